Background: an optimization exercise with open tools, aiming at small area. Do not read the settings as production practice. Function was checked by simulation only, so behaviour that the tests miss may differ from the original. Runs are listed by start time; runs that overlapped did not see each other's results, and the first one shown may already differ from the original design. Some runs may be left out. An edit can pass the tests and still lose a function that they never use. No driver is modelled on the clock port, so clocking that relies on it looks cheaper here than on a real chip. Power and IR drop assume default switching activity.

## design/flow/run.sh

```bash
#!/bin/bash
# synth_recipe.tcl (not shown) runs the flow's synth.tcl, then flattens the netlist and writes it again
# the make line also repeats each setting of config.mk as NAME=value (left out here)
make -C /OpenROAD-flow-scripts/flow DESIGN_CONFIG=/design/flow/config.mk WORK_HOME=/design/flow/orfs CLKGATE_MAP_FILE= SYNTH_SCRIPT=/design/flow/synth_recipe.tcl finish
```

## design/flow/config.mk

```make
export PLATFORM = sky130hd
export DESIGN_NAME = reram_controller
export DESIGN_NICKNAME = reram_controller
export VERILOG_FILES = /design/flow/design.v
export SDC_FILE = /design/flow/constraint.sdc
export NUM_CORES = 4
export LEC_CHECK = 0
export CAP_MARGIN = 40
export CELL_PAD_IN_SITES_DETAIL_PLACEMENT = 1
export CELL_PAD_IN_SITES_GLOBAL_PLACEMENT = 2
export CORE_MARGIN = 2
export CORE_UTILIZATION = 35
export SLEW_MARGIN = 40
```

## design/flow/constraint.sdc

```tcl
create_clock -name core_clock -period 10.0 [get_ports {clk}]
set_input_delay 2.0000 -clock core_clock [delete_from_list [all_inputs] [get_ports {clk}]]
set_output_delay 2.0000 -clock core_clock [all_outputs]
set_load 0.01 [all_outputs]
```

## design/flow/design.v

```verilog
`timescale 1ns / 1ps
module reram_controller #(
    parameter INPUT_WIDTH = 8,
    parameter OUTPUT_WIDTH = 12,
    parameter INPUT_SIZE = 784,
    parameter OUTPUT_SIZE = 256
)(
    input  wire                     clk,
    input  wire                     rst_n,
    input  wire                     start,
    output reg                      done,
    output reg                      busy,
    input  wire [INPUT_WIDTH-1:0]   input_data,
    input  wire                     input_valid,
    output reg                      input_ready,
    output wire [9:0]               dac_out,
    output wire                     dac_valid,
    output wire                     xbar_enable,
    output wire [9:0]               xbar_addr,
    input  wire [OUTPUT_WIDTH-1:0]  xbar_data,
    input  wire                     xbar_valid,
    output reg  [OUTPUT_WIDTH-1:0]  output_data,
    output reg  [7:0]               output_addr,
    output reg                      output_valid
);
    reg        ph;           
    reg        xe;           
    reg  [7:0] dac;          
    reg  [7:0] xa;           
    reg  [7:0] sample0;      
    reg  [11:0] tmp;
    assign dac_out     = {dac, 2'b00};
    assign dac_valid   = xe;
    assign xbar_enable = xe;
    assign xbar_addr   = {2'b00, xa};
    wire st_idle = ~busy;
    wire st_load = busy & ~ph & ~xe & ~output_valid;
    wire st_wait = (input_ready & ph) | ((xe | output_valid) & ~ph);
    wire st_cd   = xe & ph;
    wire st_ow   = busy & ph & ~input_ready & ~xe & ~output_valid;
    wire st_done = output_valid & ph;
    wire cnt_first = tmp[0] & tmp[1] & tmp[2] & ~tmp[4] & ~tmp[8] & ~tmp[9];
    wire cnt_last  = ~tmp[3] & tmp[4] & ~tmp[8] & ~tmp[9];
    wire last_neuron = &xa;
    always @(posedge clk or negedge rst_n) begin
        if (!rst_n) begin
            busy         <= 1'b0;
            input_ready  <= 1'b0;
            xe           <= 1'b0;
            output_valid <= 1'b0;
            done         <= 1'b0;
            ph           <= 1'b0;
        end else begin
            busy         <= st_idle ? start : ~st_done;
            input_ready  <= st_load;
            xe           <= st_wait;
            output_valid <= st_ow;
            done         <= st_done;
            ph           <= (st_load & input_valid & cnt_last) |
                            (st_wait & xbar_valid) | st_cd |
                            (st_ow & last_neuron);
        end
    end
    always @(posedge clk) begin
        tmp[11:10] <= xbar_data[11:10];
        if (ph)
            tmp[9:0] <= xbar_data[9:0];
        else if (st_idle)
            tmp[9:0] <= 10'd7;
        else if (input_valid)
            tmp[9:0] <= tmp[9:0] - 1'b1;
        if (cnt_first)
            sample0 <= input_data;
    end
    wire wait_first_load = input_ready & ph;
    wire wait_first_ow   = output_valid & ~ph;
    always @(posedge clk or negedge rst_n) begin
        if (!rst_n) begin
            dac         <= 8'b0;
            xa          <= 8'b0;
            output_addr <= 8'b0;
            output_data <= {OUTPUT_WIDTH{1'b0}};
        end else begin
            if (wait_first_load)
                dac <= sample0;
            if (wait_first_ow | (wait_first_load & xa[7]))
                xa <= xa + 1'b1;
            if (st_ow) begin
                output_addr <= xa;
                output_data <= tmp;
            end
        end
    end
endmodule
```

==> impl_metrics.json, run 1 <==
{
  "grt_pass1_vias": 1951,
  "endpoint_kind": "primary output",
  "post-route-drc-count": 0,
  "crit_type": "register to primary output",
  "synth_warnings": 1,
  "reg2reg_depth": 3,
  "clk_pin_slew_ns": 0.07,
  "wl_per_cell_um": 16.38,
  "slowest_stage": "clkdlybuf4s50_1",
  "place_inst": 348,
  "path_cells": "clkdlybuf4s50_1",
  "nNetsFinal": 288,
  "ys_ff_latch": 62,
  "crit_path_start": "busy$_DFF_PN0_",
  "core-area_um2": 7292,
  "drt_pre_antenna_iters": 4,
  "dieArea_um2": 8257,
  "reg2reg_slack_ns": 8.06,
  "rows": 31,
  "grt_remaining_overflow": 0,
  "p_per_area_nw_per_um2": 310.6,
  "antenna_found_initial": 0,
  "rsz0062_at_grt": "false",
  "root_buffer": "clkbuf_8",
  "clock_skew_ns": 0.007954,
  "clockBufferDepth": 2,
  "setup_violations": 0,
  "worst_skew_pair.late_latency_ns": 0.33,
  "grt_pass1_wl_mm": 9.887,
  "area_delta_synth_final_pct": 34.96,
  "fp.dieW_um": 90.87,
  "fp.dieH_um": 90.87,
  "max-cap-violations": 0,
  "ys.flop_type": "dfrtp_1",
  "crit_family": "buffers and inverters",
  "power.leakage_uw": 0.001461,
  "start_util": 0.3622,
  "worstPathMaxFanout": 7,
  "critPathMaxStageDelay_ns": 0.59,
  "synth_common_cells": "42 x dfrtp_1, 18 x edfxtp_1, 15 x nand2_1",
  "synthCells": 189,
  "drt_iter0_markers": 29,
  "synth_area_leader_cell": "dfrtp_1",
  "vias": 1717,
  "clock-sinks": 62,
  "cp.required_ns": 8.00,
  "cts_tree": "built",
  "seq_area_frac_synth": 0.6177,
  "htreeDepth": 3,
  "synth-edff-count": 18,
  "syn_area_um2": 2641,
  "r2r_start": "ph$_DFF_PN0_",
  "slew_violations": 0,
  "whs_ns": 0.4736,
  "synth_cell_types": 34,
  "postCtsHoldBufs": 0,
  "crit_arrival_ns": 1.41,
  "cp.depth": 1,
  "ant_nets": 0,
  "via_per_inst": 4.717,
  "routed_wl_mm": 5.964,
  "grt_max_degree": 43,
  "tightest_slew_ns": 0.6372,
  "r2r_end": "output_data[10]$_DFFE_PN0P_",
  "cts_buffers": 9,
  "final_cells": 364,
  "n_antenna_cell": 0,
  "yosysMostFrequentCell": "dfrtp_1",
  "synth_top_area_frac": 0.3979,
  "hold_start": "tmp[11]$_DFF_P_",
  "drive_above_1_share": 0.1849,
  "relSlewSlack": 0.5752,
  "fmax_ghz": 0.2933,
  "hold_violations": 0,
  "hold_class": "register to register",
  "cts_resized": 0,
  "outcome": "no timing/DRC/antenna violations",
  "synth.area.top_cells": "dfrtp_1 40%, edfxtp_1 20%, mux2_4 8.0%, mux2_2 6.0%, xnor2_1 2.7%",
  "setup_tns_ns": 0,
  "worstHoldPathCells": 1,
  "post_cts_buffers": 0,
  "p_total_uw": 1107,
  "ys_async_sr_fraction": 0.6774,
  "syn_avg_cell_area_um2": 13.98,
  "path_buf_inv": 1,
  "ios": 71,
  "io_buffers": 66,
  "routabilityCongestion": 0.7827,
  "ir_drop_mv": 0.1121,
  "layout_min_cycle_time_ns": 3.410,
  "start_kind": "register",
  "grtUsageTotal": 0.1550,
  "hpwl_mm": 4.206,
  "timing.critical_path.to": "busy",
  "min_period_over_period": 0.3410
}
layout by cell type, fill, tap and decap left out, types with 3 or more instances in the layout:
cell and n:
ha_1 3, conb_1 4, nand4_1 4, nor2b_1 5
dfrtp_1 42, a21oi_1 3, nand2_1 15, nand3_1 5
clkdlybuf4s50_1 65, nor2_1 6, o21ai_0 9, edfxtp_1 18
nor3_1 3, clkbuf_8 9, mux2_2 14, mux2_4 14
xor2_1 7, inv_1 4, xnor2_1 8
where the power goes:
group | internal [µW] | leakage [µW] | total (µW) | switching, µW
sequential | 371 | 0.000715 | 473 | 103
clock | 105 | 0.0000904 | 204 | 99.2
combinational | 251 | 0.000655 | 430 | 179
how the worst min path moves through the flow:
stage,to,slack (ns)
after floorplan,output_data[10]$_DFFE_PN0P_,0.44
after global placement,output_data[11]$_DFFE_PN0P_,0.45
after detailed placement,output_data[11]$_DFFE_PN0P_,0.46
after CTS,output_data[11]$_DFFE_PN0P_,0.48
after global routing,output_data[11]$_DFFE_PN0P_,0.49
final,output_data[11]$_DFFE_PN0P_,0.47
flip-flops by register name (all words and copies together) (netlist names):
register      count
tmp              12
dac               8
input_ready       1
ph                1
xe                1
busy              1
output_addr       8
xa                8
done              1
output_data      12
output_valid      1
sample0           8
layout make-up:
| type | instances | area, µm² |
|---|---|---|
| clock buffers | 11 | 152.6 |
| repair buffers | 66 | 658.1 |
| flip-flops and latches | 62 | 1632 |
| well taps | 99 | 123.9 |
| clock inverters | 5 | 33.78 |
| fillers | 787 | 3727 |
| inverters | 4 | 15.01 |
| multi-input cells | 117 | 949.7 |
stage by stage:
stage | util | setup WS, ns | cell area [µm²]
6_report | 0.4888 | 6.590 | 3565
5_1_grt | 0.4888 | 6.510 | 3565
4_1_cts | 0.4888 | 6.552 | 3565
3_5_place_dp | 0.4633 | 6.706 | 3378
3_3_place_gp | 0.4617 | 6.777 | 3367
2_1_floorplan | - | 7.360 | 2653
logic make-up (layout without fill, tap and decap cells):
group                      count (synthesis)  in the layout  synth area share
xor gates and xnor gates                  15             15           0.04974
adders and majority gates                  3              3           0.01421
and+or+nand+nor                           52             52            0.1137
DFF                                       62             62            0.6177
other                                      1              4          0.001420
AOI/OAI and AO/OA                         15             15           0.03127
muxes                                     28             28            0.1393
buffers and inverters                     13             86           0.03268
routing by layer:
layer,part of all wire,GRT usage,vias to the layer above
li1,-,-,796
met1,0.43,0.1818,865
met2,0.52,0.2674,47
met3,0.040,0.03088,9
met4,0.014,0.08207,0
met5,0,0,-
==> run 2: changes to the inputs <==
--- a/design/flow/design.v
+++ b/design/flow/design.v
@@ -26,12 +26,14 @@
     reg        ph;           
     reg        xe;           
     reg  [7:0] dac;          
-    reg  [7:0] xa;           
+    reg        seen_ow;      
     reg  [7:0] sample0;      
     reg  [11:0] tmp;
     assign dac_out     = {dac, 2'b00};
     assign dac_valid   = xe;
     assign xbar_enable = xe;
+    wire st_mid = xe | (busy & ph & ~input_ready & ~output_valid);
+    wire [7:0] xa = output_addr + (st_mid & seen_ow);
     assign xbar_addr   = {2'b00, xa};
     wire st_idle = ~busy;
     wire st_load = busy & ~ph & ~xe & ~output_valid;
@@ -39,8 +41,8 @@
     wire st_cd   = xe & ph;
     wire st_ow   = busy & ph & ~input_ready & ~xe & ~output_valid;
     wire st_done = output_valid & ph;
-    wire cnt_first = tmp[0] & tmp[1] & tmp[2] & ~tmp[4] & ~tmp[8] & ~tmp[9];
-    wire cnt_last  = ~tmp[3] & tmp[4] & ~tmp[8] & ~tmp[9];
+    wire cnt_first = ~|tmp[7:0];
+    wire cnt_last  = &{tmp[9:7], tmp[4], tmp[2:0]};
     wire last_neuron = &xa;
     always @(posedge clk or negedge rst_n) begin
         if (!rst_n) begin
@@ -66,26 +68,24 @@
         if (ph)
             tmp[9:0] <= xbar_data[9:0];
         else if (st_idle)
-            tmp[9:0] <= 10'd7;
+            tmp[9:0] <= 10'd0;
         else if (input_valid)
-            tmp[9:0] <= tmp[9:0] - 1'b1;
+            tmp[9:0] <= {tmp[8:0], ~(tmp[9] ^ tmp[0])};
         if (cnt_first)
             sample0 <= input_data;
     end
     wire wait_first_load = input_ready & ph;
-    wire wait_first_ow   = output_valid & ~ph;
     always @(posedge clk or negedge rst_n) begin
         if (!rst_n) begin
             dac         <= 8'b0;
-            xa          <= 8'b0;
+            seen_ow     <= 1'b0;
             output_addr <= 8'b0;
             output_data <= {OUTPUT_WIDTH{1'b0}};
         end else begin
             if (wait_first_load)
                 dac <= sample0;
-            if (wait_first_ow | (wait_first_load & xa[7]))
-                xa <= xa + 1'b1;
             if (st_ow) begin
+                seen_ow     <= 1'b1;
                 output_addr <= xa;
                 output_data <= tmp;
             end
==> design/flow/flow/run.sh (new file) <==
#!/bin/bash
# Standard synthesis; then the standard ORFS layout with minimum-size port
# buffers and combinational cells downsized after floorplan.
set -euo pipefail
F=$(pwd)/flow
bash standard.sh synth > synth.log 2>&1
bash standard.sh \
  "BUFFER_PORTS_ARGS=-buffer_cell sky130_fd_sc_hd__buf_1" \
  POST_FLOORPLAN_TCL=$F/downsize.tcl \
  SKIP_REPAIR_TIE_FANOUT=1 \
  finish > layout.log 2>&1
==> design/flow/flow/downsize.tcl (new file) <==
# Swap every combinational cell to the smallest cell of the same function
# (same name but for the drive-strength suffix). Registers are left alone.
set dont_use {}
if {[info exists ::env(DONT_USE_CELLS)]} { set dont_use $::env(DONT_USE_CELLS) }
set db [ord::get_db]
set block [ord::get_db_block]
set n 0
foreach inst [$block getInsts] {
  set name [[$inst getMaster] getName]
  if {![regexp {^(sky130_fd_sc_hd__[a-z0-9]+)_([0-9]+)$} $name -> base drv]} { continue }
  if {[regexp {__(df|edf|sdf|sedf|dl|conb|tap|fill|decap|clk|probe|lpflow)} $name]} { continue }
  set best $name
  set bestw [[$inst getMaster] getWidth]
  foreach d {0 1 2 3 4 6 8 12 16} {
    set cn ${base}_$d
    if {[lsearch -exact $dont_use $cn] >= 0} { continue }
    set mm [$db findMaster $cn]
    if {$mm == "NULL" || $mm == ""} { continue }
    if {[$mm getWidth] < $bestw} { set best $cn; set bestw [$mm getWidth] }
  }
  if {$best ne $name} {
    replace_cell [$inst getName] $best
    incr n
  }
}
puts "downsize: replaced $n cells"
==> design/flow/standard.sh (new file) <==
#!/bin/bash
# synth_recipe.tcl (not shown) runs the flow's synth.tcl, then flattens the netlist and writes it again
# the make line also repeats each setting of config.mk as NAME=value (left out here)
make -C /OpenROAD-flow-scripts/flow DESIGN_CONFIG=/design/flow/config.mk WORK_HOME=/design/flow/orfs CLKGATE_MAP_FILE= SYNTH_SCRIPT=/design/flow/synth_recipe.tcl "${@:-finish}"
removed: design/flow/run.sh
==> run 2 against run 1 <==
Still clean on timing, DRC and antenna. Setup slack got worse by 0.94 ns. Wire length decreased by 13%. Synthesized cell count shrank 3.7%. Area after synthesis fell by 14%. First-iteration DRC count rose to 2.6 times the previous value. Critical endpoint is now xbar_addr[6]. Highest routed layer unchanged.
==> impl_metrics.json, run 2 <==
{
  "grt_pass1_vias": 1636,
  "worstPathMaxFanout": 20,
  "layout_min_cycle_time_ns": 4.347,
  "p_switching_uw": 321.1,
  "reg2reg_depth": 4,
  "routabilityCongestion": 0.8086,
  "endpoint_kind": "primary output",
  "fp.dieH_um": 84.55,
  "start_util": 0.3597,
  "synth_warnings": 1,
  "routed_wl_mm": 5.216,
  "antenna_found_initial": 0,
  "io_buffers": 66,
  "relSlewSlack": 0.4931,
  "yosysMostFrequentCell": "nand2_1",
  "timing.critical_path.to": "xbar_addr[6]",
  "fp.dieW_um": 84.55,
  "grt_use_met1": 0.1919,
  "swShare": 0.3968,
  "setup_violations": 0,
  "ys_async_sr_fraction": 0.6364,
  "final_common_cell": "buf_1",
  "syn_area_um2": 2271,
  "p_per_area_nw_per_um2": 308.9,
  "rsz0062_at_grt": "false",
  "worst_skew_pair.late_latency_ns": 0.32,
  "p_int_uw": 488.1,
  "synth.area.top_cells": "dfrtp_1 39%, edfxtp_1 24%, nand2_1 7.6%, mux2_2 4.0%, a22o_1 3.9%",
  "crit_path_start": "ph$_DFF_PN0_",
  "postCtsHoldBufs": 0,
  "grt_remaining_overflow": 0,
  "fin_util": 0.4150,
  "core-area_um2": 6314,
  "crit_arrival_ns": 2.35,
  "comb_power_share": 0.343,
  "post_cts_buffers": 0,
  "mostFrequentLayoutCells": "65 x buf_1, 46 x nand2_1, 35 x dfrtp_1",
  "grt_pass1_wl_mm": 8.466,
  "ios": 71,
  "dieArea_um2": 7149,
  "cp.depth": 6,
  "fmax_ghz": 0.2301,
  "via_per_inst": 4.888,
  "p_seq_frac": 0.493,
  "drive_above_1_share": 0.07377,
  "r2r_end": "ph$_DFF_PN0_",
  "min_period_over_period": 0.4347,
  "clockBufferDepth": 2,
  "drt_pre_antenna_iters": 4,
  "ys.flop_type": "dfrtp_1",
  "syn_avg_cell_area_um2": 12.48,
  "seq_area_frac_synth": 0.6413,
  "area_delta_synth_final_pct": 15.37,
  "grtUsageMet3": 0.03736,
  "synth_area_leader_cell": "dfrtp_1",
  "clock-sinks": 55,
  "grtUsageMet2": 0.2634,
  "slew_violations": 0,
  "crit_type": "register to primary output",
  "reg2reg_slack_ns": 7.50,
  "grtUsageTotal": 0.1518,
  "grt_max_degree": 36,
  "htreeDepth": 2,
  "tightest_slew_ns": 0.7589,
  "top_regs": "output_data (12), tmp (12)",
  "hold_violations": 0,
  "vias": 1569,
  "nNetsFinal": 270,
  "max-cap-violations": 0,
  "n_antenna_cell": 0,
  "setup_tns_ns": 0,
  "outcome": "no timing/DRC/antenna violations",
  "synth_cell_types": 35,
  "hold_class": "register to register",
  "start_kind": "register",
  "root_buffer": "clkbuf_8",
  "synthCells": 182,
  "wl_per_cell_um": 16.25,
  "cts_resized": 0,
  "ys_ff_latch": 55,
  "dp_slack_ns": 5.948,
  "clk_pin_slew_ns": 0.11,
  "path_cells": "nor4bb_1 > o21a_1 > ha_1 > and4_1 > xor2_1 > buf_1",
  "cp.required_ns": 8.00,
  "hpwl_mm": 3.813,
  "critPathMaxStageDelay_ns": 0.72,
  "clock_power_share": 0.164,
  "clock_skew_ns": 0.005961,
  "path_buf_inv": 1,
  "synth-edff-count": 18,
  "timing.final.ws_setup_ns": 5.653,
  "busiest_layer": "met2",
  "cts_tree": "built",
  "rows": 29,
  "crit_family": "flip-flops",
  "r2r_start": "ph$_DFF_PN0_",
  "ant_nets": 0,
  "slowest_stage": "dfrtp_1",
  "ir_drop_mv": 0.1118,
  "synth_common_cells": "46 x nand2_1, 35 x dfrtp_1, 18 x edfxtp_1",
  "synth_top_area_frac": 0.3857,
  "post-route-drc-count": 0,
  "num-fill-cells": 720,
  "power.leakage_uw": 0.001110,
  "drt_iter0_markers": 74,
  "cts_buffers": 5
}
==> run 2: worst min path at each step <==
| stage | start | to | slack (ns) | cells after the start |
|---|---|---|---|---|
| 2_1_floorplan | tmp[10]$_DFF_P_ | output_data[10]$_DFFE_PN0P_ | 0.40 | 2 |
| 3_3_place_gp | tmp[10]$_DFF_P_ | output_data[10]$_DFFE_PN0P_ | 0.40 | 2 |
| 3_5_place_dp | tmp[11]$_DFF_P_ | output_data[11]$_DFFE_PN0P_ | 0.43 | 2 |
| 4_1_cts | tmp[11]$_DFF_P_ | output_data[11]$_DFFE_PN0P_ | 0.44 | 2 |
| 5_1_grt | tmp[11]$_DFF_P_ | output_data[11]$_DFFE_PN0P_ | 0.48 | 2 |
| 6_report | tmp[11]$_DFF_P_ | output_data[11]$_DFFE_PN0P_ | 0.44 | 2 |
==> run 2: layer usage <==
metal | routed length (µm) | up-vias | part of all wire
met2 | 2679 | 46 | 0.51
met5 | 0 | - | 0
met3 | 249 | 6 | 0.048
li1 | - | 742 | -
met4 | 48 | 0 | 0.0092
met1 | 2239 | 775 | 0.43
==> run 2: power groups by stage <==
stage          combinational (µW)  sequential [µW]  clock (µW)
2_1_floorplan                 187              401           0
3_3_place_gp                  276              400           0
3_5_place_dp                  282              406           0
4_1_cts                       284              402         136
5_1_grt                       310              413         144
6_report                      278              399         133
==> run 2: cell families after synthesis <==
logic type	Yosys count	synth area share
simple gates	72	0.1521
compound gates	15	0.05455
xor+xnor	15	0.05785
buf+inv	14	0.04187
flops	55	0.6413
other cells	1	0.001651
mux	8	0.03967
fa+ha+maj	2	0.01102
==> run 2: area by class of cell <==
type | instances | area [µm²] | share of cell area
clock buffer | 5 | 68.82 | 0.02627
tap | 77 | 96.34 | 0.03677
multi-input combinational | 113 | 709.4 | 0.2708
timing repair buffer | 66 | 251.5 | 0.09599
inverter | 2 | 8.758 | 0.003343
clock inverter | 3 | 28.78 | 0.01098
sequential | 55 | 1456 | 0.5559
==> run 2: worst reg2reg max path, stage by stage (launching register included) <==
cell      delay, ns
dfrtp_1        0.61
or3b_1         0.72
clkinv_2       0.48
and4b_1        0.36
a31o_1         0.23
==> run 2: metrics by stage <==
stage / hold slack [ns] / total power [µW] / area, µm² / instances
after detailed placement: 0.4287 / 688.5 / 2522 / 313
final: 0.4365 / 809.2 / 2620 / 321
after global routing: 0.4794 / 867.3 / 2620 / 321
after global placement: 0.4037 / 676.2 / 2520 / 313
after floorplan: 0.3982 / 587.9 / 2271 / 182
after CTS: 0.4431 / 821.4 / 2620 / 321
==> run 3: changes to the inputs <==
==> design/flow/flow/run.sh (replaced) <==
#!/bin/bash
# Standard synthesis; then the standard ORFS layout with minimum-size port
# buffers, combinational cells downsized after floorplan, and a small clock
# tree without dummy loads.
set -euo pipefail
F=$(pwd)/flow
bash standard.sh synth > synth.log 2>&1
bash standard.sh \
  "BUFFER_PORTS_ARGS=-buffer_cell sky130_fd_sc_hd__buf_1" \
  POST_FLOORPLAN_TCL=$F/downsize.tcl \
  SKIP_REPAIR_TIE_FANOUT=1 \
  "CTS_ARGS=-sink_clustering_enable -repair_clock_nets -dont_use_dummy_load -buf_list sky130_fd_sc_hd__clkbuf_8 -root_buf sky130_fd_sc_hd__clkbuf_8 -sink_clustering_size 30 -sink_clustering_max_diameter 200" \
  finish > layout.log 2>&1
==> design/flow/config.mk (replaced) <==
export PLATFORM = sky130hd
export DESIGN_NAME = reram_controller
export DESIGN_NICKNAME = reram_controller
export VERILOG_FILES = /design/flow/design.v
export SDC_FILE = /design/flow/constraint.sdc
export NUM_CORES = 4
export LEC_CHECK = 0
export CAP_MARGIN = 20
export CELL_PAD_IN_SITES_DETAIL_PLACEMENT = 1
export CELL_PAD_IN_SITES_GLOBAL_PLACEMENT = 2
export CORE_MARGIN = 2
export CORE_UTILIZATION = 55
export SLEW_MARGIN = 20
==> run 3 against run 2 <==
Register-to-register slack better by 0.05 ns. Global-route usage grew 8.6 points. Sequential power hardly changed. Setup slack worse by 0.085 ns. Cell count fell by 9.3%. Wire length down 0.92%. Via count grew 1.1%. Clock skew increased by 0.019 ns. Non-clock buffer count did not move. Count of clock-buffer cells in the layout is the same. Core utilization grew 22 points. Hold slack lost 0.0078 ns. Critical path type unchanged. Largest cell class unchanged. Largest power group unchanged. Highest routed layer unchanged.
==> impl_metrics.json, run 3 <==
{
  "outcome": "no timing/DRC/antenna violations",
  "drive_above_1_share": 0.06224,
  "rsz0062_at_grt": "false",
  "synthAdderAreaFrac": 0.01102,
  "num-fill-cells": 439,
  "final_common_cell": "buf_1",
  "synth.area.top_cells": "dfrtp_1 39%, edfxtp_1 24%, nand2_1 7.6%, mux2_2 4.0%, a22o_1 3.9%",
  "seq_area_frac_synth": 0.6413,
  "ys.flop_type": "dfrtp_1",
  "ys_async_sr_fraction": 0.6364,
  "comb_power_share": 0.356,
  "grtUsageTotal": 0.2374,
  "routabilityCongestion": 0.8283,
  "nNetsFinal": 270,
  "synth_warnings": 1,
  "syn_area_um2": 2271,
  "p_seq_frac": 0.505,
  "p_per_area_nw_per_um2": 309.6,
  "synth-edff-count": 18,
  "slew_violations": 0,
  "setup_tns_ns": 0,
  "grt_pass1_wl_mm": 7.700,
  "place_inst": 286,
  "synth_cell_types": 35,
  "synth_mux_area_frac": 0.03967,
  "max-cap-violations": 0,
  "n_antenna_cell": 0,
  "drt_pre_antenna_iters": 4,
  "synth_common_cells": "46 x nand2_1, 35 x dfrtp_1, 18 x edfxtp_1",
  "ios": 71,
  "worst_skew_pair.late_latency_ns": 0.31,
  "grt_pass1_vias": 1590,
  "grt_max_degree": 36,
  "cp.required_ns": 8.00,
  "root_buffer": "clkbuf_8",
  "start_kind": "register",
  "syn_avg_cell_area_um2": 12.48,
  "min_period_over_period": 0.4431,
  "clock-sinks": 55,
  "clock_power_share": 0.139,
  "ys_ff_latch": 55,
  "final_cells": 291,
  "layout_min_cycle_time_ns": 4.431,
  "ir_drop_mv": 0.1550,
  "post_synth_and_or_nand_nor_area_fraction": 0.1521,
  "crit_type": "register to primary output",
  "mostFrequentLayoutCells": "65 x buf_1, 46 x nand2_1, 35 x dfrtp_1",
  "swShare": 0.3910,
  "drt_iter0_markers": 75,
  "synth_top_family_by_area": "simple AND/OR/NAND/NOR gates",
  "clk_pin_slew_ns": 0.09,
  "clock_skew_ns": 0.02510,
  "via_per_inst": 5.454,
  "synth-compound-area-share": 0.05455,
  "p_switching_uw": 309.3,
  "fmax_ghz": 0.2257,
  "cts_resized": 0,
  "tightest_slew_ns": 0.8871,
  "synth_area_leader_cell": "dfrtp_1",
  "hpwl_mm": 3.812,
  "routed_wl_mm": 5.168,
  "yosysMostFrequentCell": "nand2_1",
  "post-route-drc-count": 0,
  "setup_violations": 0,
  "io_buffers": 66,
  "grt_remaining_overflow": 0,
  "final_area_um2": 2555,
  "htreeDepth": 2,
  "fin_util": 0.6387,
  "reg2reg_slack_ns": 7.55,
  "crit_arrival_ns": 2.43,
  "dieArea_um2": 4659,
  "placed_area_um2": 2486,
  "cts_buffers": 5,
  "hold_violations": 0,
  "top_regs": "output_data (12), tmp (12)",
  "p_int_uw": 481.7,
  "power.leakage_uw": 0.001096,
  "synth-xor-area-share": 0.05785,
  "worstPathMaxFanout": 20,
  "core-area_um2": 4000,
  "antenna_found_initial": 0,
  "postCtsHoldBufs": 0,
  "wl_per_cell_um": 17.76,
  "hold_class": "register to register",
  "clockBufferDepth": 2,
  "start_util": 0.5677,
  "fp.dieH_um": 68.26,
  "fp.dieW_um": 68.26,
  "rows": 23,
  "cts_tree": "built",
  "area_delta_synth_final_pct": 12.51,
  "ant_nets": 0,
  "vias": 1587,
  "synth_top_area_frac": 0.3857,
  "synthCells": 182,
  "post_cts_buffers": 0,
  "relSlewSlack": 0.4086,
  "endpoint_kind": "primary output"
}
run 3: cells by family (layout without fill, tap and decap cells):
| family | count (synthesis) | in the layout |
|---|---|---|
| compound gates | 15 | 15 |
| xor+xnor | 15 | 15 |
| fa+ha+maj | 2 | 2 |
| buf+inv | 14 | 73 |
| flops | 55 | 55 |
| mux | 8 | 8 |
| other cells | 1 | 1 |
| simple gates | 72 | 72 |
run 3: worst paths after layout:
kind	to	depth (start not counted)	from
min in group asynchronous	dac[1]$_DFFE_PN0P_	1	rst_n
max reg2reg	ph$_DFF_PN0_	4	ph$_DFF_PN0_
max	xbar_addr[6]	6	ph$_DFF_PN0_
min	output_data[11]$_DFFE_PN0P_	2	tmp[11]$_DFF_P_
max in group asynchronous	output_data[6]$_DFFE_PN0P_	1	rst_n
min reg2reg	output_data[11]$_DFFE_PN0P_	2	tmp[11]$_DFF_P_
run 3: per-layer routing:
layer | global-route usage | share of wire | vias up
li1 | - | - | 734
met1 | 0.2753 | 0.40 | 794
met2 | 0.4260 | 0.54 | 52
met3 | 0.05428 | 0.051 | 7
met4 | 0.08750 | 0.015 | 0
met5 | 0 | 0 | -
run 3: worst max-delay path, stage by stage, from the launching register on:
cell and delay, ns:
dfrtp_1 0.74, nor4bb_1 0.31, o21a_1 0.19, ha_1 0.19, and4_1 0.29, xor2_1 0.22
buf_1 0.19
run 3: layout make-up:
type,count,area (µm²),share of cell area
Clock buffer,5,68.82,0.02693
Inverter,2,8.758,0.003428
Multi-Input combinational cell,113,709.4,0.2777
Sequential cell,55,1456,0.5700
Tap cell,50,62.56,0.02449
Timing Repair Buffer,66,249.0,0.09745
run 3: power groups by stage:
stage / registers (µW) / logic [µW] / clock network (µW)
final: 399 / 282 / 110
after global routing: 412 / 312 / 121
after CTS: 400 / 286 / 111
after detailed placement: 404 / 283 / 0
after global placement: 395 / 268 / 0
after floorplan: 401 / 187 / 0
run 3: per-stage QoR:
step           power, µW  hold WS (ns)  setup slack, ns
4_1_cts            797.5        0.4337            5.564
6_report           791.0        0.4287            5.569
3_3_place_gp       663.4        0.4047            6.058
5_1_grt            845.4        0.4439            5.408
2_1_floorplan      587.9        0.3982            6.315
3_5_place_dp       687.3        0.4196            5.918
==> run 4: changes to the inputs <==
==> design/flow/design.v (replaced) <==
`timescale 1ns / 1ps
module reram_controller #(
    parameter INPUT_WIDTH = 8,
    parameter OUTPUT_WIDTH = 12,
    parameter INPUT_SIZE = 784,
    parameter OUTPUT_SIZE = 256
)(
    input  wire                     clk,
    input  wire                     rst_n,
    input  wire                     start,
    output wire                     done,
    output reg                      busy,
    input  wire [INPUT_WIDTH-1:0]   input_data,
    input  wire                     input_valid,
    output reg                      input_ready,
    output wire [9:0]               dac_out,
    output wire                     dac_valid,
    output wire                     xbar_enable,
    output wire [9:0]               xbar_addr,
    input  wire [OUTPUT_WIDTH-1:0]  xbar_data,
    input  wire                     xbar_valid,
    output reg  [OUTPUT_WIDTH-1:0]  output_data,
    output reg  [7:0]               output_addr,
    output reg                      output_valid
);
    reg        ph;           
    reg        xe;           
    reg        seen_ow;      
    reg  [7:0] dac;          
    reg  [7:0] sample0;
    reg  [9:0] tmp;
    wire st_idle = ~busy;
    wire st_load = busy & ~ph & ~xe & ~output_valid;
    wire st_wait = (input_ready & ph) | ((xe | output_valid) & ~ph);
    wire st_cd   = xe & ph;
    wire st_ow   = busy & ph & ~input_ready & ~xe & ~output_valid;
    wire st_done = output_valid & ph;
    wire st_mid  = xe | st_ow;       
    wire wait_first_load = input_ready & ph;
    assign done        = ~busy & ph;
    assign dac_out     = {dac, 2'b00};
    assign dac_valid   = xe;
    assign xbar_enable = xe;
    wire [7:0] xa = output_addr + (st_mid & seen_ow);
    assign xbar_addr   = {2'b00, xa};
    wire cnt_first = ~|tmp[7:0];
    wire cnt_last  = &{tmp[9:7], tmp[4], tmp[2:0]};
    wire last_neuron = (output_addr == 8'hfe);   
    always @(posedge clk or negedge rst_n) begin
        if (!rst_n) begin
            busy         <= 1'b0;
            input_ready  <= 1'b0;
            xe           <= 1'b0;
            output_valid <= 1'b0;
            ph           <= 1'b0;
        end else begin
            busy         <= st_idle ? start : ~st_done;
            input_ready  <= st_load;
            xe           <= st_wait;
            output_valid <= st_ow;
            ph           <= (st_load & input_valid & cnt_last) |
                            (st_wait & xbar_valid) | st_cd | st_done |
                            (st_ow & last_neuron);
        end
    end
    always @(posedge clk) begin
        if (xe)
            tmp <= xbar_data[9:0];
        else if (st_idle)
            tmp <= 10'd0;
        else if (input_valid)
            tmp <= {tmp[8:0], ~(tmp[9] ^ tmp[0])};
        if (cnt_first)
            sample0[7:2] <= input_data[7:2];
        if (xe)
            sample0[1:0] <= xbar_data[11:10];
        else if (cnt_first)
            sample0[1:0] <= input_data[1:0];
    end
    always @(posedge clk or negedge rst_n) begin
        if (!rst_n) begin
            dac         <= 8'b0;
            seen_ow     <= 1'b0;
            output_addr <= 8'b0;
            output_data <= {OUTPUT_WIDTH{1'b0}};
        end else begin
            if (wait_first_load)
                dac <= sample0;
            if (st_ow) begin
                seen_ow     <= 1'b1;
                output_addr <= xa;
                output_data <= {sample0[1:0], tmp};
            end
        end
    end
endmodule
==> design/flow/flow/run.sh (replaced) <==
#!/bin/bash
# Standard synthesis; then the standard ORFS layout with minimum-size port
# buffers, combinational cells downsized after floorplan, and the clock
# buffered by one clock buffer before CTS.
set -euo pipefail
F=$(pwd)/flow
bash standard.sh synth > synth.log 2>&1
bash standard.sh \
  "BUFFER_PORTS_ARGS=-buffer_cell sky130_fd_sc_hd__buf_1" \
  POST_FLOORPLAN_TCL=$F/downsize.tcl \
  SKIP_REPAIR_TIE_FANOUT=1 \
  PRE_CTS_TCL=$F/clkbuf.tcl POST_CTS_TCL=$F/clkroot.tcl CLK_LEAF_CELL=sky130_fd_sc_hd__buf_6 CLK_NCLUSTER=4 CLK_ROOT_CELL=sky130_fd_sc_hd__clkbuf_2 \
  "CTS_ARGS=-clk_nets clk -dont_use_dummy_load -buf_list sky130_fd_sc_hd__clkbuf_8 -root_buf sky130_fd_sc_hd__clkbuf_8" \
  finish > layout.log 2>&1
==> design/flow/flow/clkbuf.tcl (new file) <==
# Clock distribution: the register clock pins are split into CLK_NCLUSTER
# groups by position (balanced k-means); each group is driven by one CLK_LEAF_CELL
# buffer at its centroid. With more than one group, the clock port drives one
# CLK_ROOT_CELL buffer at the centre of the groups, which drives the others.
set cell $::env(CLK_LEAF_CELL)
set k $::env(CLK_NCLUSTER)
set block [ord::get_db_block]
set db [ord::get_db]
set clknet [$block findNet clk]
set master [$db findMaster $cell]
set sinks {}
foreach it [$clknet getITerms] {
  set inst [$it getInst]
  set box [$inst getBBox]
  lappend sinks [list $it [expr {([$box xMin] + [$box xMax]) / 2.0}] [expr {([$box yMin] + [$box yMax]) / 2.0}]]
}
set n [llength $sinks]
# initial centres: sinks spread along x+y order
set sorted [lsort -real -index 1 $sinks]
set cx {}; set cy {}
for {set i 0} {$i < $k} {incr i} {
  set s [lindex $sorted [expr {int(($i + 0.5) * $n / $k)}]]
  lappend cx [lindex $s 1]; lappend cy [lindex $s 2]
}
# balanced k-means: each group takes at most ceil(n/k) pins
set cap [expr {($n + $k - 1) / $k}]
for {set iter 0} {$iter < 30} {incr iter} {
  set pairs {}
  set si 0
  foreach s $sinks {
    for {set i 0} {$i < $k} {incr i} {
      set d [expr {abs([lindex $s 1] - [lindex $cx $i]) + abs([lindex $s 2] - [lindex $cy $i])}]
      lappend pairs [list $d $si $i]
    }
    incr si
  }
  set assign [lrepeat $n -1]
  set fill [lrepeat $k 0]
  foreach p [lsort -real -index 0 $pairs] {
    lassign $p d si i
    if {[lindex $assign $si] >= 0 || [lindex $fill $i] >= $cap} { continue }
    lset assign $si $i
    lset fill $i [expr {[lindex $fill $i] + 1}]
  }
  set nx {}; set ny {}
  for {set i 0} {$i < $k} {incr i} {
    set sx 0; set sy 0; set m 0
    foreach s $sinks a $assign {
      if {$a == $i} { set sx [expr {$sx + [lindex $s 1]}]; set sy [expr {$sy + [lindex $s 2]}]; incr m }
    }
    if {$m > 0} { lappend nx [expr {$sx / $m}]; lappend ny [expr {$sy / $m}] } else { lappend nx [lindex $cx $i]; lappend ny [lindex $cy $i] }
  }
  set cx $nx; set cy $ny
}
set src $clknet
if {$k > 1} {
  set rmaster [$db findMaster $::env(CLK_ROOT_CELL)]
  set root [odb::dbInst_create $block $rmaster clkbuf_root]
  set src [odb::dbNet_create $block clknet_root]
  $src setSigType CLOCK
  [$root findITerm A] connect $clknet
  [$root findITerm X] connect $src
  set sx 0; set sy 0
  for {set i 0} {$i < $k} {incr i} { set sx [expr {$sx + [lindex $cx $i]}]; set sy [expr {$sy + [lindex $cy $i]}] }
  $root setLocation [expr {int($sx / $k)}] [expr {int($sy / $k)}]
  $root setPlacementStatus PLACED
}
for {set i 0} {$i < $k} {incr i} {
  set buf [odb::dbInst_create $block $master clkbuf_leaf_$i]
  set net [odb::dbNet_create $block clknet_leaf_$i]
  $net setSigType CLOCK
  set m 0
  foreach s $sinks a $assign {
    if {$a == $i} {
      set it [lindex $s 0]
      $it disconnect
      $it connect $net
      incr m
    }
  }
  [$buf findITerm A] connect $src
  [$buf findITerm X] connect $net
  set w [$master getWidth]; set h [$master getHeight]
  $buf setLocation [expr {int([lindex $cx $i] - $w / 2)}] [expr {int([lindex $cy $i] - $h / 2)}]
  $buf setPlacementStatus PLACED
  puts "clkbuf: $cell clkbuf_leaf_$i drives $m clock pins"
}
detailed_placement
==> design/flow/flow/clkroot.tcl (new file) <==
# After CTS: the root buffer only served to keep TritonCTS from rebuilding
# the clock tree; the clock port now drives the group buffers directly.
set block [ord::get_db_block]
set root [$block findInst clkbuf_root]
if {$root != "NULL" && $root != ""} {
  set clknet [$block findNet clk]
  set rnet [$block findNet clknet_root]
  set leaves {}
  foreach it [$rnet getITerms] {
    if {[$it getInst] != $root} { lappend leaves $it }
  }
  odb::dbInst_destroy $root
  foreach it $leaves { $it disconnect; $it connect $clknet }
  odb::dbNet_destroy $rnet
  puts "clkroot: clock port drives [llength $leaves] buffers"
}
--- a/design/flow/flow/downsize.tcl
+++ b/design/flow/flow/downsize.tcl
@@ -8,7 +8,7 @@
 foreach inst [$block getInsts] {
   set name [[$inst getMaster] getName]
   if {![regexp {^(sky130_fd_sc_hd__[a-z0-9]+)_([0-9]+)$} $name -> base drv]} { continue }
-  if {[regexp {__(df|edf|sdf|sedf|dl|conb|tap|fill|decap|clk|probe|lpflow)} $name]} { continue }
+  if {[regexp {__(df|edf|sdf|sedf|dl|conb|tap|fill|decap|clkbuf|clkdly|probe|lpflow)} $name]} { continue }
   set best $name
   set bestw [[$inst getMaster] getWidth]
   foreach d {0 1 2 3 4 6 8 12 16} {
==> run 4 against run 3 <==
Clock skew down 0.017 ns. Combinational power about the same. Hold slack better by 0.046 ns. Largest power group unchanged. Largest cell class unchanged. Sequential share of layout area down 1.3 points. Via count down 8.4%. Clock power down 26%. Global-route usage down 4.0 points. Final area down 2.3%. Core utilization down 1.5 points. Critical path type unchanged. Wire length down 11%.
==> impl_metrics.json, run 4 <==
{
  "p_switching_uw": 277.4,
  "final_area_um2": 2496,
  "dp_slack_ns": 5.304,
  "grt_pass1_wl_mm": 7.107,
  "slowest_stage": "dfrtp_1",
  "largest-register": "output_data",
  "routed_wl_mm": 4.576,
  "crit_type": "register to primary output",
  "grt_remaining_overflow": 0,
  "vias": 1454,
  "synth-edff-count": 18,
  "timing.final.ws_setup_ns": 5.152,
  "worst_skew_pair.late_latency_ns": 0.12,
  "hpwl_mm": 3.440,
  "largest_reg_flops": 12,
  "max-cap-violations": 0,
  "hold_class": "register to register",
  "endpoint_kind": "primary output",
  "slew_violations": 0,
  "area_delta_synth_final_pct": 8.838,
  "worstPathMaxFanout": 22,
  "synth.area.top_cells": "dfrtp_1 37%, edfxtp_1 24%, mux2_2 8.3%, mux2_4 4.6%, a22o_1 3.8%",
  "num-fill-cells": 425,
  "clk_pin_slew_ns": 0.08,
  "core-area_um2": 4000,
  "ant_nets": 0,
  "start_kind": "register",
  "comb_power_share": 0.368,
  "rows": 23,
  "clock_power_share": 0.107,
  "start_util": 0.5734,
  "via_per_inst": 5.487,
  "drive_above_1_share": 0.1116,
  "path_buf_inv": 2,
  "register_area_um2": 1391,
  "cpMostUsedCell": "nor2_1",
  "hold_start": "seen_ow$_DFFE_PN0P_",
  "ios": 71,
  "post-route-drc-count": 0,
  "layout_min_cycle_time_ns": 4.848,
  "nNetsFinal": 244,
  "min_period_over_period": 0.4848,
  "antenna_found_initial": 0,
  "critPathMaxStageDelay_ns": 0.64,
  "synth_top_area_frac": 0.3710,
  "fin_util": 0.6240,
  "routabilityCongestion": 0.7610,
  "drt_iter0_markers": 35,
  "ys_ff_latch": 52,
  "fp.dieW_um": 68.58,
  "synth_warnings": 1,
  "hold_violations": 0,
  "fp.dieH_um": 68.58,
  "synth_common_cells": "34 x dfrtp_1, 18 x edfxtp_1, 17 x mux2_2",
  "fmax_ghz": 0.2063,
  "seq_area_frac_synth": 0.6067,
  "swShare": 0.3654,
  "synthCells": 157,
  "setup_violations": 0,
  "relSlewSlack": 0.4239,
  "mostFrequentLayoutCells": "65 x buf_1, 34 x dfrtp_1, 18 x edfxtp_1",
  "clock_skew_ns": 0.008410,
  "grt_pass1_vias": 1543,
  "cp.required_ns": 8.00,
  "setup_tns_ns": 0,
  "n_antenna_cell": 0,
  "io_buffers": 66,
  "synth_cell_types": 39,
  "power.leakage_uw": 0.001016,
  "multi_input_area_um2": 733.2,
  "ir_drop_mv": 0.1551,
  "syn_avg_cell_area_um2": 14.61,
  "crit_path_start": "xe$_DFF_PN0_",
  "syn_area_um2": 2293,
  "ys_async_sr_fraction": 0.6538,
  "yosysMostFrequentCell": "dfrtp_1",
  "r2r_start": "xe$_DFF_PN0_",
  "crit_arrival_ns": 2.85,
  "p_per_area_nw_per_um2": 304.1,
  "synth_area_leader_cell": "dfrtp_1",
  "crit_family": "simple AND/OR/NAND/NOR gates",
  "final_common_cell": "buf_1",
  "grt_max_degree": 35,
  "tightest_slew_ns": 0.8642,
  "grtUsageTotal": 0.1975,
  "wl_per_cell_um": 17.27,
  "outcome": "no timing/DRC/antenna violations",
  "top_regs": "output_data (12), tmp (10)",
  "rsz0062_at_grt": "false",
  "p_seq_frac": 0.525,
  "ys.flop_type": "dfrtp_1",
  "placed_area_um2": 2451,
  "whs_ns": 0.4746,
  "p_int_uw": 481.7,
  "dieArea_um2": 4703,
  "path_cells": "nand4bb_1 > nor2_1 > buf_4 > o21a_1 > ha_1 > nand3_1 > nor2_1 > xor2_1 > buf_1",
  "drt_pre_antenna_iters": 4
}
## run 4: changes by cell type in the layout (fill, tap and decap cells not counted), sizes merged, moves of 3 or more
cell	previous run	this run
nor2	5	8
nor4	1	4
xor2	5	10
xnor2	10	3
buf	65	70
nand2	46	2
mux2	8	24
clkbuf	6	1
## run 4: routing by layer
| layer | GRT usage | vias to the layer above | wire (µm) |
|---|---|---|---|
| li1 | - | 683 | - |
| met1 | 0.2495 | 722 | 1893 |
| met2 | 0.3654 | 43 | 2350 |
| met3 | 0.02435 | 6 | 273 |
| met4 | 0.03500 | 0 | 59 |
| met5 | 0 | - | 0 |
## run 4: final cells by class
cell class,instances,share of cell area
inverter,2,0.003008
timing repair buffer,67,0.1028
buffer,4,0.01805
tap,50,0.02506
multi-input combinational,90,0.2937
sequential,52,0.5574
## run 4: cells by family (layout without fill, tap and decap cells)
group	after synthesis	in the layout	synth area share
compound gates	17	17	0.05783
flops	52	52	0.6067
buf+inv	15	73	0.04691
fa+ha+maj	2	2	0.01091
xor+xnor	13	13	0.04965
mux	24	24	0.1293
simple gates	33	33	0.09712
other cells	1	1	0.001635
## run 4: worst paths after layout
check / endpoint / slack [ns] / cells past startpoint
min in group asynchronous: output_addr[6]$_DFFE_PN0P_ / 1.98 / 1
min reg2reg: seen_ow$_DFFE_PN0P_ / 0.47 / 1
max reg2reg: output_addr[6]$_DFFE_PN0P_ / 7.26 / 9
min: seen_ow$_DFFE_PN0P_ / 0.47 / 1
max in group asynchronous: dac[7]$_DFFE_PN0P_ / 7.48 / 1
max: xbar_addr[7] / 5.15 / 9
## run 4: through the flow
stage          std cells  total power, µW
5_1_grt              265            817.8
6_report             265            759.1
2_1_floorplan        157            629.8
3_5_place_dp         261            688.2
3_3_place_gp         261            666.3
## run 4: worst register-to-register path: stages (launching register included)
cell and delay, ns:
dfrtp_1 0.64, nand4bb_1 0.50, nor2_1 0.18, buf_4 0.27, o21a_1 0.15, ha_1 0.17, ha_1 0.23, nand3_1 0.11
nor4_1 0.25, xor2_1 0.18
## run 4: power by group through the flow
| stage | registers, µW | logic, µW | clock network, µW |
|---|---|---|---|
| floorplan | 396 | 233 | 0 |
| global placement | 396 | 270 | 0 |
| detailed placement | 404 | 284 | 0 |
| global route | 414 | 312 | 91.9 |
| finish | 399 | 279 | 81.3 |
==> run 5: changes to the inputs <==
--- a/design/flow/flow/run.sh
+++ b/design/flow/flow/run.sh
@@ -1,7 +1,12 @@
 #!/bin/bash
 # Standard synthesis; then the standard ORFS layout with minimum-size port
-# buffers, combinational cells downsized after floorplan, and the clock
-# buffered by one clock buffer before CTS.
+# buffers, combinational cells downsized after floorplan, and a hand-built
+# clock distribution: the register clock pins are split into 4 groups by
+# position, each driven by one buffer that the clock port drives (clkbuf.tcl
+# before CTS, clkroot.tcl after it; TritonCTS is pointed at the clock port
+# net, which then has a single sink, so it adds nothing).
+# Each make run's full output goes to its own log here (synth.log,
+# layout.log); ORFS keeps per-step logs under orfs/logs.
 set -euo pipefail
 F=$(pwd)/flow
 bash standard.sh synth > synth.log 2>&1
==> run 5 against run 4 <==
Still clean. Synthesized cell count did not move. Area after synthesis is the same. Sequential power is essentially flat. Critical path depth did not move. Core utilization unchanged. Flip-flop and latch count unchanged.
==> impl_metrics.json, run 5 <==
{
  "outcome": "no timing/DRC/antenna violations",
  "num-fill-cells": 425,
  "syn_avg_cell_area_um2": 14.61,
  "grt_max_degree": 35,
  "clk_pin_slew_ns": 0.08,
  "fmax_ghz": 0.2063,
  "ys_ff_latch": 52,
  "post-route-drc-count": 0,
  "setup_violations": 0,
  "ys_async_sr_fraction": 0.6538,
  "register_area_um2": 1391,
  "reg2reg_slack_ns": 7.26,
  "drive_above_1_share": 0.1116,
  "area_delta_synth_final_pct": 8.838,
  "swShare": 0.3654,
  "ys.flop_type": "dfrtp_1",
  "synth-edff-count": 18,
  "p_seq_frac": 0.525,
  "vias": 1454,
  "synth_warnings": 1,
  "hpwl_mm": 3.440,
  "p_switching_uw": 277.4,
  "crit_arrival_ns": 2.85,
  "crit_type": "register to primary output",
  "io_buffers": 66,
  "yosysMostFrequentCell": "dfrtp_1",
  "synth_top_area_frac": 0.3710,
  "p_per_area_nw_per_um2": 304.1,
  "fin_util": 0.6240,
  "tightest_slew_ns": 0.8642,
  "final_cells": 265,
  "routabilityCongestion": 0.7610,
  "fp.dieW_um": 68.58,
  "drt_iter0_markers": 35,
  "synth_area_leader_cell": "dfrtp_1",
  "ant_nets": 0,
  "worst_skew_pair.late_latency_ns": 0.12,
  "place_inst": 261,
  "drt_pre_antenna_iters": 4,
  "fp.dieH_um": 68.58,
  "seq_area_frac_synth": 0.6067,
  "rsz0062_at_grt": "false",
  "setup_tns_ns": 0,
  "multi_input_area_um2": 733.2,
  "ir_drop_mv": 0.1551,
  "top_regs": "output_data (12), tmp (10)",
  "n_antenna_cell": 0,
  "max-cap-violations": 0,
  "power.leakage_uw": 0.001016,
  "grt_remaining_overflow": 0,
  "largest_reg_flops": 12,
  "relSlewSlack": 0.4239,
  "clock_power_share": 0.107,
  "p_total_uw": 759.1,
  "r2r_start": "xe$_DFF_PN0_",
  "hold_violations": 0,
  "worstPathMaxFanout": 22,
  "synth_common_cells": "34 x dfrtp_1, 18 x edfxtp_1, 17 x mux2_2",
  "routed_wl_mm": 4.576,
  "hold_start": "seen_ow$_DFFE_PN0P_",
  "ios": 71,
  "wl_per_cell_um": 17.27,
  "synth_cell_types": 39,
  "synthCells": 157,
  "grtUsageTotal": 0.1975,
  "rows": 23,
  "nNetsFinal": 244,
  "grt_pass1_vias": 1543,
  "via_per_inst": 5.487,
  "start_kind": "register",
  "largest-register": "output_data",
  "antenna_found_initial": 0,
  "comb_power_share": 0.368,
  "hold_class": "register to register",
  "final_common_cell": "buf_1",
  "cp.required_ns": 8.00,
  "min_period_over_period": 0.4848,
  "slew_violations": 0,
  "grt_pass1_wl_mm": 7.107,
  "p_int_uw": 481.7,
  "dieArea_um2": 4703,
  "syn_area_um2": 2293,
  "mostFrequentLayoutCells": "65 x buf_1, 34 x dfrtp_1, 18 x edfxtp_1",
  "clock_skew_ns": 0.008410,
  "endpoint_kind": "primary output",
  "crit_path_start": "xe$_DFF_PN0_",
  "start_util": 0.5734,
  "synth.area.top_cells": "dfrtp_1 37%, edfxtp_1 24%, mux2_2 8.3%, mux2_4 4.6%, a22o_1 3.8%",
  "core-area_um2": 4000,
  "layout_min_cycle_time_ns": 4.848
}
==> run 5: worst paths after layout <==
kind                                              end  cells after the start
max                                      xbar_addr[7]                      9
min                               seen_ow$_DFFE_PN0P_                      1
max reg2reg                output_addr[6]$_DFFE_PN0P_                      9
min reg2reg                       seen_ow$_DFFE_PN0P_                      1
max in group asynchronous          dac[7]$_DFFE_PN0P_                      1
min in group asynchronous  output_addr[6]$_DFFE_PN0P_                      1
==> run 5: worst max-delay path, stage by stage (launching register included) <==
cell,delay [ns]
dfrtp_1,0.64
nand4bb_1,0.50
nor2_1,0.18
buf_4,0.27
o21a_1,0.15
ha_1,0.17
nand3_1,0.23
nor2_1,0.19
xor2_1,0.20
buf_1,0.20
==> run 5: kinds of logic (layout without fill, tap and decap cells) <==
kind of cell	after synthesis	in the layout	synth area share
simple gates	33	33	0.09712
compound gates	17	17	0.05783
other cells	1	1	0.001635
flops	52	52	0.6067
xor+xnor	13	13	0.04965
buf+inv	15	73	0.04691
mux	24	24	0.1293
fa+ha+maj	2	2	0.01091
==> run 5: power groups by stage <==
stage	registers, µW	clock network [µW]	logic (µW)
after global routing	414	91.9	312
after floorplan	396	0	233
after detailed placement	404	0	284
after global placement	396	0	270
final	399	81.3	279
==> run 5: metrics by stage <==
step           setup WS (ns)  hold slack, ns  instance area (µm²)
2_1_floorplan          5.998          0.4401                 2293
3_3_place_gp           5.411          0.4554                 2451
3_5_place_dp           5.304          0.4566                 2451
5_1_grt                4.897          0.4944                 2496
6_report               5.152          0.4746                 2496
==> run 5: per-layer routing <==
layer / wire [µm] / GRT usage
met2: 2350 / 0.3654
met5: 0 / 0
met4: 59 / 0.03500
met1: 1893 / 0.2495
met3: 273 / 0.02435
==> run 5: cell type report <==
| type | instances | area share |
|---|---|---|
| multi-input cells | 90 | 0.2937 |
| flip-flops and latches | 52 | 0.5574 |
| well taps | 50 | 0.02506 |
| inverters | 2 | 0.003008 |
| repair buffers | 67 | 0.1028 |
| plain buffers | 4 | 0.01805 |
==> run 6: changes to the inputs <==
==> design/flow/flow/run.sh (replaced) <==
#!/bin/bash
# Standard synthesis, whose combinational logic is then re-mapped for area
# (resyn.sh; registers untouched); then the standard ORFS layout with
# minimum-size port buffers, combinational cells downsized after floorplan,
# and a hand-built clock distribution: the register clock pins are split into
# 4 groups by position, each driven by one buffer that the clock port drives
# (clkbuf.tcl before CTS, clkroot.tcl after it; TritonCTS is pointed at the
# clock port net, which then has a single sink, so it adds nothing).
# Each tool run's full output goes to its own log here (synth.log, resyn.log,
# layout.log); ORFS keeps per-step logs under orfs/logs.
set -euo pipefail
W=$(pwd)
F=$W/flow
R=$W/orfs/results/${FLOW_PLATFORM:-sky130hd}/reram_controller/base
bash standard.sh synth > synth.log 2>&1
cp $R/1_2_yosys.v $W/standard_synth.v
bash $F/resyn.sh $W/standard_synth.v $W/resyn.v
cp $W/resyn.v $R/1_2_yosys.v
bash standard.sh \
  "BUFFER_PORTS_ARGS=-buffer_cell sky130_fd_sc_hd__buf_1" \
  POST_FLOORPLAN_TCL=$F/downsize.tcl \
  SKIP_REPAIR_TIE_FANOUT=1 \
  PRE_CTS_TCL=$F/clkbuf.tcl POST_CTS_TCL=$F/clkroot.tcl CLK_LEAF_CELL=sky130_fd_sc_hd__buf_6 CLK_NCLUSTER=4 CLK_ROOT_CELL=sky130_fd_sc_hd__clkbuf_2 \
  "CTS_ARGS=-clk_nets clk -dont_use_dummy_load -buf_list sky130_fd_sc_hd__clkbuf_8 -root_buf sky130_fd_sc_hd__clkbuf_8" \
  finish > layout.log 2>&1
==> design/flow/flow/lib2v.py (new file) <==
# Write Verilog models of the sky130hd combinational cells (from the liberty
# 'function' attributes) and blackbox stubs of the sequential ones.
import re, sys
lib = open(sys.argv[1]).read()
out = open(sys.argv[2], 'w')
def expr(f):
    f = f.strip().strip('"')
    # liberty: ! or ' for not, & or * or space for and, | or + for or, ^ xor
    f = re.sub(r"(\w+)'", r"!\1", f)
    f = re.sub(r"\(([^()]*)\)'", r"!(\1)", f)
    f = f.replace('*', '&').replace('+', '|')
    # implicit AND: identifier/paren followed by space then identifier/paren/!
    f = re.sub(r'([\w)])\s+(?=[\w(!])', r'\1 & ', f)
    f = f.replace('!', '~')
    return f
pos = 0
cells = [(m.start(), m.group(1)) for m in re.finditer(r'\n\s*cell\s*\(\s*"?(\w+)"?\s*\)', lib)]
for i, (st, name) in enumerate(cells):
    body = lib[st: cells[i+1][0] if i+1 < len(cells) else len(lib)]
    pins = []
    for pm in re.finditer(r'\n\s*pin\s*\(\s*"?(\w+)"?\s*\)\s*\{', body):
        # find the pin block text up to next 'pin (' at same level (approx)
        seg = body[pm.end(): pm.end() + 20000]
        d = re.search(r'direction\s*:\s*"?(\w+)"?', seg).group(1)
        fn = None
        nxt = re.search(r'\n\s*pin\s*\(', seg)
        segp = seg[:nxt.start()] if nxt else seg
        fm = re.search(r'\n\s*function\s*:\s*("[^"]*")', segp)
        if fm: fn = fm.group(1)
        if pm.group(1) not in [p[0] for p in pins]:
            pins.append((pm.group(1), d, fn))
    seq = re.search(r'\n\s*(ff|latch|statetable)\s*\(', body) is not None
    ins = [p for p in pins if p[1] == 'input']
    outs = [p for p in pins if p[1] == 'output']
    if not outs: continue
    ports = ', '.join([p[0] for p in ins] + [p[0] for p in outs])
    if seq or any(o[2] is None for o in outs):
        out.write('(* blackbox *)\nmodule %s(%s);\n' % (name, ports))
        for p in ins: out.write('  input %s;\n' % p[0])
        for p in outs: out.write('  output %s;\n' % p[0])
        out.write('endmodule\n')
        continue
    out.write('module %s(%s);\n' % (name, ports))
    for p in ins: out.write('  input %s;\n' % p[0])
    for p in outs:
        out.write('  output %s;\n  assign %s = %s;\n' % (p[0], p[0], expr(p[2])))
    out.write('endmodule\n')
==> design/flow/flow/resyn.sh (new file) <==
#!/bin/bash
# Re-map the combinational logic of the standard synthesis netlist for area.
# The registers are left exactly as the standard synthesis made them (same
# instances, names and cells): they are blackboxes here, and only the logic
# between them is rebuilt by ABC (deepsyn + amap, fixed seed and iteration
# counts, so the result is reproducible).
# usage: resyn.sh IN.v OUT.v
set -euo pipefail
IN=$1; OUT=$2
F=$(cd "$(dirname "$0")" && pwd)
PLAT=$FLOW_HOME/platforms/${FLOW_PLATFORM:-sky130hd}
LIB=$PLAT/lib/sky130_fd_sc_hd__tt_025C_1v80.lib
YOSYS=$(command -v yosys || echo "$FLOW_HOME/../tools/install/yosys/bin/yosys")
python3 "$F/lib2v.py" "$LIB" cells_models.v
DU=$(sed -n '/DONT_USE_CELLS +=/,/^$/p' "$PLAT/config.mk" | grep -o 'sky130_fd_sc_hd__[a-z0-9_]*' | sed 's/^/-dont_use /' | tr '\n' ' ')
cat > resyn.ys <<EOS
read_verilog cells_models.v
read_verilog $IN
hierarchy -top $FLOW_TOP
flatten
techmap
opt -purge
abc -liberty $LIB $DU -script "+strash; &get -n; &deepsyn -I 4 -J 200 -S 1; &put; dch -f; amap; topo"
opt_clean -purge
rename -hide w:*.*
opt_clean -purge
hilomap -singleton -hicell sky130_fd_sc_hd__conb_1 HI -locell sky130_fd_sc_hd__conb_1 LO
splitnets
opt_clean -purge
insbuf -buf sky130_fd_sc_hd__buf_1 A X
rename -enumerate -pattern rs_%
check
stat -liberty $LIB
write_verilog -noattr -nohex -nodec $OUT
EOS
"$YOSYS" -s resyn.ys > resyn.log 2>&1
==> design/flow/config.mk (replaced) <==
export PLATFORM = sky130hd
export DESIGN_NAME = reram_controller
export DESIGN_NICKNAME = reram_controller
export VERILOG_FILES = /design/flow/design.v
export SDC_FILE = /design/flow/constraint.sdc
export NUM_CORES = 4
export LEC_CHECK = 0
export CAP_MARGIN = 20
export CELL_PAD_IN_SITES_DETAIL_PLACEMENT = 0
export CELL_PAD_IN_SITES_GLOBAL_PLACEMENT = 0
export CORE_MARGIN = 2
export CORE_UTILIZATION = 50
export SLEW_MARGIN = 20
==> run 6 against run 5 <==
Combinational power increased by 22%. Synthesized cell count is 15% higher. Flip-flop and latch count unchanged. Cell count increased by 12%. Register-to-register slack worse by 1.0 ns. Final area down 4.2%. Via count up 10%. Core utilization decreased by 2.2 points. Global-route usage increased by 0.17 points. Critical endpoint is now xbar_addr[5].
==> impl_metrics.json, run 6 <==
{
  "outcome": "no timing/DRC/antenna violations",
  "wl_per_cell_um": 15.41,
  "r2r_start": "xe$_DFF_PN0_",
  "antenna_found_initial": 0,
  "nNetsFinal": 273,
  "final_cells": 296,
  "path_buf_inv": 3,
  "comb_power_share": 0.413,
  "synthCells": 181,
  "cpMostUsedCell": "nor2_1",
  "slowest_stage": "dfrtp_1",
  "grt_remaining_overflow": 0,
  "io_buffers": 66,
  "p_per_area_nw_per_um2": 345.3,
  "endpoint_kind": "primary output",
  "layout_min_cycle_time_ns": 5.786,
  "syn_area_um2": 2054,
  "n_antenna_cell": 0,
  "mostFrequentLayoutCells": "65 x buf_1, 34 x dfrtp_1, 20 x nor2_1",
  "syn_avg_cell_area_um2": 11.35,
  "via_per_inst": 5.412,
  "vias": 1602,
  "crit_family": "simple AND/OR/NAND/NOR gates",
  "hold_class": "register to register",
  "swShare": 0.4140,
  "setup_violations": 0,
  "tightest_slew_ns": 0.9173,
  "grt_pass1_vias": 1518,
  "hold_start": "sample0[3]$_DFFE_PP_",
  "fin_util": 0.6024,
  "slew_violations": 0,
  "grt_pass1_wl_mm": 7.051,
  "drt_iter0_markers": 102,
  "p_seq_frac": 0.488,
  "rsz0062_at_grt": "false",
  "whs_ns": 0.4825,
  "fmax_ghz": 0.1728,
  "top_regs": "output_data (12), tmp (10)",
  "clock_power_share": 0.099,
  "start_kind": "register",
  "crit_path_start": "xe$_DFF_PN0_",
  "fp.dieH_um": 68.10,
  "timing.final.ws_setup_ns": 4.215,
  "relSlewSlack": 0.3838,
  "ant_nets": 0,
  "clk_pin_slew_ns": 0.08,
  "dieArea_um2": 4638,
  "ios": 71,
  "start_util": 0.5173,
  "p_switching_uw": 342.0,
  "max-cap-violations": 0,
  "routabilityCongestion": 0.7533,
  "drive_above_1_share": 0.02033,
  "synth_warnings": 1,
  "core-area_um2": 3971,
  "post-route-drc-count": 0,
  "crit_arrival_ns": 3.79,
  "final_common_cell": "buf_1",
  "p_int_uw": 484.0,
  "dp_slack_ns": 4.408,
  "setup_tns_ns": 0,
  "hpwl_mm": 3.307,
  "path_cells": "nor2_1 > nand3_1 > clkinv_1 > o21ai_0 > nor2_1 > nand2_1 > nor2_1 > nand2_1 > nor2_1 > o21ai_0 > clkinv_1 > buf_1",
  "min_period_over_period": 0.5786,
  "cp.required_ns": 8.00,
  "largest-register": "output_data",
  "worst_skew_pair.late_latency_ns": 0.12,
  "clock_skew_ns": 0.007519,
  "rows": 23,
  "drt_pre_antenna_iters": 4,
  "critPathMaxStageDelay_ns": 0.80,
  "ir_drop_mv": 0.1483,
  "hold_violations": 0,
  "worstPathMaxFanout": 27,
  "routed_wl_mm": 4.561,
  "fp.dieW_um": 68.10,
  "largest_reg_flops": 12,
  "grtUsageTotal": 0.1991,
  "place_inst": 292,
  "area_delta_synth_final_pct": 16.44,
  "power.leakage_uw": 0.0008794,
  "crit_type": "register to primary output",
  "grt_max_degree": 35
}
run 6: worst register-to-register path: stages (launching register included):
cell	delay, ns
dfrtp_1	0.80
nor2_1	0.18
nand3_1	0.43
clkinv_1	0.71
o21ai_0	0.51
nor2_1	0.12
nand2_1	0.14
nor2_1	0.10
nand4_1	0.17
nor2_1	0.10
nor2_1	0.09
a21oi_1	0.06
o22a_1	0.21
run 6: final timing paths:
| path | end | slack [ns] | cells past startpoint |
|---|---|---|---|
| setup / recovery | xbar_addr[5] | 4.21 | 12 |
| hold reg to reg | dac[3]$_DFFE_PN0P_ | 0.48 | 1 |
| setup reg to reg | output_addr[7]$_DFFE_PN0P_ | 6.26 | 12 |
| max in group asynchronous | output_data[10]$_DFFE_PN0P_ | 7.50 | 1 |
| min in group asynchronous | dac[6]$_DFFE_PN0P_ | 1.97 | 1 |
| hold / removal | dac[3]$_DFFE_PN0P_ | 0.48 | 1 |
run 6: area by class of cell:
class                           instances  area, µm²
Multi-Input combinational cell        106      576.8
Sequential cell                        52       1391
Fill cell                             348       1579
Buffer                                  4      45.04
Timing Repair Buffer                   66      249.0
Tap cell                               50      62.56
Inverter                               18      67.56
run 6: power groups by stage:
stage               Combinational, µW  Sequential (µW)  Clock, µW
detailed placement                342              407          0
finish                            341              403       82.2
floorplan                         198              421          0
global route                      386              418       94.6
global placement                  331              403          0
run 6: routing by layer:
metal / part of all wire / routed length [µm] / up-vias / global-route usage
met5: 0 / 0 / - / 0
met4: 0.0079 / 36 / 0 / 0.02500
met3: 0.059 / 268 / 5 / 0.01316
met2: 0.50 / 2271 / 59 / 0.3471
met1: 0.44 / 1985 / 764 / 0.2840
li1: - / - / 774 / -
run 6: per-stage QoR:
stage                     total power, µW  area (µm²)
after floorplan                     618.5        2054
after global placement              733.4        2347
after detailed placement            749.4        2347
after global routing                898.4        2392
final                               826.0        2392
==> run 7: changes to the inputs <==
--- a/design/flow/design.v
+++ b/design/flow/design.v
@@ -64,10 +64,10 @@
         end
     end
     always @(posedge clk) begin
-        if (xe)
+        if (st_idle)
+            tmp <= 10'd0;
+        else if (xe)
             tmp <= xbar_data[9:0];
-        else if (st_idle)
-            tmp <= 10'd0;
         else if (input_valid)
             tmp <= {tmp[8:0], ~(tmp[9] ^ tmp[0])};
         if (cnt_first)
--- a/design/flow/flow/resyn.sh
+++ b/design/flow/flow/resyn.sh
@@ -20,7 +20,7 @@
 flatten
 techmap
 opt -purge
-abc -liberty $LIB $DU -script "+strash; &get -n; &deepsyn -I 4 -J 200 -S 1; &put; dch -f; amap; topo"
+abc -liberty $LIB $DU -script "+strash; &get -n; &deepsyn -I 4 -J 200 -S 1; &put; dch -f; amap -A 10 -F 3 -E 0.05; topo"
 opt_clean -purge
 rename -hide w:*.*
 opt_clean -purge
==> run 7 against run 6 <==
Still clean on timing, DRC and antenna. Register-to-register slack gained 1.0 ns. First-iteration DRC count shrank 18%. Setup slack gained 0.98 ns. Sequential share of layout area shrank 2.9 points. Combinational power shrank 13%. Core utilization grew 2.2 points. Fmax grew 20%. Global-route usage shrank 0.82 points. Hold slack lost 0.0045 ns. Wire length shrank 8.7%. Critical path depth is the same. Power shrank 10%. Largest power group unchanged.
==> impl_metrics.json, run 7 <==
{
  "outcome": "no timing/DRC/antenna violations",
  "syn_area_um2": 1994,
  "grt_remaining_overflow": 0,
  "io_buffers": 66,
  "setup_violations": 0,
  "hpwl_mm": 3.003,
  "grtUsageTotal": 0.1910,
  "post-route-drc-count": 0,
  "antenna_found_initial": 0,
  "max-cap-violations": 0,
  "drt_pre_antenna_iters": 4,
  "wl_per_cell_um": 15.09,
  "area_delta_synth_final_pct": 17.25,
  "largest-register": "output_data",
  "core-area_um2": 3744,
  "hold_class": "register to register",
  "worstPathMaxFanout": 11,
  "via_per_inst": 5.703,
  "syn_avg_cell_area_um2": 12.24,
  "p_per_area_nw_per_um2": 317.2,
  "placed_area_um2": 2293,
  "crit_type": "register to primary output",
  "fp.dieW_um": 67.16,
  "drive_above_1_share": 0.03070,
  "cp.required_ns": 8.00,
  "start_util": 0.5328,
  "top_regs": "output_data (12), tmp (10)",
  "vias": 1574,
  "relSlewSlack": 0.3761,
  "routabilityCongestion": 0.7654,
  "rsz0062_at_grt": "false",
  "min_period_over_period": 0.4806,
  "crit_arrival_ns": 2.81,
  "endpoint_kind": "primary output",
  "final_area_um2": 2338,
  "setup_tns_ns": 0,
  "start_kind": "register",
  "n_antenna_cell": 0,
  "power.leakage_uw": 0.0009199,
  "grt_pass1_vias": 1470,
  "routed_wl_mm": 4.165,
  "ir_drop_mv": 0.1629,
  "ant_nets": 0,
  "slew_violations": 0,
  "largest_reg_flops": 12,
  "fp.dieH_um": 67.16,
  "clock_skew_ns": 0.009951,
  "fmax_ghz": 0.2081,
  "tightest_slew_ns": 0.9288,
  "hold_violations": 0,
  "ios": 71,
  "dieArea_um2": 4510,
  "rows": 22,
  "layout_min_cycle_time_ns": 4.806,
  "synth_warnings": 1,
  "clk_pin_slew_ns": 0.09,
  "grt_max_degree": 35,
  "grt_pass1_wl_mm": 6.824,
  "drt_iter0_markers": 84,
  "synthCells": 163,
  "final_common_cell": "buf_1",
  "mostFrequentLayoutCells": "65 x buf_1, 34 x dfrtp_1, 21 x clkinv_1",
  "worst_skew_pair.late_latency_ns": 0.12,
  "nNetsFinal": 255
}
[run 7: cell count changes in the layout (fill, tap and decap cells not counted), moves of 11 or more]
cell / change
nor2_1: -11
a21oi_1: -11
o21ai_0: -13
a22o_1: +15
nand2_1: -12
[run 7: cell type report]
cell class	instances	area, µm²
fill	337	1405
sequential	52	1291
multi-input combinational	84	606.8
timing repair buffer	67	256.5
inverter	21	78.83
tap	48	60.06
buffer	4	45.04
[run 7: where the power goes]
group / internal (µW) / total, µW / switching [µW]
sequential: 299 / 362 / 63.0
clock: 32.0 / 82.5 / 50.5
combinational: 120 / 297 / 177
total: 451 / 742 / 291
[run 7: critical path, cell delays in order (launching register included)]
cell and delay [ns]:
dfrtp_1 0.45, nand2_1 0.32, nand2_1 0.14, nor3_2 0.14, o21ai_0 0.13, nor2_1 0.19, nand2_1 0.12, nor2_1 0.17
nand2_1 0.11, nor2_1 0.18, nand2_1 0.14, o32ai_1 0.38, buf_1 0.19
[run 7: through the flow]
stage | setup WS, ns | power [µW] | util | hold slack [ns] | cells
global route | 4.825 | 801.6 | 0.6247 | 0.4980 | 276
finish | 5.194 | 741.7 | 0.6247 | 0.4780 | 276
floorplan | 4.315 | 558.6 | - | 0.4367 | 163
detailed placement | 5.401 | 666.2 | 0.6126 | 0.4597 | 272
global placement | 5.566 | 656.9 | 0.6126 | 0.4500 | 272
[run 7: worst paths after layout]
path,slack [ns],depth (start not counted),startpoint,endpoint
min reg2reg,0.48,1,sample0[2]$_DFFE_PP_,dac[2]$_DFFE_PN0P_
max reg2reg,7.29,12,ph$_DFF_PN0_,output_addr[7]$_DFFE_PN0P_
max in group asynchronous,7.51,1,rst_n,output_valid$_DFF_PN0_
min,0.48,1,sample0[2]$_DFFE_PP_,dac[2]$_DFFE_PN0P_
max,5.19,12,ph$_DFF_PN0_,xbar_addr[7]
min in group asynchronous,1.96,1,rst_n,output_addr[0]$_DFFE_PN0P_
[run 7: metal layers]
layer | vias up | track usage | wire length, µm
met5 | - | 0 | 0
met2 | 61 | 0.3205 | 1985
met3 | 0 | 0.02333 | 346
met1 | 762 | 0.2792 | 1832
li1 | 751 | - | -
met4 | 0 | 0.01531 | 0
==> run 8: changes to the inputs <==
--- a/design/flow/flow/run.sh
+++ b/design/flow/flow/run.sh
@@ -20,6 +20,6 @@
   "BUFFER_PORTS_ARGS=-buffer_cell sky130_fd_sc_hd__buf_1" \
   POST_FLOORPLAN_TCL=$F/downsize.tcl \
   SKIP_REPAIR_TIE_FANOUT=1 \
-  PRE_CTS_TCL=$F/clkbuf.tcl POST_CTS_TCL=$F/clkroot.tcl CLK_LEAF_CELL=sky130_fd_sc_hd__buf_6 CLK_NCLUSTER=4 CLK_ROOT_CELL=sky130_fd_sc_hd__clkbuf_2 \
+  PRE_CTS_TCL=$F/clkbuf.tcl POST_CTS_TCL=$F/clkroot.tcl CLK_LEAF_CELL=sky130_fd_sc_hd__buf_6 CLK_NCLUSTER=3 CLK_ROOT_CELL=sky130_fd_sc_hd__clkbuf_2 \
   "CTS_ARGS=-clk_nets clk -dont_use_dummy_load -buf_list sky130_fd_sc_hd__clkbuf_8 -root_buf sky130_fd_sc_hd__clkbuf_8" \
   finish > layout.log 2>&1
==> run 8 against run 7 <==
Still clean on timing, DRC and antenna. Via count shrank 0.95%. Cell count fell by 0.36%. Power down 1.1%. Critical path type unchanged. Largest power group unchanged.
==> impl_metrics.json, run 8 <==
{
  "max-cap-violations": 0,
  "slew_violations": 0,
  "rows": 22,
  "fp.dieW_um": 67.16,
  "p_per_area_nw_per_um2": 315.3,
  "mostFrequentLayoutCells": "65 x buf_1, 34 x dfrtp_1, 21 x clkinv_1",
  "hold_violations": 0,
  "r2r_start": "ph$_DFF_PN0_",
  "hold_class": "register to register",
  "top_regs": "output_data (12), tmp (10)",
  "tightest_slew_ns": 0.9932,
  "ant_nets": 0,
  "crit_arrival_ns": 2.84,
  "n_antenna_cell": 0,
  "cpMostUsedCell": "nand2_1",
  "reg2reg_slack_ns": 7.27,
  "timing.final.ws_setup_ns": 5.164,
  "dp_slack_ns": 5.401,
  "clk_pin_slew_ns": 0.11,
  "antenna_found_initial": 0,
  "r2r_end": "output_addr[7]$_DFFE_PN0P_",
  "path_buf_inv": 1,
  "hold_start": "sample0[5]$_DFFE_PP_",
  "drive_above_1_share": 0.02643,
  "crit_type": "register to primary output",
  "routabilityCongestion": 0.7654,
  "setup_tns_ns": 0,
  "rsz0062_at_grt": "false",
  "largest_reg_flops": 12,
  "routed_wl_mm": 4.160,
  "drt_pre_antenna_iters": 4,
  "crit_path_start": "ph$_DFF_PN0_",
  "grt_max_degree": 35,
  "start_util": 0.5328,
  "syn_avg_cell_area_um2": 12.24,
  "worstHoldPathCells": 1,
  "clock_skew_ns": 0.01086,
  "dieArea_um2": 4510,
  "power.leakage_uw": 0.0009138,
  "core-area_um2": 3744,
  "grt_pass1_vias": 1476,
  "ir_drop_mv": 0.1656,
  "outcome": "no timing/DRC/antenna violations",
  "setup_violations": 0,
  "ios": 71,
  "worstPathMaxFanout": 11,
  "start_kind": "register",
  "slowest_stage": "dfrtp_1",
  "grt_remaining_overflow": 0,
  "path_cells": "nand2_1 > nand2_1 > nor3_2 > o21ai_0 > nor2_1 > nand2_1 > nor2_1 > nand2_1 > nor2_1 > nand2_1 > o32ai_1 > buf_1",
  "min_period_over_period": 0.4836,
  "grtUsageTotal": 0.1899,
  "synth_warnings": 1,
  "synthCells": 163,
  "drt_iter0_markers": 108,
  "endpoint_kind": "primary output",
  "syn_area_um2": 1994,
  "wl_per_cell_um": 15.13,
  "fp.dieH_um": 67.16,
  "crit_family": "simple AND/OR/NAND/NOR gates",
  "final_common_cell": "buf_1",
  "critPathMaxStageDelay_ns": 0.45,
  "via_per_inst": 5.669,
  "layout_min_cycle_time_ns": 4.836,
  "area_delta_synth_final_pct": 16.69,
  "cp.required_ns": 8.00,
  "grt_pass1_wl_mm": 6.782,
  "reg2reg_depth": 12,
  "fmax_ghz": 0.2068,
  "io_buffers": 66,
  "nNetsFinal": 254,
  "min_to": "dac[5]$_DFFE_PN0P_",
  "vias": 1559,
  "worst_skew_pair.late_latency_ns": 0.14,
  "largest-register": "output_data",
  "hpwl_mm": 3.003,
  "relSlewSlack": 0.3328,
  "post-route-drc-count": 0
}
run 8: worst max path at each step:
stage,depth (start not counted),to,slack (ns)
global route,12,xbar_addr[7],4.81
global placement,12,xbar_addr[7],5.57
finish,12,xbar_addr[7],5.16
detailed placement,12,xbar_addr[7],5.40
floorplan,11,xbar_addr[7],4.31
run 8: report_power, final:
part	switching, µW	internal, µW	total (µW)
logic	178	120	299
registers	62.9	298	361
clock network	49.8	24.3	74.2
run 8: area by class of cell:
cell class,count,area (µm²)
Fill cell,336,1416
Sequential cell,52,1291
Multi-Input combinational cell,84,606.8
Timing Repair Buffer,67,256.5
Inverter,21,78.83
Tap cell,48,60.06
Buffer,3,33.78
run 8: layer usage:
metal	vias up	wire, µm	track usage
met5	-	0	0
met4	0	36	0.01786
met3	3	343	0.02167
met2	66	1879	0.3205
met1	741	1901	0.2759
li1	749	-	-
run 8: worst register-to-register path, delay by kind of cell, from the launching register on:
kind / cells / cell delay (ns)
flip-flops: 1 / 0.45
AND/OR/NAND/NOR: 9 / 1.51
AO/OA/AOI/OAI: 3 / 0.68
run 8: stage by stage:
step	hold slack [ns]	std cells	util	area, µm²	total power, µW
5_1_grt	0.5006	275	0.6217	2327	792.8
2_1_floorplan	0.4367	163	-	1994	558.6
3_5_place_dp	0.4597	272	0.6126	2293	666.2
3_3_place_gp	0.4500	272	0.6126	2293	656.9
6_report	0.4687	275	0.6217	2327	733.9
==> run 9: changes to the inputs <==
--- a/design/flow/flow/run.sh
+++ b/design/flow/flow/run.sh
@@ -3,7 +3,7 @@
 # (resyn.sh; registers untouched); then the standard ORFS layout with
 # minimum-size port buffers, combinational cells downsized after floorplan,
 # and a hand-built clock distribution: the register clock pins are split into
-# 4 groups by position, each driven by one buffer that the clock port drives
+# 3 groups by position, each driven by one buffer that the clock port drives
 # (clkbuf.tcl before CTS, clkroot.tcl after it; TritonCTS is pointed at the
 # clock port net, which then has a single sink, so it adds nothing).
 # Each tool run's full output goes to its own log here (synth.log, resyn.log,
==> run 9 against run 8 <==
Synthesized cell count is the same. Sequential power is essentially flat. Register-to-register slack is essentially flat. Die area is the same. Core utilization is the same. Fmax is the same. Flip-flop and latch count is the same. Combinational power is essentially flat. Power is the same. Cell count is the same. Wire length is the same. Area after synthesis is the same. Critical endpoint unchanged. Largest power group unchanged.
==> impl_metrics.json, run 9 <==
{
  "hold_start": "sample0[5]$_DFFE_PP_",
  "post-route-drc-count": 0,
  "crit_arrival_ns": 2.84,
  "synth_warnings": 1,
  "wl_met3_um": 343,
  "n_antenna_cell": 0,
  "grt_pass1_vias": 1476,
  "core-area_um2": 3744,
  "endpoint_kind": "primary output",
  "top_layer_used": "met4",
  "start_kind": "register",
  "worst_skew_pair.late_latency_ns": 0.14,
  "setup_violations": 0,
  "hold_violations": 0,
  "crit_type": "register to primary output",
  "ios": 71,
  "drt_iter0_markers": 108,
  "cp.required_ns": 8.00,
  "io_buffers": 66,
  "r2r_start": "ph$_DFF_PN0_",
  "fp.dieH_um": 67.16,
  "fin_util": 0.6217,
  "syn_area_um2": 1994,
  "largest-register": "output_data",
  "ir_drop_mv": 0.1656,
  "grt_remaining_overflow": 0,
  "antenna_found_initial": 0,
  "wl_per_cell_um": 15.13,
  "slew_violations": 0,
  "mostFrequentLayoutCells": "65 x buf_1, 34 x dfrtp_1, 21 x clkinv_1",
  "register_area_um2": 1291,
  "vias": 1559,
  "area_delta_synth_final_pct": 16.69,
  "crit_path_start": "ph$_DFF_PN0_",
  "start_util": 0.5328,
  "setup_tns_ns": 0,
  "grtUsageTotal": 0.1899,
  "relSlewSlack": 0.3328,
  "final_common_cell": "buf_1",
  "clock_skew_ns": 0.01086,
  "multi_input_area_um2": 606.8,
  "power.leakage_uw": 0.0009138,
  "via_per_inst": 5.669,
  "synthCells": 163,
  "p_per_area_nw_per_um2": 315.3,
  "top_regs": "output_data (12), tmp (10)",
  "nNetsFinal": 254,
  "wirelength_met1_mm": 1.901,
  "clk_pin_slew_ns": 0.11,
  "drt_pre_antenna_iters": 4,
  "ant_nets": 0,
  "fmax_ghz": 0.2068,
  "tightest_slew_ns": 0.9932,
  "outcome": "no timing/DRC/antenna violations",
  "layout_min_cycle_time_ns": 4.836,
  "max-cap-violations": 0,
  "rows": 22,
  "num-fill-cells": 336,
  "wl_met2_mm": 1.879,
  "worstPathMaxFanout": 11,
  "syn_avg_cell_area_um2": 12.24,
  "routabilityCongestion": 0.7654,
  "grt_max_degree": 35,
  "routed_wl_mm": 4.160,
  "drive_above_1_share": 0.02643,
  "largest_reg_flops": 12,
  "hpwl_mm": 3.003,
  "grt_pass1_wl_mm": 6.782,
  "min_period_over_period": 0.4836,
  "fp.dieW_um": 67.16,
  "dieArea_um2": 4510,
  "rsz0062_at_grt": "false",
  "hold_class": "register to register"
}
## run 9: cell counts in the layout (fill, tap and decap cells not counted)
No cell type changed its count.
## run 9: final cells by class
type / count / area share
Tap cell: 48 / 0.02581
Timing Repair Buffer: 67 / 0.1102
Buffer: 3 / 0.01452
Inverter: 21 / 0.03387
Sequential cell: 52 / 0.5548
Multi-Input combinational cell: 84 / 0.2608
## run 9: critical path, stage by stage, from the launching register on
cell     delay [ns]
dfrtp_1        0.45
nand2_1        0.31
nand2_1        0.14
nor3_2         0.14
o21ai_0        0.13
nor2_1         0.19
nand2_1        0.12
nor2_1         0.18
nand2_1        0.11
nor2_1         0.18
nand2_1        0.14
o32ai_1        0.39
buf_1          0.19
## run 9: final timing paths
kind / cells past startpoint / end / slack (ns)
worst max-delay path: 12 / xbar_addr[7] / 5.16
worst min-delay path: 1 / dac[5]$_DFFE_PN0P_ / 0.47
worst max register to register: 12 / output_addr[7]$_DFFE_PN0P_ / 7.27
worst min register to register: 1 / dac[5]$_DFFE_PN0P_ / 0.47
max in group asynchronous: 1 / dac[3]$_DFFE_PN0P_ / 7.53
min in group asynchronous: 1 / dac[1]$_DFFE_PN0P_ / 1.94
## run 9: through the flow
| step | hold WS, ns | total power [µW] | std cells | setup slack [ns] | cell area (µm²) |
|---|---|---|---|---|---|
| floorplan | 0.4367 | 558.6 | 163 | 4.315 | 1994 |
| global placement | 0.4500 | 656.9 | 272 | 5.566 | 2293 |
| detailed placement | 0.4597 | 666.2 | 272 | 5.401 | 2293 |
| global route | 0.5006 | 792.8 | 275 | 4.812 | 2327 |
| finish | 0.4687 | 733.9 | 275 | 5.164 | 2327 |
## run 9: power by group
part	internal [µW]	total, µW	switching [µW]
combinational	120	299	178
sequential	298	361	62.9
clock	24.3	74.2	49.8
total	443	734	291
## run 9: per-layer routing
metal,GRT usage,vias to the layer above
met5,0,-
met4,0.01786,0
met3,0.02167,3
met2,0.3205,66
met1,0.2759,741
li1,-,749
==> run 10: changes to the inputs <==
--- a/design/flow/design.v
+++ b/design/flow/design.v
@@ -25,7 +25,6 @@
 );
     reg        ph;           
     reg        xe;           
-    reg        seen_ow;      
     reg  [7:0] dac;          
     reg  [7:0] sample0;
     reg  [9:0] tmp;
@@ -41,7 +40,8 @@
     assign dac_out     = {dac, 2'b00};
     assign dac_valid   = xe;
     assign xbar_enable = xe;
-    wire [7:0] xa = output_addr + (st_mid & seen_ow);
+    wire first_after_reset = sample0[2];
+    wire [7:0] xa = output_addr + (st_mid & ~first_after_reset);
     assign xbar_addr   = {2'b00, xa};
     wire cnt_first = ~|tmp[7:0];
     wire cnt_last  = &{tmp[9:7], tmp[4], tmp[2:0]};
@@ -71,7 +71,13 @@
         else if (input_valid)
             tmp <= {tmp[8:0], ~(tmp[9] ^ tmp[0])};
         if (cnt_first)
-            sample0[7:2] <= input_data[7:2];
+            sample0[7:3] <= input_data[7:3];
+        if (wait_first_load)
+            sample0[2] <= ~output_addr[7];
+        else if (st_ow)
+            sample0[2] <= 1'b0;
+        else if (cnt_first & ~(ph | xe | output_valid))
+            sample0[2] <= input_data[2];
         if (xe)
             sample0[1:0] <= xbar_data[11:10];
         else if (cnt_first)
@@ -80,14 +86,12 @@
     always @(posedge clk or negedge rst_n) begin
         if (!rst_n) begin
             dac         <= 8'b0;
-            seen_ow     <= 1'b0;
             output_addr <= 8'b0;
             output_data <= {OUTPUT_WIDTH{1'b0}};
         end else begin
             if (wait_first_load)
                 dac <= sample0;
             if (st_ow) begin
-                seen_ow     <= 1'b1;
                 output_addr <= xa;
                 output_data <= {sample0[1:0], tmp};
             end
==> run 10 against run 9 <==
Still clean on timing, DRC and antenna. Die area fell by 0.58%. Clock power fell by 1%. Clock skew fell by 0.00058 ns. Power rose by 4.6%. Critical path depth rose by 4. Global-route usage rose by 0.22 points. Hold slack improved by 0.019 ns. Sequential power rose by 4%. Register-to-register slack got worse by 1.2 ns. Cell count rose by 1.5%.
==> impl_metrics.json, run 10 <==
{
  "fmax_ghz": 0.1668,
  "p_switching_uw": 307.6,
  "rows": 22,
  "num-fill-cells": 338,
  "setup_violations": 0,
  "min_to": "dac[5]$_DFFE_PN0P_",
  "cpMostUsedCell": "nand2_1",
  "crit_family": "simple AND/OR/NAND/NOR gates",
  "p_int_uw": 460.2,
  "largest-register": "output_data",
  "ir_drop_mv": 0.1538,
  "fin_util": 0.6170,
  "hpwl_mm": 3.091,
  "dp_slack_ns": 4.206,
  "relSlewSlack": 0.3292,
  "crit_type": "register to primary output",
  "p_total_uw": 767.8,
  "start_util": 0.5294,
  "final_common_cell": "buf_1",
  "hold_class": "register to register",
  "cp.depth": 16,
  "start_kind": "register",
  "grtUsageTotal": 0.1920,
  "outcome": "no timing/DRC/antenna violations",
  "fp.dieW_um": 66.96,
  "dieArea_um2": 4484,
  "max-cap-violations": 0,
  "clock_skew_ns": 0.01028,
  "final_area_um2": 2310,
  "routed_wl_mm": 4.253,
  "worst_skew_pair.late_latency_ns": 0.14,
  "worstPathMaxFanout": 24,
  "routabilityCongestion": 0.8366,
  "cp.required_ns": 8.00,
  "slew_violations": 0,
  "clk_pin_slew_ns": 0.10,
  "reg2reg_slack_ns": 6.10,
  "synthCells": 166,
  "drive_above_1_share": 0.01732,
  "syn_avg_cell_area_um2": 11.94,
  "post-route-drc-count": 0,
  "slowest_stage": "nand3_1",
  "min_period_over_period": 0.5997,
  "worstHoldPathCells": 1,
  "drt_pre_antenna_iters": 4,
  "setup_tns_ns": 0,
  "ant_nets": 0,
  "fp.dieH_um": 66.96,
  "swShare": 0.4006,
  "reg2reg_depth": 16,
  "n_antenna_cell": 0,
  "mostFrequentLayoutCells": "65 x buf_1, 33 x dfrtp_1, 24 x clkinv_1",
  "top_regs": "output_data (12), tmp (10)",
  "grt_max_degree": 34,
  "path_buf_inv": 4,
  "tightest_slew_ns": 0.9985,
  "critPathMaxStageDelay_ns": 0.68,
  "area_delta_synth_final_pct": 16.54,
  "synth_warnings": 1,
  "largest_reg_flops": 12,
  "placed_area_um2": 2276,
  "hold_violations": 0,
  "io_buffers": 66,
  "syn_area_um2": 1982,
  "antenna_found_initial": 0,
  "rsz0062_at_grt": "false",
  "grt_remaining_overflow": 0,
  "vias": 1573,
  "clock_power_share": 0.095,
  "grt_pass1_vias": 1437,
  "layout_min_cycle_time_ns": 5.997,
  "grt_pass1_wl_mm": 6.658,
  "core-area_um2": 3744,
  "hold_start": "sample0[5]$_DFFE_PP_",
  "path_cells": "nand2_1 > clkinv_1 > nor2_1 > nand3_1 > a21oi_1 > nand2_1 > nor2_1 > nand2_1 > nor2_1 > nand2_1 > clkinv_1 > nand2_1 > clkinv_1 > nand2_1 > a32oi_1 > buf_1",
  "power.leakage_uw": 0.0008740,
  "p_per_area_nw_per_um2": 332.4,
  "nNetsFinal": 258,
  "crit_arrival_ns": 4.00,
  "drt_iter0_markers": 111,
  "wl_per_cell_um": 15.24,
  "r2r_start": "ph$_DFF_PN0_",
  "via_per_inst": 5.638,
  "r2r_end": "output_addr[7]$_DFFE_PN0P_",
  "ios": 71,
  "p_seq_frac": 0.488,
  "timing.final.ws_setup_ns": 4.003,
  "endpoint_kind": "primary output",
  "comb_power_share": 0.417
}
==> run 10: worst reg2reg max path, cell delays in order, from the launching register on <==
cell and delay (ns):
dfrtp_1 0.45, nand2_1 0.35, clkinv_1 0.39, nor2_1 0.22, nand3_1 0.68, a21oi_1 0.43, nand2_1 0.12, nor2_1 0.17
nand2_1 0.11, nor2_1 0.17, nand2_1 0.10, clkinv_1 0.07, nand2_1 0.07, clkinv_1 0.08, nand2_1 0.07, a32oi_1 0.21
o22a_1 0.15
==> run 10: worst max path at each step <==
stage	slack (ns)	startpoint	end
3_5_place_dp	4.21	ph$_DFF_PN0_	xbar_addr[7]
3_3_place_gp	4.48	ph$_DFF_PN0_	xbar_addr[7]
6_report	4.00	ph$_DFF_PN0_	xbar_addr[7]
5_1_grt	3.59	ph$_DFF_PN0_	xbar_addr[7]
2_1_floorplan	5.06	ph$_DFF_PN0_	xbar_addr[7]
==> run 10: cell type report <==
| cell class | instances | area (µm²) | share of cell area |
|---|---|---|---|
| timing repair buffer | 66 | 249.0 | 0.1078 |
| buffer | 3 | 33.78 | 0.01463 |
| inverter | 24 | 90.09 | 0.03900 |
| multi-input combinational | 87 | 610.6 | 0.2644 |
| sequential | 51 | 1266 | 0.5482 |
| tap | 48 | 60.06 | 0.02600 |
==> run 10: metrics by stage <==
stage,instances,hold WS (ns)
detailed placement,276,0.4598
global route,279,0.5113
floorplan,166,0.4489
finish,279,0.4881
global placement,276,0.4597
==> run 10: per-layer routing <==
metal / vias up / routed length (µm) / track usage / part of all wire
li1: 762 / - / - / -
met1: 758 / 1897 / 0.2673 / 0.45
met2: 50 / 2067 / 0.3400 / 0.49
met3: 3 / 253 / 0.01858 / 0.059
met4: 0 / 35 / 0.01276 / 0.0082
met5: - / 0 / 0 / 0
==> run 10: power groups by stage <==
stage               clock network [µW]  registers [µW]  logic, µW
floorplan                            0             392        195
global placement                     0             376        315
detailed placement                   0             380        322
global route                      83.5             389        359
finish                            73.1             375        320

## static timing again, ports no longer ideal
In the flow no input, the clock included, has a driving cell. The finished layouts below were timed again as built, in two steps. Step 1 assumes that a clkbuf_16 drives the clock port and a buf_2 every other input. Step 2 times the ports against the registers' clock, not the clock port: input delays grow and output delays shrink by t, the midpoint of the rising clock arrivals with the driver on. a / b / c = ideal / step 1 / step 2; a / b = the first two.
run | t (ns) | slack for setup (ns) | worst setup path at the end | pins driven straight from the clock port
run 1 | 0.362 | 6.590 / 6.560 / 6.693 | input to register | 1
run 2 | 0.341 | 5.653 / 5.625 / 5.966 | register to output | 1
run 3 | 0.330 | 5.569 / 5.541 / 5.871 | register to output | 1
run 4 | 0.173 | 5.152 / 5.095 / 5.268 | register to output | 4
run 5 | 0.173 | 5.152 / 5.095 / 5.268 | register to output | 4
run 6 | 0.174 | 4.215 / 4.158 / 4.332 | register to output | 4
run 7 | 0.171 | 5.194 / 5.140 / 5.311 | register to output | 4
run 8 | 0.182 | 5.164 / 5.115 / 5.298 | register to output | 3
run 9 | 0.182 | 5.164 / 5.115 / 5.298 | register to output | 3
run 10 | 0.178 | 4.003 / 3.958 / 4.136 | register to output | 3
After both steps every run listed still meets setup and hold.
